This is an optimization exercise on Yosys and OpenROAD, whose aim is small area, not a production implementation.
The RTL was checked by simulation tests, not by an equivalence proof against the original design.
Order is by start time. A run may have started before the one above it ended, and the first run may already hold edits.
Some runs may be left out. An edit can pass the tests and still lose a function that they never use.
The clock cells of runs 8 to 13 come from the design's own scripts or RTL, not from TritonCTS.
No driver is modelled on the clock port, so clock power and skew are understated where the tree is cut down; a real chip needs a root buffer or a tree.

[config.mk]
export PLATFORM = sky130hd
export DESIGN_NAME = top_nec_uart
export DESIGN_NICKNAME = top_nec_uart
export VERILOG_FILES = /design/flow/design.v
export SDC_FILE = /design/flow/constraint.sdc
export NUM_CORES = 4
export LEC_CHECK = 0
export CAP_MARGIN = 20
export CORE_MARGIN = 2
export CORE_UTILIZATION = 40
export SLEW_MARGIN = 20
[constraint.sdc]
create_clock -name core_clock -period 20.0 [get_ports {sys_clk}]
set_input_delay 4.0000 -clock core_clock [delete_from_list [all_inputs] [get_ports {sys_clk}]]
set_output_delay 4.0000 -clock core_clock [all_outputs]
set_load 0.01 [all_outputs]
[design.v]
package g;
    localparam int CLK_FREQ = 50_000_000;
    localparam int BAUD_RATE = 115200;
    localparam int NEC_SAMPLING_RATE = 80000;
    typedef logic [11:0] bcd_t;
endpackage
module syncer #(
    parameter int WIDTH     = 1,
    parameter bit RESET_VAL = 1'b0
) (
    input  logic             sys_clk,
    input  logic             sys_rst_n,
    input  logic [WIDTH-1:0] in,
    output logic [WIDTH-1:0] out,
    output logic             posedge_out,
    output logic             negedge_out
);
    (* syn_keep = 1 *)logic [WIDTH-1:0] sync_r0;
    (* syn_keep = 1 *)logic [WIDTH-1:0] sync_r1;
    always_ff @(posedge sys_clk or negedge sys_rst_n) begin
        if (!sys_rst_n) begin
            sync_r0 <= {WIDTH{RESET_VAL}};
            sync_r1 <= {WIDTH{RESET_VAL}};
        end else begin
            sync_r0 <= in;
            sync_r1 <= sync_r0;
        end
    end
    assign out = sync_r1;
    assign posedge_out = !sync_r0 && sync_r1;
    assign negedge_out = sync_r0 && !sync_r1;
endmodule
module bin2bcd (
    input  logic [ 7:0] bin,
    output logic [11:0] bcd
);
    logic [19:0] tmp;
    always_comb begin
        tmp = {12'b0, bin};
        for (int i = 0; i < 8; i = i + 1) begin
            tmp[11:8] = (tmp[11:8] > 4'd4) ? tmp[11:8] + 4'd3 : tmp[11:8];
            tmp[15:12] = (tmp[15:12] > 4'd4) ? tmp[15:12] + 4'd3 : tmp[15:12];
            tmp[19:16] = (tmp[19:16] > 4'd4) ? tmp[19:16] + 4'd3 : tmp[19:16];
            tmp = tmp << 1;
        end
        bcd = tmp[19:8];
    end
endmodule
module nec (
    input logic sys_clk,
    input logic sys_rst_n,
    input logic remote_in,
    output logic [7:0] data_out,
    output logic data_out_en,
    output logic repeat_out_en
);
    localparam int MAX_SAMPLING_CNT = g::CLK_FREQ / g::NEC_SAMPLING_RATE / 2 - 1;
    localparam int SAMPLING_9MS_CNT = 9 * g::NEC_SAMPLING_RATE / 1_000;
    localparam int SAMPLING_4_5MS_CNT = 45 * g::NEC_SAMPLING_RATE / 10_000;
    localparam int SAMPLING_2_25MS_CNT = 225 * g::NEC_SAMPLING_RATE / 100_000;
    localparam int SAMPLING_562_5US_CNT = 5625 * g::NEC_SAMPLING_RATE / 10_000_000;
    localparam int SAMPLING_1_6875MS_CNT = 16875 * g::NEC_SAMPLING_RATE / 10_000_000;
    localparam int TIMING_TOLERANCE = 10;
    localparam logic [5:0] MAX_DATA_CNT = 32;
    typedef enum logic [3:0] {
        S_IDLE = 0,
        S_WAIT_BURST_9MS = 1,
        S_JUDGEING = 2,
        S_FIN_REPEAT = 3,
        S_WAIT_DATA_562_5US = 4,
        S_WAIT_DATA_JUDGE = 5,
        S_GET_DATA_0 = 6,
        S_GET_DATA_1 = 7,
        S_CHK_DATA = 8,
        S_FIN_DATA = 9,
        S_FIN = 10
    } state_t;
    state_t current_state;
    state_t next_state;
    int sampling_cnt;
    logic sampling_clk;
    logic remote_in0;
    logic remote_in1;
    int timer_cnt;
    logic [5:0] data_cnt;
    logic [31:0] data_buf;
    logic clr_timer;
    assign clr_timer = current_state != next_state;
    logic sampling_tick;
    assign sampling_tick = (sampling_cnt == MAX_SAMPLING_CNT) && !sampling_clk;
    always_ff @(posedge sys_clk or negedge sys_rst_n) begin
        if (!sys_rst_n) begin
            remote_in0 <= 1;
            remote_in1 <= 1;
        end else if (sampling_tick) begin
            remote_in0 <= remote_in;
            remote_in1 <= remote_in0;
        end
    end
    always_ff @(posedge sys_clk or negedge sys_rst_n) begin
        if (!sys_rst_n) begin
            sampling_cnt <= 0;
            sampling_clk <= 0;
        end else if (sampling_cnt == MAX_SAMPLING_CNT) begin
            sampling_cnt <= 0;
            sampling_clk <= !sampling_clk;
        end else begin
            sampling_cnt <= sampling_cnt + 1;
        end
    end
    always_ff @(posedge sys_clk or negedge sys_rst_n) begin
        if (!sys_rst_n) begin
            current_state <= S_IDLE;
        end else if (sampling_tick) begin
            current_state <= next_state;
        end
    end
    always_comb begin
        next_state = current_state;
        case (current_state)
            S_IDLE: begin
                if (!remote_in1) begin
                    next_state = S_WAIT_BURST_9MS;
                end
            end
            S_WAIT_BURST_9MS: begin
                if (timer_cnt >= SAMPLING_9MS_CNT - TIMING_TOLERANCE && timer_cnt <= SAMPLING_9MS_CNT + TIMING_TOLERANCE && remote_in1) begin
                    next_state = S_JUDGEING;
                end else if (timer_cnt > SAMPLING_9MS_CNT + TIMING_TOLERANCE) begin
                    next_state = S_IDLE;
                end else if (remote_in1) begin
                    next_state = S_IDLE;
                end
            end
            S_JUDGEING: begin
                if (timer_cnt >= SAMPLING_2_25MS_CNT - TIMING_TOLERANCE && timer_cnt <= SAMPLING_2_25MS_CNT + TIMING_TOLERANCE) begin
                    if (!remote_in1) begin
                        next_state = S_FIN_REPEAT;
                    end
                end else if (timer_cnt >= SAMPLING_4_5MS_CNT - TIMING_TOLERANCE && timer_cnt <= SAMPLING_4_5MS_CNT + TIMING_TOLERANCE) begin
                    if (!remote_in1) begin
                        next_state = S_WAIT_DATA_562_5US;
                    end
                end else if (timer_cnt > SAMPLING_4_5MS_CNT + TIMING_TOLERANCE) begin
                    next_state = S_IDLE;
                end
            end
            S_FIN_REPEAT: begin
                next_state = S_FIN;
            end
            S_WAIT_DATA_562_5US: begin
                if (timer_cnt >= SAMPLING_562_5US_CNT - TIMING_TOLERANCE && timer_cnt <= SAMPLING_562_5US_CNT + TIMING_TOLERANCE) begin
                    if (remote_in1) begin
                        next_state = S_WAIT_DATA_JUDGE;
                    end
                end else if (timer_cnt > SAMPLING_562_5US_CNT + TIMING_TOLERANCE) begin
                    next_state = S_IDLE;
                end
            end
            S_WAIT_DATA_JUDGE: begin
                if (timer_cnt >= SAMPLING_562_5US_CNT - TIMING_TOLERANCE && timer_cnt <= SAMPLING_562_5US_CNT + TIMING_TOLERANCE) begin
                    if (!remote_in1) begin
                        next_state = S_GET_DATA_0;
                    end
                end else if (timer_cnt >= SAMPLING_1_6875MS_CNT - TIMING_TOLERANCE && timer_cnt <= SAMPLING_1_6875MS_CNT + TIMING_TOLERANCE) begin
                    if (!remote_in1) begin
                        next_state = S_GET_DATA_1;
                    end
                end else if (timer_cnt > SAMPLING_1_6875MS_CNT + TIMING_TOLERANCE) begin
                    next_state = S_IDLE;
                end
            end
            S_GET_DATA_0, S_GET_DATA_1: begin
                if (data_cnt == MAX_DATA_CNT) begin
                    next_state = S_CHK_DATA;
                end else begin
                    next_state = S_WAIT_DATA_562_5US;
                end
            end
            S_CHK_DATA: begin
                if (data_buf[31:24] == ~data_buf[23:16]) begin
                    next_state = S_FIN_DATA;
                end else begin
                    next_state = S_IDLE;
                end
            end
            S_FIN_DATA: begin
                next_state = S_FIN;
            end
            S_FIN: begin
                if (remote_in1) begin
                    next_state = S_IDLE;
                end
            end
            default: begin
            end
        endcase
    end
    always_ff @(posedge sys_clk or negedge sys_rst_n) begin
        if (!sys_rst_n) begin
            timer_cnt <= 0;
            data_cnt <= 0;
            data_out <= 0;
            data_out_en <= 0;
            repeat_out_en <= 0;
            data_buf <= 0;
        end else if (sampling_tick) begin
            if (clr_timer) begin
                timer_cnt <= 0;
            end else begin
                timer_cnt <= timer_cnt + 1;
            end
            case (next_state)
                S_IDLE: begin
                    timer_cnt <= 0;
                    data_cnt <= 0;
                    data_out <= 0;
                    data_out_en <= 0;
                    repeat_out_en <= 0;
                    data_buf <= 0;
                end
                S_FIN_REPEAT: begin
                    repeat_out_en <= 1;
                end
                S_GET_DATA_0: begin
                    data_buf[data_cnt[4:0]] <= 1'b0;
                    data_cnt <= data_cnt + 1'b1;
                end
                S_GET_DATA_1: begin
                    data_buf[data_cnt[4:0]] <= 1'b1;
                    data_cnt <= data_cnt + 1'b1;
                end
                S_FIN_DATA: begin
                    data_out <= data_buf[23:16];
                    data_out_en <= 1;
                end
                S_FIN: begin
                    data_out <= 0;
                    data_out_en <= 0;
                    repeat_out_en <= 0;
                end
                default: begin
                end
            endcase
        end
    end
endmodule
module nec_bcd (
    input logic sys_clk,
    input logic sys_rst_n,
    input logic [7:0] data_in,
    input logic data_in_en,
    input logic repeat_in_en,
    output g::bcd_t bcd_out,
    output logic bcd_out_en
);
    typedef enum logic [2:0] {
        S_IDLE,
        S_SEND,
        S_REPEAT
    } state_t;
    state_t current_state;
    state_t next_state;
    g::bcd_t tmp_bcd;
    g::bcd_t last_bcd;
    logic [7:0] data_in0;
    logic posedge_data_in;
    logic posedge_repeat_in;
    syncer #(
        .WIDTH(8)
    ) u_syncer_data_in (
        .sys_clk(sys_clk),
        .sys_rst_n(sys_rst_n),
        .in(data_in),
        .out(data_in0),
        .posedge_out(),
        .negedge_out()
    );
    syncer #(
        .WIDTH(1)
    ) u_syncer_data_in_en (
        .sys_clk(sys_clk),
        .sys_rst_n(sys_rst_n),
        .in(data_in_en),
        .out(),
        .posedge_out(posedge_data_in),
        .negedge_out()
    );
    syncer #(
        .WIDTH(1)
    ) u_syncer_repeat_in_en (
        .sys_clk(sys_clk),
        .sys_rst_n(sys_rst_n),
        .in(repeat_in_en),
        .out(),
        .posedge_out(posedge_repeat_in),
        .negedge_out()
    );
    bin2bcd u_bin2bcd (
        .bin(data_in0),
        .bcd(tmp_bcd)
    );
    always_ff @(posedge sys_clk or negedge sys_rst_n) begin
        if (!sys_rst_n) begin
            current_state <= S_IDLE;
        end else begin
            current_state <= next_state;
        end
    end
    always_comb begin
        next_state = current_state;
        case (current_state)
            S_IDLE: begin
                if (posedge_data_in) begin
                    next_state = S_SEND;
                end else if (posedge_repeat_in) begin
                    next_state = S_REPEAT;
                end
            end
            S_SEND, S_REPEAT: begin
                next_state = S_IDLE;
            end
            default: begin
            end
        endcase
    end
    always_ff @(posedge sys_clk or negedge sys_rst_n) begin
        if (!sys_rst_n) begin
            bcd_out_en <= 0;
            last_bcd <= 0;
        end else begin
            case (next_state)
                S_IDLE: begin
                    bcd_out_en <= 0;
                end
                S_SEND: begin
                    last_bcd <= tmp_bcd;
                    bcd_out_en <= 1;
                end
                S_REPEAT: begin
                    bcd_out_en <= 1;
                end
                default: begin
                end
            endcase
        end
    end
    always_ff @(posedge sys_clk) begin
        case (next_state)
            S_SEND: bcd_out <= tmp_bcd;
            S_REPEAT: bcd_out <= last_bcd;
            default: begin
            end
        endcase
    end
endmodule
module bcd_display (
    input logic sys_clk,
    input logic sys_rst_n,
    input logic bcd_in_en,
    input g::bcd_t bcd_in,
    input logic busy_in,
    output logic [7:0] data_out,
    output logic data_out_en
);
    typedef enum logic [2:0] {
        S_IDLE,
        S_START_TX,
        S_WAIT_BUSY,
        S_TX
    } state_t;
    state_t current_state;
    state_t next_state;
    localparam [2:0] MAX_OUT_IDX = 5;
    g::bcd_t bcd_buf;
    logic [2:0] out_idx;
    always_ff @(posedge sys_clk or negedge sys_rst_n) begin
        if (!sys_rst_n) begin
            current_state <= S_IDLE;
        end else begin
            current_state <= next_state;
        end
    end
    always_comb begin
        next_state = current_state;
        case (current_state)
            S_IDLE: begin
                if (bcd_in_en) begin
                    next_state = S_START_TX;
                end
            end
            S_START_TX: begin
                next_state = S_WAIT_BUSY;
            end
            S_WAIT_BUSY: begin
                if (!busy_in) begin
                    if (out_idx == MAX_OUT_IDX) begin
                        next_state = S_IDLE;
                    end else begin
                        next_state = S_TX;
                    end
                end
            end
            S_TX: begin
                next_state = S_WAIT_BUSY;
            end
            default: begin
            end
        endcase
    end
    always_ff @(posedge sys_clk or negedge sys_rst_n) begin
        if (!sys_rst_n) begin
            bcd_buf <= 0;
            out_idx <= 0;
            data_out <= '0;
            data_out_en <= 0;
        end else begin
            case (next_state)
                S_IDLE: begin
                    data_out <= '0;
                    data_out_en <= 0;
                    out_idx <= 0;
                end
                S_START_TX: begin
                    bcd_buf <= bcd_in;
                    data_out_en <= 0;
                end
                S_WAIT_BUSY: begin
                    data_out_en <= 0;
                end
                S_TX: begin
                    data_out_en <= 1;
                    out_idx <= out_idx + 1'b1;
                    case (out_idx)
                        0: data_out <= 8'd48 + {4'b0, bcd_buf[11:8]};
                        1: data_out <= 8'd48 + {4'b0, bcd_buf[7:4]};
                        2: data_out <= 8'd48 + {4'b0, bcd_buf[3:0]};
                        3: data_out <= 8'd13;
                        4: data_out <= 8'd10;
                    endcase
                end
                default: begin
                end
            endcase
        end
    end
endmodule
module uart_tx #(
    parameter int CLK_FREQ  = g::CLK_FREQ,
    parameter int BAUD_RATE = g::BAUD_RATE
) (
    input logic sys_clk,
    input logic sys_rst_n,
    input logic [7:0] data,
    input logic data_en,
    output logic busy,
    output logic tx
);
    localparam int MAX_CLK_CNT = CLK_FREQ / BAUD_RATE - 1;
    localparam logic [3:0] MAX_SHIFT_CNT = 10;
    int clk_cnt;
    logic [9:0] tmp_data;
    logic [3:0] shift_cnt;
    assign tmp_data = {1'b1, data, 1'b0};
    always_ff @(posedge sys_clk or negedge sys_rst_n) begin
        if (!sys_rst_n) begin
            busy <= 0;
        end else if (!busy && data_en) begin
            busy <= 1;
        end else if (shift_cnt == MAX_SHIFT_CNT) begin
            busy <= 0;
        end
    end
    always_ff @(posedge sys_clk or negedge sys_rst_n) begin
        if (!sys_rst_n) begin
            clk_cnt <= 0;
        end else if (busy) begin
            if (clk_cnt == MAX_CLK_CNT) begin
                clk_cnt <= 0;
            end else begin
                clk_cnt <= clk_cnt + 1;
            end
        end else begin
            clk_cnt <= 0;
        end
    end
    always_ff @(posedge sys_clk or negedge sys_rst_n) begin
        if (!sys_rst_n) begin
            shift_cnt <= 0;
        end else if (busy) begin
            if (clk_cnt == MAX_CLK_CNT) begin
                shift_cnt <= shift_cnt + 1'b1;
            end
        end else begin
            shift_cnt <= 0;
        end
    end
    always_ff @(posedge sys_clk or negedge sys_rst_n) begin
        if (!sys_rst_n) begin
            tx <= 1;
        end else if (busy) begin
            if (shift_cnt == MAX_SHIFT_CNT) begin
                tx <= 1;
            end else if (clk_cnt == 0) begin
                tx <= tmp_data[shift_cnt];
            end
        end else begin
            tx <= 1;
        end
    end
endmodule
module top_nec_uart #(
    parameter logic [27:0] MAX_TIMER_CNT = 27'd25_000_000 - 27'b1
) (
    input logic sys_clk,
    input logic sys_rst_n,
    input  logic remote_in,
    output logic uart_out
);
    logic [7:0] nec_data;
    logic nec_data_en;
    logic nec_repeat_en;
    g::bcd_t bcd;
    logic bcd_en;
    logic uart_busy;
    logic [7:0] data;
    logic data_en;
    nec u_nec (
        .sys_clk(sys_clk),
        .sys_rst_n(sys_rst_n),
        .remote_in(remote_in),
        .data_out(nec_data),
        .data_out_en(nec_data_en),
        .repeat_out_en(nec_repeat_en)
    );
    nec_bcd u_nec_bcd (
        .sys_clk  (sys_clk),
        .sys_rst_n(sys_rst_n),
        .data_in(nec_data),
        .data_in_en(nec_data_en),
        .repeat_in_en(nec_repeat_en),
        .bcd_out(bcd),
        .bcd_out_en(bcd_en)
    );
    bcd_display u_bcd_display (
        .sys_clk(sys_clk),
        .sys_rst_n(sys_rst_n),
        .bcd_in_en(bcd_en),
        .bcd_in(bcd),
        .busy_in(uart_busy),
        .data_out(data),
        .data_out_en(data_en)
    );
    uart_tx u_uart_tx (
        .sys_clk(sys_clk),
        .sys_rst_n(sys_rst_n),
        .data(data),
        .data_en(data_en),
        .busy(uart_busy),
        .tx(uart_out)
    );
endmodule
[run.sh]
#!/bin/bash
# synth_recipe.tcl (not shown) runs the flow's synth.tcl, then flattens the netlist and writes it again
# the make line also repeats each setting of config.mk as NAME=value (left out here)
make -C /OpenROAD-flow-scripts/flow DESIGN_CONFIG=/design/flow/config.mk WORK_HOME=/design/flow/orfs CLKGATE_MAP_FILE= SYNTH_SCRIPT=/design/flow/synth_recipe.tcl finish
==> flow_summary.toml, run 1 <==
[synthesis]
post_synth_most_frequent_cells = "sky130_fd_sc_hd__dfrtp_1 (194), sky130_fd_sc_hd__nand2_1 (137), sky130_fd_sc_hd__nor2_1 (91), sky130_fd_sc_hd__o21ai_0 (61), sky130_fd_sc_hd__nand3_1 (52)"
post-synth-top-count-cell = "sky130_fd_sc_hd__dfrtp_1"
synth_flop_cell = "sky130_fd_sc_hd__dfrtp_1"
postSynthAreaPerCell_um2 = 9.646
asyncSetResetFlopFracSynth_pct = 95.17
syn-num-nets = 1191
netlist_instances = 1154
netlist-cell-type-count = 85
synth_largest_type_area_fraction_pct = 43.61
synth_edf_count = 10
netlist_top_cells_area = "sky130_fd_sc_hd__dfrtp_1 (44%), sky130_fd_sc_hd__nand2_1 (4.6%), sky130_fd_sc_hd__ha_1 (3.8%), sky130_fd_sc_hd__xnor2_1 (3.6%), sky130_fd_sc_hd__nor2_1 (3.1%)"
yosysTopAreaCell = "sky130_fd_sc_hd__dfrtp_1"
ys_ff_latch = 207
yosys_warnings = 7
syn-cell-area_um2 = 11130
synth-seq-area-share_pct = 47.02

[worst_setup_path]
cp_slowest_stage_delay_ns = 0.53
critPathSlowestCell = "sky130_fd_sc_hd__dfstp_2"
critical_path_required_ns = 16.00
worst_setup_path_end_kind = "output port"
critical_path.cell_chain = "clkdlybuf4s50_1"
cp_data_arrival_time_ns = 1.58
critical_path.max_fanout = 2
gate_family_responsible_for_the_most_delay_along_the_worst_path = "flip-flops"
timing.critical_path.from_type = "register"
criticalPathCategory = "register to output port"
critPathBufInv = 1

[cells_and_area]
post_route_cells_drive_above_1_share_pct = 9.200
syn_to_final_growth_pct = 10.63
final_design_area_no_fill_um2 = 12320
layout.filler_cells = 2650
antenna_cells = 0
num-nets-final = 1182

[route]
drt_drc_violations_left = 0
via_count = 8291
route.final.wire_length_um = 22650
first_iter_violations = 537
wl_per_cell_um = 14.70
routed_vias_inst = 5.380
postRouteAntennaNets = 0
detailedRoute.firstPassIterationCount = 4

[floorplanning]
io_pins = 4
die_width_um = 170.8
start_util_pct = 40.29
die_height_um = 170.8
fp.dieArea_um2 = 29180
core.rowCount = 61
fp.coreArea_um2 = 27630

[cts]
cts_tree = "built"
post_cts_resize_count = 0
cts_hold_buffers = 0
postCtsSetupRepairBufs = 0
clock_path_buffers = 3
cts.sinks = 207
clk_root_buffer_cell = "sky130_fd_sc_hd__clkbuf_16"
cts-htree-levels = 1
cts_buffers = 24
worst_skew_pair_later_pin_latency_ns = 0.52
worst_setup_hold_path_clk_slew_ns = 0.06

[min_path]
hold_crit_path_type = "register to register"

[sta]
clock_skew_ns = 0.01440
max_slew.worst_pin.slew_ns = 0.9955
max-slew-margin-rel_pct = 33.63
setup_viol = 0
timing.final.hold_violations = 0
fin_max_slew_vios = 0
unrepaired_setup_endpoints_after_global_routing = "no"
timing.setup.tns_ns = 0
min_cycle_time_layout_ns = 5.583
final.setup.worst_slack_ns = 14.42
clock.fmax_mhz = 179.1
timing.final.crit_share_pct = 27.92

[grt]
grt_pass1_vias = 8243
grt_antenna_before_repair = 0
grt-ovfl-total = 0
total_global_routing_track_utilization_pct = 16.27
grt_start_max_net_pins = 83
wire_length_of_the_first_global_routing_pass_um = 39920

[run_status]
result_of_the_run = "complete, no violations"

[placed_design]
dp_slack_ns = 13.70
gp_congestion = 0.8432
placed_cell_area_um2 = 11450
placement.io_buffers = 3
hpwlAfterDp_um = 15290

[run]
drv_cap = 0
==> area by class of cell <==
class / count / area (um^2) / area share (%)
sequential: 207 / 5234 / 42.50
multi-input combinational: 854 / 5492 / 44.59
clock buffer: 32 / 701.9 / 5.699
inverter: 49 / 183.9 / 1.493
timing repair buffer: 9 / 82.58 / 0.6705
tap: 378 / 473.0 / 3.840
clock inverter: 12 / 148.9 / 1.209
==> cell usage in the layout (no fill, tap or decap), drive strengths merged, types with 28 or more instances in the layout <==
cell / Yosys / layout
clkbuf: 21 / 33
xnor2: 46 / 46
ha: 34 / 34
nand3: 52 / 52
inv: 49 / 49
a21oi: 46 / 46
o21ai: 65 / 65
xor2: 37 / 37
nor2: 96 / 96
mux2: 28 / 28
a31oi: 33 / 33
nand2: 137 / 137
dfrtp: 194 / 194
==> registers in the layout, summed over array words and instances (netlist names), 3 cells and up <==
name,cells
u_nec.data_buf,16
u_bcd_display.bcd_buf,10
u_nec.timer_cnt,32
u_nec.data_out,8
u_bcd_display.data_out,5
u_bcd_display.current_state,3
u_uart_tx.clk_cnt,32
u_bcd_display.out_idx,3
u_nec_bcd.u_syncer_data_in.sync_r0,8
u_nec_bcd.last_bcd,10
u_nec_bcd.u_syncer_data_in.sync_r1,8
u_nec_bcd.bcd_out,10
u_nec.data_cnt,6
u_nec_bcd.current_state,3
u_nec.current_state,4
u_uart_tx.shift_cnt,4
u_nec.sampling_cnt,32
==> worst paths after layout <==
path,from,endpoint,slack [ns],cells after the start
min in group asynchronous,sys_rst_n,u_uart_tx.clk_cnt[7],3.41,1
worst min-delay path,u_nec_bcd.u_syncer_data_in.sync_r0[3],u_nec_bcd.u_syncer_data_in.sync_r1[3],0.34,0
worst max-delay path,u_uart_tx.tx,uart_out,14.42,1
worst max register to register,u_nec_bcd.u_syncer_data_in.sync_r1[5],u_nec_bcd.bcd_out[5],15.15,21
max in group asynchronous,sys_rst_n,u_nec.timer_cnt[7],14.65,3
worst min register to register,u_nec_bcd.u_syncer_data_in.sync_r0[3],u_nec_bcd.u_syncer_data_in.sync_r1[3],0.34,0
==> routing by layer <==
metal / track usage [%] / part of all wire [%] / vias up
li1: - / - / 4108
met2: 27.67 / 48 / 96
met4: 3.574 / 1.7 / 0
met3: 2.429 / 2.9 / 28
met1: 22.05 / 47 / 4059
met5: 0 / 0 / -
==> per-stage QoR <==
stage | hold WS, ns | utilization (%) | std cells
2_1_floorplan | 0.3312 | - | 1154
3_3_place_gp | 0.3317 | 41.45 | 1497
3_5_place_dp | 0.3347 | 41.45 | 1497
4_1_cts | 0.3437 | 44.53 | 1541
5_1_grt | 0.3555 | 44.57 | 1541
6_report | 0.3375 | 44.57 | 1541
==> cell families (layout without fill, tap and decap cells) <==
family	after synthesis	count (layout)	synth area share, %
AOI/OAI and AO/OA	234	234	13.76
muxes	39	39	4.001
and+or+nand+nor	464	464	21.04
xor gates and xnor gates	83	83	6.530
DFF	207	207	47.02
buffers and inverters	93	102	3.833
adders and majority gates	34	34	3.822
Power of run 1 is not shown: the default activity estimate is doubtful for this run.
==> run 2, diff against run 1 <==
==> design.v (replaced) <==
package g;
    localparam int CLK_FREQ = 50_000_000;
    localparam int BAUD_RATE = 115200;
    localparam int NEC_SAMPLING_RATE = 80000;
    typedef logic [11:0] bcd_t;
endpackage
module top_nec_uart #(
    parameter logic [27:0] MAX_TIMER_CNT = 27'd25_000_000 - 27'b1
) (
    input logic sys_clk,
    input logic sys_rst_n,
    input  logic remote_in,
    output logic uart_out
);
    typedef enum logic [3:0] {
        S_IDLE = 0,
        S_WAIT_BURST_9MS = 1,
        S_JUDGEING = 2,
        S_FIN_REPEAT = 3,
        S_WAIT_DATA_562_5US = 4,
        S_WAIT_DATA_JUDGE = 5,
        S_GET_DATA_0 = 6,
        S_GET_DATA_1 = 7,
        S_CHK_DATA = 8,
        S_FIN_DATA = 9,
        S_FIN = 10
    } state_t;
    logic [9:0] pc;
    logic tick;
    assign tick = pc[9] & pc[6] & pc[5] & pc[3] & pc[2] & pc[1] & pc[0];   
    always_ff @(posedge sys_clk or negedge sys_rst_n) begin
        if (!sys_rst_n) pc <= 10'd312;
        else if (tick) pc <= 10'd0;
        else pc <= pc + 10'd1;
    end
    logic rin0, rin1;
    always_ff @(posedge sys_clk or negedge sys_rst_n) begin
        if (!sys_rst_n) begin
            rin0 <= 1'b1;
            rin1 <= 1'b1;
        end else if (tick) begin
            rin0 <= remote_in;
            rin1 <= rin0;
        end
    end
    state_t cur, nxt;
    logic [9:0] timer;
    logic [4:0] bit_cnt;   
    logic [7:0] cmd;       
    logic       bad;       
    logic [7:0] last;      
    logic t_9ms, t_2_25ms, t_4_5ms, t_562us, t_1_6875ms;
    assign t_9ms      = timer >= 10'd710 && timer <= 10'd730;
    assign t_2_25ms   = timer >= 10'd170 && timer <= 10'd190;
    assign t_4_5ms    = timer >= 10'd350 && timer <= 10'd370;
    assign t_562us    = timer >= 10'd35 && timer <= 10'd55;
    assign t_1_6875ms = timer >= 10'd125 && timer <= 10'd145;
    always_comb begin
        nxt = cur;
        case (cur)
            S_IDLE: if (!rin1) nxt = S_WAIT_BURST_9MS;
            S_WAIT_BURST_9MS: begin
                if (t_9ms && rin1) nxt = S_JUDGEING;
                else if (timer > 10'd730) nxt = S_IDLE;
                else if (rin1) nxt = S_IDLE;
            end
            S_JUDGEING: begin
                if (t_2_25ms) begin
                    if (!rin1) nxt = S_FIN_REPEAT;
                end else if (t_4_5ms) begin
                    if (!rin1) nxt = S_WAIT_DATA_562_5US;
                end else if (timer > 10'd370) nxt = S_IDLE;
            end
            S_FIN_REPEAT: nxt = S_FIN;
            S_WAIT_DATA_562_5US: begin
                if (t_562us) begin
                    if (rin1) nxt = S_WAIT_DATA_JUDGE;
                end else if (timer > 10'd55) nxt = S_IDLE;
            end
            S_WAIT_DATA_JUDGE: begin
                if (t_562us) begin
                    if (!rin1) nxt = S_GET_DATA_0;
                end else if (t_1_6875ms) begin
                    if (!rin1) nxt = S_GET_DATA_1;
                end else if (timer > 10'd145) nxt = S_IDLE;
            end
            S_GET_DATA_0, S_GET_DATA_1: begin
                if (bit_cnt == 5'd0) nxt = S_CHK_DATA;
                else nxt = S_WAIT_DATA_562_5US;
            end
            S_CHK_DATA: begin
                if (!bad) nxt = S_FIN_DATA;
                else nxt = S_IDLE;
            end
            S_FIN_DATA: nxt = S_FIN;
            S_FIN: if (rin1) nxt = S_IDLE;
            default: ;
        endcase
    end
    always_ff @(posedge sys_clk or negedge sys_rst_n) begin
        if (!sys_rst_n) cur <= S_IDLE;
        else if (tick) cur <= nxt;
    end
    always_ff @(posedge sys_clk) begin
        if (tick) begin
            if (cur != nxt || nxt == S_IDLE) timer <= 10'd0;
            else timer <= timer + 10'd1;
        end
    end
    logic get_bit, bit_val;
    assign get_bit = nxt == S_GET_DATA_0 || nxt == S_GET_DATA_1;
    assign bit_val = nxt == S_GET_DATA_1;
    always_ff @(posedge sys_clk) begin
        if (tick) begin
            if (nxt == S_IDLE) bit_cnt <= 5'd0;
            else if (get_bit) bit_cnt <= bit_cnt + 5'd1;
        end
    end
    always_ff @(posedge sys_clk) begin
        if (tick && get_bit) begin
            if (bit_cnt[4:3] == 2'b11) begin
                cmd <= {cmd[0], cmd[7:1]};
                bad <= bad | (bit_val == cmd[0]);
            end else begin
                cmd <= {bit_val, cmd[7:1]};
                bad <= 1'b0;
            end
        end
    end
    always_ff @(posedge sys_clk or negedge sys_rst_n) begin
        if (!sys_rst_n) last <= 8'd0;
        else if (tick && cur == S_CHK_DATA && !bad) last <= cmd;
    end
    logic [8:0] cyc;
    logic [3:0] slot;
    logic [2:0] chr;    
    logic idle, go, cyc_end;
    assign idle = chr == 3'd5;
    assign go = (cur == S_FIN_DATA || cur == S_FIN_REPEAT) && pc == 10'd196;
    assign cyc_end = cyc[8] & cyc[7] & cyc[5] & cyc[4] & cyc[0];   
    always_ff @(posedge sys_clk) begin
        if (go) begin
            cyc <= 9'd0;
            slot <= 4'd15;
        end else if (cyc_end) begin
            if (slot == 4'd9) begin
                cyc <= 9'd431;
                slot <= 4'd15;
            end else begin
                cyc <= 9'd0;
                slot <= slot + 4'd1;
            end
        end else begin
            cyc <= cyc + 9'd1;
        end
    end
    always_ff @(posedge sys_clk or negedge sys_rst_n) begin
        if (!sys_rst_n) chr <= 3'd5;
        else if (go) chr <= 3'd7;
        else if (!idle && cyc_end && slot == 4'd15) chr <= chr + 3'd1;
    end
    logic [1:0] d2;
    logic [3:0] d1, d0;
    always_comb begin
        logic [19:0] t;
        t = {12'b0, last};
        for (int i = 0; i < 8; i = i + 1) begin
            t[11:8]  = (t[11:8] > 4'd4) ? t[11:8] + 4'd3 : t[11:8];
            t[15:12] = (t[15:12] > 4'd4) ? t[15:12] + 4'd3 : t[15:12];
            t = t << 1;
        end
        d2 = t[17:16];
        d1 = t[15:12];
        d0 = t[11:8];
    end
    logic [7:0] ch;
    always_comb begin
        case (chr)
            3'd0: ch = {6'b001100, d2};
            3'd1: ch = {4'b0011, d1};
            3'd2: ch = {4'b0011, d0};
            3'd3: ch = 8'd13;
            default: ch = 8'd10;
        endcase
    end
    always_comb begin
        if (idle || slot == 4'd15 || slot == 4'd9) uart_out = 1'b1;
        else if (slot == 4'd0) uart_out = 1'b0;
        else uart_out = ch[slot[2:0]-3'd1];
    end
endmodule
==> flow_summary.toml, run 2 <==
[run_status]
result_of_the_run = "complete, no violations"

[floorplanning]
die_height_um = 110.0
core.rowCount = 38
fp.dieArea_um2 = 12100
io_pins = 4
die_width_um = 110.0
fp.coreArea_um2 = 10890
start_util_pct = 41.29

[grt]
wire_length_of_the_first_global_routing_pass_um = 15660
total_global_routing_track_utilization_pct = 16.29
grt_start_max_net_pins = 28
use_met3_pct = 3.939
grt_most_used_layer = "met2"
grt_pass1_vias = 3398
grt-ovfl-total = 0
grt_antenna_before_repair = 0
grt_use_met2_pct = 25.42
globalRouteMet1Util_pct = 22.39

[worst_setup_path]
gate_family_responsible_for_the_most_delay_along_the_worst_path = "compound AO/OA/AOI/OAI gates"
critical_path.cell_chain = "inv_1, ha_1, inv_1, ha_1, and2b_4, nor2_1, o221ai_1, or2b_1, a21oi_1, a31oi_1, ha_1, o21ai_0, a22oi_1, nand2_1, xnor2_1, ha_1, o21ai_1, xnor2_1, a211oi_1, nor3b_1, o31ai_1, o211ai_1, clkdlybuf4s50_1"
critPathSlowestCell = "sky130_fd_sc_hd__o221ai_1"
worst_r2r_endpoint = "timer[6]"
critPathBufInv = 3
cp_slowest_stage_delay_ns = 0.73
cp_data_arrival_time_ns = 6.01
worst_setup_path_end_kind = "output port"
timing.critical_path.from_type = "register"
regToRegStartpoint = "timer[1]"
criticalPathCategory = "register to output port"
critical_path.most_common_cell = "sky130_fd_sc_hd__ha_1"
critical_path_required_ns = 16.00
reg2reg_slack_ns = 16.48
critical_path.max_fanout = 14
rr_worst_depth = 11

[sta]
clock.fmax_mhz = 99.87
max-slew-margin-rel_pct = 37.62
timing.final.hold_violations = 0
timing.setup.tns_ns = 0
max_slew.worst_pin.slew_ns = 0.9357
unrepaired_setup_endpoints_after_global_routing = "no"
timing.final.crit_share_pct = 50.06
fin_max_slew_vios = 0
clock_skew_ns = 0.01005
min_cycle_time_layout_ns = 10.01
setup_viol = 0

[route]
routed_vias_inst = 5.550
via_count = 3602
first_iter_violations = 336
wl_per_cell_um = 14.11
postRouteAntennaNets = 0
detailedRoute.firstPassIterationCount = 5
drt_drc_violations_left = 0
route.final.wire_length_um = 9157

[cts]
cts_hold_buffers = 0
cts.sinks = 64
worst_skew_pair_later_pin_latency_ns = 0.35
clk_root_buffer_cell = "sky130_fd_sc_hd__clkbuf_8"
cts-htree-levels = 3
worst_setup_hold_path_clk_slew_ns = 0.07
cts_buffers = 9
postCtsSetupRepairBufs = 0
post_cts_resize_count = 0
cts_tree = "built"
clock_path_buffers = 2

[cells_and_area]
layout_commonest_cell = "sky130_fd_sc_hd__nor2_1"
layout_common_cells = "sky130_fd_sc_hd__nor2_1 (57), sky130_fd_sc_hd__nand2_1 (52), sky130_fd_sc_hd__inv_1 (33)"
num-nets-final = 536
layout_top_registers = "pc x10, timer x10, cyc x9"
antenna_cells = 0
syn_to_final_growth_pct = 6.374
post_route_cells_drive_above_1_share_pct = 8.841

[synthesis]
ys_ff_latch = 64
yosysTopAreaCell = "sky130_fd_sc_hd__edfxtp_1"
synth_flop_cell = "sky130_fd_sc_hd__edfxtp_1"
syn-num-nets = 545
yosys_warnings = 1
postSynthAreaPerCell_um2 = 8.763
netlist_top_cells_area = "sky130_fd_sc_hd__edfxtp_1 (16%), sky130_fd_sc_hd__dfrtp_1 (11%), sky130_fd_sc_hd__ha_1 (8.1%), sky130_fd_sc_hd__dfxtp_1 (5.8%), sky130_fd_sc_hd__nor2_1 (4.8%)"
netlist_instances = 513
synth_largest_type_area_fraction_pct = 16.03
syn-cell-area_um2 = 4496
post-synth-top-count-cell = "sky130_fd_sc_hd__nor2_1"
netlist-cell-type-count = 73
synth-seq-area-share_pct = 37.07
post_synth_most_frequent_cells = "sky130_fd_sc_hd__nor2_1 (57), sky130_fd_sc_hd__nand2_1 (52), sky130_fd_sc_hd__inv_1 (33), sky130_fd_sc_hd__o21ai_0 (32), sky130_fd_sc_hd__ha_1 (29)"
asyncSetResetFlopFracSynth_pct = 42.19
synth_edf_count = 24

[min_path]
whs_endpoint = "rin1"
number_of_cells_traversed_by_the_worst_hold_path = 2
hold_crit_path_type = "register to register"
min_from = "rin0"

[placed_design]
placement.io_buffers = 3
hpwlAfterDp_um = 6551
gp_congestion = 0.8980

[run]
drv_cap = 0
-- run 2: changes by cell type after synthesis, sizes merged, moves of 26 or more --
cell,previous run,this run
xnor2,46,20
o21ai,65,38
nand3,52,24
nand2,137,52
dfrtp,194,19
a31oi,33,6
nor2,96,57
-- run 2: worst register-to-register path: cells and delay by family, from the launching register on --
kind                     cells  cell delay [ns]
AO/OA/AOI/OAI                7             1.85
AND/OR/NAND/NOR              2             0.70
flip-flops                   1             0.52
adder cells (fa/ha/maj)      1             0.17
buffers and inverters        1             0.14
-- run 2: how the worst max path moves through the flow --
stage / from / to / slack, ns / cells after the start
3_5_place_dp: last[5] / uart_out / 10.40 / 23
6_report: last[5] / uart_out / 9.99 / 23
2_1_floorplan: last[5] / uart_out / 11.57 / 25
4_1_cts: last[5] / uart_out / 9.98 / 23
3_3_place_gp: last[5] / uart_out / 10.63 / 23
5_1_grt: last[5] / uart_out / 9.33 / 23
-- run 2: layout make-up --
type	instances	area [um^2]
clock buffer	9	123.9
fill	1054	6106
inverter	33	123.9
sequential	64	1667
multi-input combinational	391	2599
timing repair buffer	5	45.04
tap	140	175.2
clock inverter	7	48.80
-- run 2: layer usage --
layer | routed length [um] | vias to the layer above
li1 | - | 1811
met1 | 4570 | 1736
met2 | 4187 | 44
met3 | 281 | 11
met4 | 118 | 0
met5 | 0 | -
-- run 2: cell families after synthesis --
group / after synthesis / share of synthesized area (%)
flops: 64 / 37.07
compound gates: 133 / 20.51
xor+xnor: 37 / 7.375
mux: 10 / 2.561
fa+ha+maj: 29 / 8.071
buf+inv: 58 / 5.260
simple gates: 182 / 19.15
-- run 2: per-stage QoR --
| step | utilization, % | cells | cell area, um^2 | worst slack, ns | hold WS, ns |
|---|---|---|---|---|---|
| 6_report | 43.92 | 649 | 4782 | 9.987 | 0.4585 |
| 3_5_place_dp | 42.28 | 633 | 4603 | 10.40 | 0.4326 |
| 2_1_floorplan | - | 513 | 4496 | 11.57 | 0.4204 |
| 3_3_place_gp | 42.28 | 633 | 4603 | 10.63 | 0.4278 |
| 5_1_grt | 43.92 | 649 | 4782 | 9.328 | 0.4795 |
| 4_1_cts | 43.86 | 649 | 4776 | 9.983 | 0.4606 |
Power of run 2 is not shown: the default activity estimate is doubtful for this run.
==> run 3, diff against run 2 <==
--- a/config.mk
+++ b/config.mk
@@ -10,2 +10,5 @@
 export CORE_UTILIZATION = 40
+export CTS_BUF_LIST = sky130_fd_sc_hd__clkbuf_4
+export CTS_CLUSTER_DIAMETER = 100
+export CTS_CLUSTER_SIZE = 30
 export SLEW_MARGIN = 20
==> flow_summary.toml, run 3 <==
[route]
wl_per_cell_um = 13.96
routed_vias_inst = 5.565
detailedRoute.firstPassIterationCount = 4
postRouteAntennaNets = 0
route.final.wire_length_um = 9059
drt_drc_violations_left = 0
via_count = 3612
first_iter_violations = 308

[placed_design]
placement.io_buffers = 3
gp_congestion = 0.8980
hpwlAfterDp_um = 6551
dp_slack_ns = 10.40

[synthesis]
post_synth_most_frequent_cells = "sky130_fd_sc_hd__nor2_1 (57), sky130_fd_sc_hd__nand2_1 (52), sky130_fd_sc_hd__inv_1 (33), sky130_fd_sc_hd__o21ai_0 (32), sky130_fd_sc_hd__ha_1 (29)"
yosys_warnings = 1
syn-cell-area_um2 = 4496
post-synth-top-count-cell = "sky130_fd_sc_hd__nor2_1"
yosysTopAreaCell = "sky130_fd_sc_hd__edfxtp_1"
netlist_top_cells_area = "sky130_fd_sc_hd__edfxtp_1 (16%), sky130_fd_sc_hd__dfrtp_1 (11%), sky130_fd_sc_hd__ha_1 (8.1%), sky130_fd_sc_hd__dfxtp_1 (5.8%), sky130_fd_sc_hd__nor2_1 (4.8%)"
synth.mux.area_fraction_pct = 2.561
post_synth_fa_ha_maj_area_fraction_pct = 8.071
synth_simple_gate_area_share_pct = 19.15
synth_edf_count = 24
postSynthAreaPerCell_um2 = 8.763
asyncSetResetFlopFracSynth_pct = 42.19
ys_ff_latch = 64
synth-seq-area-share_pct = 37.07
netlist-cell-type-count = 73
synth-compound-area-share_pct = 20.51
syn-num-nets = 545
synth_xor_xnor_area_share_pct = 7.375
synth_flop_cell = "sky130_fd_sc_hd__edfxtp_1"
main_combinational_cell_family_by_area_after_synthesis = "compound AO/OA/AOI/OAI gates"
netlist_instances = 513
synth_largest_type_area_fraction_pct = 16.03

[cells_and_area]
layout_commonest_cell = "sky130_fd_sc_hd__nor2_1"
antenna_cells = 0
num-nets-final = 536
layout_top_registers = "pc x10, timer x10, cyc x9"
layout_common_cells = "sky130_fd_sc_hd__nor2_1 (57), sky130_fd_sc_hd__nand2_1 (52), sky130_fd_sc_hd__inv_1 (33)"
syn_to_final_growth_pct = 5.121
post_route_cells_drive_above_1_share_pct = 8.841

[worst_setup_path]
cp_slowest_stage_delay_ns = 0.73
critPathSlowestCell = "sky130_fd_sc_hd__o221ai_1"
critical_path.cell_chain = "inv_1, ha_1, inv_1, ha_1, and2b_4, nor2_1, o221ai_1, or2b_1, a21oi_1, a31oi_1, ha_1, o21ai_0, a22oi_1, nand2_1, xnor2_1, ha_1, o21ai_1, xnor2_1, a211oi_1, nor3b_1, o31ai_1, o211ai_1, clkdlybuf4s50_1"
critPathBufInv = 3
timing.critical_path.from_type = "register"
critical_path.max_fanout = 14
worst_setup_path_end_kind = "output port"
criticalPathCategory = "register to output port"
cp_data_arrival_time_ns = 6.10
critical_path_required_ns = 16.00
gate_family_responsible_for_the_most_delay_along_the_worst_path = "compound AO/OA/AOI/OAI gates"
critical_path.most_common_cell = "sky130_fd_sc_hd__ha_1"

[floorplanning]
start_util_pct = 41.29
die_height_um = 110.0
fp.coreArea_um2 = 10890
core.rowCount = 38
io_pins = 4
fp.dieArea_um2 = 12100
die_width_um = 110.0

[run]
drv_cap = 0

[sta]
final.setup.worst_slack_ns = 9.901
max_slew.worst_pin.slew_ns = 0.9266
unrepaired_setup_endpoints_after_global_routing = "no"
timing.final.crit_share_pct = 50.49
min_cycle_time_layout_ns = 10.10
timing.final.hold_violations = 0
timing.setup.tns_ns = 0
max-slew-margin-rel_pct = 38.23
fin_max_slew_vios = 0
setup_viol = 0
clock_skew_ns = 0.02085
hold_ws_ns = 0.4666
clock.fmax_mhz = 99.02

[cts]
clk_root_buffer_cell = "sky130_fd_sc_hd__clkbuf_4"
postCtsSetupRepairBufs = 0
cts.sinks = 64
cts_tree = "built"
worst_setup_hold_path_clk_slew_ns = 0.11
cts_hold_buffers = 0
cts_buffers = 9
post_cts_resize_count = 0
cts-htree-levels = 3
clock_path_buffers = 2
worst_skew_pair_later_pin_latency_ns = 0.42

[grt]
wire_length_of_the_first_global_routing_pass_um = 15660
grt_antenna_before_repair = 0
grt_start_max_net_pins = 28
grt_pass1_vias = 3410
total_global_routing_track_utilization_pct = 16.31
grt-ovfl-total = 0

[min_path]
hold_crit_path_type = "register to register"

[run_status]
result_of_the_run = "complete, no violations"
==> run 3: changes by cell type in the layout (fill, tap and decap cells not counted) <==
cell and delta:
sky130_fd_sc_hd__clkbuf_4 +9, sky130_fd_sc_hd__clkbuf_8 -9
==> run 3: layer usage <==
layer  track usage [%]  vias up  share of wire [%]
met1             22.28     1741                 50
li1                  -     1812                  -
met5                 0        -                  0
met4             5.063        0                1.2
met3             3.939       11                3.0
met2             25.50       48                 46
==> run 3: final timing paths <==
check                      cells after the start  slack (ns)  endpoint      start
max                                           23        9.90  uart_out    last[5]
max in group asynchronous                      2       15.73    chr[2]  sys_rst_n
min in group asynchronous                      2        3.94   last[7]  sys_rst_n
min reg2reg                                    2        0.47      rin1       rin0
max reg2reg                                   11       16.44  timer[6]   timer[1]
min                                            2        0.47      rin1       rin0
==> run 3: kinds of logic after synthesis <==
| group | count (synthesis) |
|---|---|
| compound gates | 133 |
| buf+inv | 58 |
| fa+ha+maj | 29 |
| mux | 10 |
| simple gates | 182 |
| flops | 64 |
| xor+xnor | 37 |
==> run 3: area by class of cell <==
cell class | count | area [um^2]
Tap cell | 140 | 175.2
Inverter | 33 | 123.9
Sequential cell | 64 | 1667
Clock buffer | 9 | 67.56
Fill cell | 1059 | 6162
Multi-Input combinational cell | 391 | 2599
Timing Repair Buffer | 5 | 45.04
Clock inverter | 7 | 48.80
==> run 3: per-stage QoR <==
step           std cells  utilization [%]  area, um^2
2_1_floorplan        513                -        4496
3_3_place_gp         633            42.28        4603
3_5_place_dp         633            42.28        4603
4_1_cts              649            43.35        4720
5_1_grt              649            43.40        4726
6_report             649            43.40        4726
==> run 3: worst min-delay path: stages, from the launching register on <==
cell,delay [ns]
sky130_fd_sc_hd__dfstp_2,0.39
sky130_fd_sc_hd__nand2_1,0.05
sky130_fd_sc_hd__nand2_1,0.04
Power of run 3 is not shown: the default activity estimate is doubtful for this run.
==> run 4, diff against run 3 <==
--- a/config.mk
+++ b/config.mk
@@ -10,5 +10,5 @@
 export CORE_UTILIZATION = 40
-export CTS_BUF_LIST = sky130_fd_sc_hd__clkbuf_4
-export CTS_CLUSTER_DIAMETER = 100
-export CTS_CLUSTER_SIZE = 30
+export CTS_BUF_LIST = sky130_fd_sc_hd__clkbuf_8
+export CTS_CLUSTER_DIAMETER = 500
+export CTS_CLUSTER_SIZE = 100
 export SLEW_MARGIN = 20
==> flow_summary.toml, run 4 <==
[run_status]
result_of_the_run = "complete, no violations"

[cells_and_area]
post_route_cells_drive_above_1_share_pct = 8.841
layout_common_cells = "sky130_fd_sc_hd__nor2_1 (57), sky130_fd_sc_hd__nand2_1 (52), sky130_fd_sc_hd__inv_1 (33)"
layout.filler_cells = 1054
layout_commonest_cell = "sky130_fd_sc_hd__nor2_1"
antenna_cells = 0
syn_to_final_growth_pct = 6.374
num-nets-final = 536
number_of_non_filler_instances_in_the_completed_layout = 649
layout_top_registers = "pc x10, timer x10, cyc x9"

[floorplanning]
die_height_um = 110.0
fp.dieArea_um2 = 12100
start_util_pct = 41.29
fp.coreArea_um2 = 10890
io_pins = 4
core.rowCount = 38
die_width_um = 110.0

[worst_setup_path]
worst_r2r_endpoint = "timer[6]"
criticalPathCategory = "register to output port"
critical_path.max_fanout = 14
cp_data_arrival_time_ns = 6.01
regToRegStartpoint = "timer[1]"
reg2reg_slack_ns = 16.48
rr_worst_depth = 11
critical_path_required_ns = 16.00
worst_setup_path_end_kind = "output port"
cp-startpoint = "last[5]"
timing.critical_path.from_type = "register"
critical_path.endpoint = "uart_out"

[synthesis]
netlist-cell-type-count = 73
netlist_top_cells_area = "sky130_fd_sc_hd__edfxtp_1 (16%), sky130_fd_sc_hd__dfrtp_1 (11%), sky130_fd_sc_hd__ha_1 (8.1%), sky130_fd_sc_hd__dfxtp_1 (5.8%), sky130_fd_sc_hd__nor2_1 (4.8%)"
asyncSetResetFlopFracSynth_pct = 42.19
yosys_warnings = 1
synth_flop_cell = "sky130_fd_sc_hd__edfxtp_1"
synth_edf_count = 24
yosysTopAreaCell = "sky130_fd_sc_hd__edfxtp_1"
synth_largest_type_area_fraction_pct = 16.03
netlist_instances = 513
syn-cell-area_um2 = 4496
syn-num-nets = 545
post-synth-top-count-cell = "sky130_fd_sc_hd__nor2_1"
postSynthAreaPerCell_um2 = 8.763
ys_ff_latch = 64
post_synth_most_frequent_cells = "sky130_fd_sc_hd__nor2_1 (57), sky130_fd_sc_hd__nand2_1 (52), sky130_fd_sc_hd__inv_1 (33), sky130_fd_sc_hd__o21ai_0 (32), sky130_fd_sc_hd__ha_1 (29)"
synth-seq-area-share_pct = 37.07

[sta]
hold_ws_ns = 0.4585
timing.setup.tns_ns = 0
clock_skew_ns = 0.01005
timing.final.crit_share_pct = 50.06
timing.final.hold_violations = 0
max-slew-margin-rel_pct = 37.62
clock.fmax_mhz = 99.87
unrepaired_setup_endpoints_after_global_routing = "no"
setup_viol = 0
fin_max_slew_vios = 0
min_cycle_time_layout_ns = 10.01
max_slew.worst_pin.slew_ns = 0.9357
final.setup.worst_slack_ns = 9.987

[cts]
clk_root_buffer_cell = "sky130_fd_sc_hd__clkbuf_8"
cts_hold_buffers = 0
worst_setup_hold_path_clk_slew_ns = 0.07
post_cts_resize_count = 0
clock_path_buffers = 2
worst_skew_pair_later_pin_latency_ns = 0.35
cts_tree = "built"
cts.sinks = 64
postCtsSetupRepairBufs = 0
cts_buffers = 9
cts-htree-levels = 3

[placed_design]
gp_congestion = 0.8980
hpwlAfterDp_um = 6551
placement.io_buffers = 3
dp_slack_ns = 10.40
placed_cells_incl_taps = 633

[min_path]
hold_crit_path_type = "register to register"

[grt]
grt-ovfl-total = 0
grt_start_max_net_pins = 28
wire_length_of_the_first_global_routing_pass_um = 15660
grt_pass1_vias = 3398
total_global_routing_track_utilization_pct = 16.29
grt_antenna_before_repair = 0

[route]
first_iter_violations = 336
route.final.wire_length_um = 9157
drt_drc_violations_left = 0
wl_per_cell_um = 14.11
postRouteAntennaNets = 0
via_count = 3602
detailedRoute.firstPassIterationCount = 5
routed_vias_inst = 5.550

[run]
drv_cap = 0
run 4: cell counts after synthesis:
No cell type changed its count.
run 4: worst min-delay path by stage:
stage | endpoint | cells past startpoint | startpoint | slack [ns]
CTS | cmd[6] | 0 | cmd[7] | 0.46
global placement | cmd[6] | 0 | cmd[7] | 0.43
detailed placement | cmd[3] | 0 | cmd[4] | 0.43
floorplan | cmd[3] | 0 | cmd[4] | 0.42
global route | cmd[6] | 0 | cmd[7] | 0.48
finish | rin1 | 2 | rin0 | 0.46
run 4: logic make-up after synthesis:
family	count (synthesis)	share of synthesized area [%]
compound gates	133	20.51
buf+inv	58	5.260
simple gates	182	19.15
mux	10	2.561
flops	64	37.07
xor+xnor	37	7.375
fa+ha+maj	29	8.071
run 4: through the flow:
step           util, %  instance area, um^2
5_1_grt          43.92                 4782
4_1_cts          43.86                 4776
3_5_place_dp     42.28                 4603
2_1_floorplan        -                 4496
6_report         43.92                 4782
3_3_place_gp     42.28                 4603
run 4: worst max-delay path: stages, from the launching register on:
cell and delay [ns]:
sky130_fd_sc_hd__dfrtp_1 0.44, sky130_fd_sc_hd__inv_1 0.12, sky130_fd_sc_hd__ha_1 0.25, sky130_fd_sc_hd__inv_1 0.06, sky130_fd_sc_hd__ha_1 0.32, sky130_fd_sc_hd__and2b_4 0.23
sky130_fd_sc_hd__nor2_1 0.07, sky130_fd_sc_hd__o221ai_1 0.73, sky130_fd_sc_hd__or2b_1 0.21, sky130_fd_sc_hd__a21oi_1 0.07, sky130_fd_sc_hd__a31oi_1 0.17, sky130_fd_sc_hd__ha_1 0.41
sky130_fd_sc_hd__o21ai_0 0.15, sky130_fd_sc_hd__a22oi_1 0.18, sky130_fd_sc_hd__nand2_1 0.09, sky130_fd_sc_hd__xnor2_1 0.31, sky130_fd_sc_hd__ha_1 0.26, sky130_fd_sc_hd__o21ai_1 0.13
sky130_fd_sc_hd__xnor2_1 0.18, sky130_fd_sc_hd__a211oi_1 0.38, sky130_fd_sc_hd__nor3b_1 0.10, sky130_fd_sc_hd__o31ai_1 0.21, sky130_fd_sc_hd__o211ai_1 0.11, sky130_fd_sc_hd__clkdlybuf4s50_1 0.49
run 4: metal layers:
metal	track usage (%)	routed length, um	up-vias
met1	22.39	4570	1736
li1	-	-	1811
met3	3.939	281	11
met4	4.792	118	0
met5	0	0	-
met2	25.42	4187	44
run 4: cell type report:
type                       count  area, um^2  share of cell area, %
sequential                    64        1667                  34.85
clock buffer                   9       123.9                  2.590
multi-input combinational    391        2599                  54.34
inverter                      33       123.9                  2.590
clock inverter                 7       48.80                  1.020
timing repair buffer           5       45.04                 0.9419
tap                          140       175.2                  3.663
Power of run 4 is not shown: the default activity estimate is doubtful for this run.
==> run 5, diff against run 4 <==
==> design.v (replaced) <==
package g;
    localparam int CLK_FREQ = 50_000_000;
    localparam int BAUD_RATE = 115200;
    localparam int NEC_SAMPLING_RATE = 80000;
    typedef logic [11:0] bcd_t;
endpackage
module top_nec_uart #(
    parameter logic [27:0] MAX_TIMER_CNT = 27'd25_000_000 - 27'b1
) (
    input logic sys_clk,
    input logic sys_rst_n,
    input  logic remote_in,
    output logic uart_out
);
    logic [9:0] pc;
    logic tick;
    assign tick = pc[9] & pc[6] & pc[5] & pc[3] & pc[2] & pc[1] & pc[0];   
    always_ff @(posedge sys_clk or negedge sys_rst_n) begin
        if (!sys_rst_n) pc <= 10'd312;
        else if (tick) pc <= 10'd0;
        else pc <= pc + 10'd1;
    end
    logic pre_event;
    logic [7:0] last;
    nec_rx u_rx (
        .sys_clk(sys_clk),
        .sys_rst_n(sys_rst_n),
        .tick(tick),
        .remote_in(remote_in),
        .pre_event(pre_event),
        .last(last)
    );
    logic [8:0] cyc;
    logic [3:0] slot;
    logic [2:0] chr;    
    logic idle, go, cyc_end;
    assign idle = chr == 3'd5;
    assign go = pre_event && pc == 10'd196;
    assign cyc_end = cyc[8] & cyc[7] & cyc[5] & cyc[4] & cyc[0];   
    always_ff @(posedge sys_clk) begin
        if (go) begin
            cyc <= 9'd0;
            slot <= 4'd15;
        end else if (cyc_end) begin
            if (slot == 4'd9) begin
                cyc <= 9'd431;
                slot <= 4'd15;
            end else begin
                cyc <= 9'd0;
                slot <= slot + 4'd1;
            end
        end else begin
            cyc <= cyc + 9'd1;
        end
    end
    always_ff @(posedge sys_clk or negedge sys_rst_n) begin
        if (!sys_rst_n) chr <= 3'd5;
        else if (go) chr <= 3'd7;
        else if (!idle && cyc_end && slot == 4'd15) chr <= chr + 3'd1;
    end
    logic [1:0] d2;
    logic [3:0] d1, d0;
    always_comb begin
        logic [19:0] t;
        t = {12'b0, last};
        for (int i = 0; i < 8; i = i + 1) begin
            t[11:8]  = (t[11:8] > 4'd4) ? t[11:8] + 4'd3 : t[11:8];
            t[15:12] = (t[15:12] > 4'd4) ? t[15:12] + 4'd3 : t[15:12];
            t = t << 1;
        end
        d2 = t[17:16];
        d1 = t[15:12];
        d0 = t[11:8];
    end
    logic [7:0] ch;
    always_comb begin
        case (chr)
            3'd0: ch = {6'b001100, d2};
            3'd1: ch = {4'b0011, d1};
            3'd2: ch = {4'b0011, d0};
            3'd3: ch = 8'd13;
            default: ch = 8'd10;
        endcase
    end
    always_comb begin
        if (idle || slot == 4'd15 || slot == 4'd9) uart_out = 1'b1;
        else if (slot == 4'd0) uart_out = 1'b0;
        else uart_out = ch[slot[2:0]-3'd1];
    end
endmodule
module nec_rx (
    input logic sys_clk,
    input logic sys_rst_n,
    input logic tick,
    input logic remote_in,
    output logic pre_event,
    output logic [7:0] last
);
    typedef enum logic [2:0] {
        S_IDLE,
        S_BURST,    
        S_JUDGE,    
        S_MARK,     
        S_SPACE,    
        S_GOT,      
        S_POST,     
        S_FIN       
    } state_t;
    logic rin0, rin1;
    always_ff @(posedge sys_clk or negedge sys_rst_n) begin
        if (!sys_rst_n) begin
            rin0 <= 1'b1;
            rin1 <= 1'b1;
        end else if (tick) begin
            rin0 <= remote_in;
            rin1 <= rin0;
        end
    end
    state_t cur, nxt;
    logic [9:0] timer;
    logic [4:0] bit_cnt;   
    logic [7:0] cmd;       
    logic       bad;       
    logic       one;       
    logic       tload;     
    always_comb begin
        nxt = cur;
        one = 1'b0;
        tload = 1'b0;
        case (cur)
            S_IDLE: if (!rin1) nxt = S_BURST;
            S_BURST: begin
                if (timer >= 10'd710 && timer <= 10'd730 && rin1) nxt = S_JUDGE;
                else if (timer > 10'd730 || rin1) nxt = S_IDLE;
            end
            S_JUDGE: begin
                if (timer >= 10'd170 && timer <= 10'd190) begin
                    if (!rin1) begin
                        nxt = S_POST;
                        tload = 1'b1;
                    end
                end else if (timer >= 10'd350 && timer <= 10'd370) begin
                    if (!rin1) nxt = S_MARK;
                end else if (timer > 10'd370) nxt = S_IDLE;
            end
            S_MARK: begin
                if (timer >= 10'd35 && timer <= 10'd55) begin
                    if (rin1) nxt = S_SPACE;
                end else if (timer > 10'd55) nxt = S_IDLE;
            end
            S_SPACE: begin
                if (timer >= 10'd35 && timer <= 10'd55) begin
                    if (!rin1) nxt = S_GOT;
                end else if (timer >= 10'd125 && timer <= 10'd145) begin
                    if (!rin1) begin
                        nxt = S_GOT;
                        one = 1'b1;
                    end
                end else if (timer > 10'd145) nxt = S_IDLE;
            end
            S_GOT: begin
                if (bit_cnt == 5'd0) nxt = S_POST;
                else nxt = S_MARK;
            end
            S_POST: begin
                if (timer[0]) nxt = S_FIN;
                else if (bad) nxt = S_IDLE;
            end
            S_FIN: if (rin1) nxt = S_IDLE;
            default: ;
        endcase
    end
    always_ff @(posedge sys_clk or negedge sys_rst_n) begin
        if (!sys_rst_n) cur <= S_IDLE;
        else if (tick) cur <= nxt;
    end
    always_ff @(posedge sys_clk) begin
        if (tick) begin
            if (cur != nxt) timer <= {9'd0, tload};
            else timer <= timer + 10'd1;
        end
    end
    logic get_bit;
    assign get_bit = cur == S_SPACE && nxt == S_GOT;
    always_ff @(posedge sys_clk) begin
        if (tick) begin
            if (cur == S_JUDGE) bit_cnt <= 5'd0;
            else if (get_bit) bit_cnt <= bit_cnt + 5'd1;
        end
    end
    always_ff @(posedge sys_clk) begin
        if (tick && get_bit) begin
            if (bit_cnt[4:3] == 2'b11) begin
                cmd <= {cmd[0], cmd[7:1]};
                bad <= bad | (one == cmd[0]);
            end else begin
                cmd <= {one, cmd[7:1]};
                bad <= 1'b0;
            end
        end
    end
    always_ff @(posedge sys_clk or negedge sys_rst_n) begin
        if (!sys_rst_n) last <= 8'd0;
        else if (tick && cur == S_POST && !timer[0] && !bad) last <= cmd;
    end
    assign pre_event = cur == S_POST && timer[0];
endmodule
==> flow/run.sh (new file) <==
#!/bin/bash
# Layout flow: the standard flow, with area-oriented ABC mapping and no
# adder extraction in synthesis.
set -euo pipefail
W=$(pwd)
sed "s|@FLOW_SYNTH@|$W/synth_recipe.tcl|" flow/my_synth.tcl.in > my_synth.tcl
bash standard.sh SYNTH_SCRIPT=$W/my_synth.tcl ADDER_MAP_FILE= finish > flow_make.log 2>&1
==> flow/my_synth.tcl.in (new file) <==
# Standard synthesis (synth_recipe.tcl) with ABC run for area: ABC's default
# liberty-mapping script with no delay target, in place of ORFS's speed script.
proc abc {args} {
  set out {}
  set skip 0
  foreach a $args {
    if {$skip} { set skip 0; continue }
    if {$a eq "-script" || $a eq "-D" || $a eq "-constr"} { set skip 1; continue }
    lappend out $a
  }
  yosys abc {*}$out
}
source @FLOW_SYNTH@
==> standard.sh (new file) <==
#!/bin/bash
# synth_recipe.tcl (not shown) runs the flow's synth.tcl, then flattens the netlist and writes it again
# the make line also repeats each setting of config.mk as NAME=value (left out here)
make -C /OpenROAD-flow-scripts/flow DESIGN_CONFIG=/design/flow/config.mk WORK_HOME=/design/flow/orfs CLKGATE_MAP_FILE= SYNTH_SCRIPT=/design/flow/synth_recipe.tcl "${@:-finish}"
--- a/config.mk
+++ b/config.mk
@@ -10,5 +10,2 @@
 export CORE_UTILIZATION = 40
-export CTS_BUF_LIST = sky130_fd_sc_hd__clkbuf_8
-export CTS_CLUSTER_DIAMETER = 500
-export CTS_CLUSTER_SIZE = 100
 export SLEW_MARGIN = 20
removed: run.sh
==> flow_summary.toml, run 5 <==
[run_status]
result_of_the_run = "complete, no violations"

[min_path]
hold_crit_path_type = "register to register"
number_of_cells_traversed_by_the_worst_hold_path = 0

[grt]
use_met3_pct = 3.724
total_global_routing_track_utilization_pct = 16.55
grt_most_used_layer = "met2"
grt_antenna_before_repair = 0
grt_start_max_net_pins = 27
grt-ovfl-total = 0
wire_length_of_the_first_global_routing_pass_um = 12050
globalRouteMet1Util_pct = 22.06
grt_pass1_vias = 2631
grt_use_met2_pct = 26.10

[synthesis]
post_synth_fa_ha_maj_area_fraction_pct = 0
post-synth-top-count-cell = "sky130_fd_sc_hd__nor2_1"
netlist-cell-type-count = 51
synth.mux.area_fraction_pct = 1.971
synth-compound-area-share_pct = 18.43
syn-cell-area_um2 = 3428
syn-num-nets = 382
synth_simple_gate_area_share_pct = 26.35
synth_largest_type_area_fraction_pct = 21.02
postSynthAreaPerCell_um2 = 9.046
netlist_instances = 379
post_synth_most_frequent_cells = "sky130_fd_sc_hd__nor2_1 (41), sky130_fd_sc_hd__nand2_1 (36), sky130_fd_sc_hd__o21ai_0 (34), sky130_fd_sc_hd__nor3_1 (27), sky130_fd_sc_hd__a21oi_1 (25)"
synth_edf_count = 24
yosysTopAreaCell = "sky130_fd_sc_hd__edfxtp_1"
main_combinational_cell_family_by_area_after_synthesis = "simple AND/OR/NAND/NOR gates"
netlist_top_cells_area = "sky130_fd_sc_hd__edfxtp_1 (21%), sky130_fd_sc_hd__dfrtp_1 (13%), sky130_fd_sc_hd__dfxtp_1 (7.6%), sky130_fd_sc_hd__dfstp_2 (6.1%), sky130_fd_sc_hd__o21ai_0 (5.0%)"
synth-seq-area-share_pct = 47.88
asyncSetResetFlopFracSynth_pct = 41.27
synth_flop_cell = "sky130_fd_sc_hd__edfxtp_1"
synth_xor_xnor_area_share_pct = 3.832
ys_ff_latch = 63
yosys_warnings = 2

[sta]
setup_viol = 0
max-slew-margin-rel_pct = 37.21
fin_max_slew_vios = 0
clock.fmax_mhz = 114.5
timing.setup.tns_ns = 0
min_cycle_time_layout_ns = 8.731
timing.final.crit_share_pct = 43.65
max_slew.worst_pin.slew_ns = 0.9340
final.setup.worst_slack_ns = 11.27
unrepaired_setup_endpoints_after_global_routing = "no"
timing.final.hold_violations = 0
clock_skew_ns = 0.01591

[worst_setup_path]
worst_r2r_endpoint = "u_rx.timer[3]"
cp-startpoint = "u_rx.last[5]"
critical_path.max_fanout = 6
worst_setup_path_end_kind = "output port"
critical_path_required_ns = 16.00
regToRegStartpoint = "u_rx.timer[9]"
timing.critical_path.from_type = "register"
cp_data_arrival_time_ns = 4.73
critical_path.endpoint = "uart_out"
reg2reg_slack_ns = 16.83
rr_worst_depth = 8
criticalPathCategory = "register to output port"

[cts]
worst_setup_hold_path_clk_slew_ns = 0.07
cts_buffers = 9
cts_tree = "built"
worst_skew_pair_later_pin_latency_ns = 0.35
cts-htree-levels = 3
post_cts_resize_count = 0
cts_hold_buffers = 0
postCtsSetupRepairBufs = 0
cts.sinks = 63
clk_root_buffer_cell = "sky130_fd_sc_hd__clkbuf_8"
clock_path_buffers = 2

[route]
detailedRoute.firstPassIterationCount = 4
via_count = 2875
postRouteAntennaNets = 0
first_iter_violations = 125
wl_per_cell_um = 13.88
drt_drc_violations_left = 0
routed_vias_inst = 5.704
route.final.wire_length_um = 6998

[cells_and_area]
layout_top_registers = "pc x10, u_rx.timer x10, cyc x9"
layout_common_cells = "sky130_fd_sc_hd__nor2_1 (41), sky130_fd_sc_hd__nand2_1 (36), sky130_fd_sc_hd__o21ai_0 (34)"
syn_to_final_growth_pct = 10.55
layout_commonest_cell = "sky130_fd_sc_hd__nor2_1"
number_of_non_filler_instances_in_the_completed_layout = 504
num-nets-final = 397
post_route_cells_drive_above_1_share_pct = 6.516
antenna_cells = 0

[floorplanning]
die_height_um = 96.58
die_width_um = 96.58
fp.dieArea_um2 = 9328
start_util_pct = 41.52
fp.coreArea_um2 = 8258
io_pins = 4
core.rowCount = 33

[placed_design]
placed_cells_incl_taps = 488
gp_congestion = 0.7530
dp_slack_ns = 11.66
hpwlAfterDp_um = 4939
placement.io_buffers = 3

[run]
drv_cap = 0
## run 5: changes by cell type after synthesis, sizes merged, moves of 16 or more
cell and delta:
clkbuf -19, ha -29, inv -33, nand2 -16
nor2 -16, nor3 +21
## run 5: final cells by class
class / count / area [um^2]
clock buffer: 10 / 148.9
clock inverter: 6 / 37.54
sequential: 63 / 1642
timing repair buffer: 4 / 37.54
fill: 816 / 4468
inverter: 14 / 52.55
multi-input combinational: 302 / 1740
tap: 105 / 131.4
## run 5: worst min path at each step
stage / from / end / slack [ns]
global route: u_rx.cmd[3] / u_rx.cmd[2] / 0.46
finish: u_rx.cmd[3] / u_rx.cmd[2] / 0.45
floorplan: u_rx.cmd[3] / u_rx.cmd[2] / 0.42
CTS: u_rx.cmd[3] / u_rx.cmd[2] / 0.45
global placement: u_rx.cmd[3] / u_rx.cmd[2] / 0.43
detailed placement: u_rx.cmd[3] / u_rx.cmd[2] / 0.43
## run 5: routing by layer
metal / routed length [um] / vias to the layer above
met1: 3394 / 1378
met2: 3308 / 41
met3: 201 / 6
met4: 93 / 0
met5: 0 / -
li1: - / 1450
## run 5: worst max-delay path, cell delays in order (launching register included)
cell and delay (ns):
sky130_fd_sc_hd__dfrtp_1 0.40, sky130_fd_sc_hd__and3b_1 0.23, sky130_fd_sc_hd__nor4_1 0.42, sky130_fd_sc_hd__nor3_1 0.14
sky130_fd_sc_hd__o32ai_1 0.57, sky130_fd_sc_hd__a21oi_1 0.19, sky130_fd_sc_hd__a2bb2oi_1 0.19, sky130_fd_sc_hd__o21bai_1 0.36
sky130_fd_sc_hd__xnor2_1 0.19, sky130_fd_sc_hd__and3_1 0.25, sky130_fd_sc_hd__nor3_1 0.24, sky130_fd_sc_hd__xor2_1 0.18
sky130_fd_sc_hd__o211ai_1 0.09, sky130_fd_sc_hd__a222oi_1 0.34, sky130_fd_sc_hd__o21ai_0 0.13, sky130_fd_sc_hd__clkdlybuf4s50_1 0.48
## run 5: cell families after synthesis
group | Yosys count
AOI/OAI and AO/OA | 101
muxes | 6
DFF | 63
xor gates and xnor gates | 15
and+or+nand+nor | 180
buffers and inverters | 14
## run 5: metrics by stage
step                      hold slack [ns]  utilization, %  cell area, um^2
after detailed placement           0.4315           43.64             3603
after floorplan                    0.4222               -             3428
after global placement             0.4336           43.64             3603
after global routing               0.4639           45.89             3790
final                              0.4464           45.89             3790
after CTS                          0.4470           45.89             3790
Power of run 5 is not shown: the default activity estimate is doubtful for this run.
==> run 6, diff against run 5 <==
==> flow/run.sh (replaced) <==
#!/bin/bash
# Layout flow: the standard flow, with area-oriented ABC mapping and no
# adder extraction in synthesis, and a clock tree without dummy loads.
set -euo pipefail
W=$(pwd)
sed "s|@FLOW_SYNTH@|$W/synth_recipe.tcl|" flow/my_synth.tcl.in > my_synth.tcl
bash standard.sh SYNTH_SCRIPT=$W/my_synth.tcl ADDER_MAP_FILE= \
  "CTS_ARGS=-sink_clustering_enable -repair_clock_nets -sink_clustering_size 100 -sink_clustering_max_diameter 500 -dont_use_dummy_load" \
  finish > flow_make.log 2>&1
==> flow_summary.toml, run 6 <==
[synthesis]
yosysTopAreaCell = "sky130_fd_sc_hd__edfxtp_1"
synth_edf_count = 24
syn-cell-area_um2 = 3428
asyncSetResetFlopFracSynth_pct = 41.27
netlist-cell-type-count = 51
netlist_instances = 379
postSynthAreaPerCell_um2 = 9.046
synth_largest_type_area_fraction_pct = 21.02
yosys_warnings = 2
post_synth_most_frequent_cells = "sky130_fd_sc_hd__nor2_1 (41), sky130_fd_sc_hd__nand2_1 (36), sky130_fd_sc_hd__o21ai_0 (34), sky130_fd_sc_hd__nor3_1 (27), sky130_fd_sc_hd__a21oi_1 (25)"
syn-num-nets = 382
netlist_top_cells_area = "sky130_fd_sc_hd__edfxtp_1 (21%), sky130_fd_sc_hd__dfrtp_1 (13%), sky130_fd_sc_hd__dfxtp_1 (7.6%), sky130_fd_sc_hd__dfstp_2 (6.1%), sky130_fd_sc_hd__o21ai_0 (5.0%)"
post-synth-top-count-cell = "sky130_fd_sc_hd__nor2_1"
synth_flop_cell = "sky130_fd_sc_hd__edfxtp_1"
ys_ff_latch = 63
synth-seq-area-share_pct = 47.88

[route]
first_iter_violations = 147
via_count = 2836
drt_drc_violations_left = 0
route.final.wire_length_um = 6899
routed_vias_inst = 5.706
detailedRoute.firstPassIterationCount = 4
postRouteAntennaNets = 0
wl_per_cell_um = 13.88

[cts]
cts_hold_buffers = 0
cts-htree-levels = 3
clk_root_buffer_cell = "sky130_fd_sc_hd__clkbuf_8"
cts.sinks = 63
cts_buffers = 9
postCtsSetupRepairBufs = 0
worst_setup_hold_path_clk_slew_ns = 0.06
worst_skew_pair_later_pin_latency_ns = 0.34
clock_path_buffers = 2
cts_tree = "built"
post_cts_resize_count = 0

[worst_setup_path]
cp_data_arrival_time_ns = 4.70
worst_r2r_endpoint = "u_rx.timer[3]"
critPathSlowestCell = "sky130_fd_sc_hd__o32ai_1"
reg2reg_slack_ns = 16.85
rr_worst_depth = 8
criticalPathCategory = "register to output port"
critical_path.cell_chain = "and3b_1, nor4_1, nor3_1, o32ai_1, a21oi_1, a2bb2oi_1, o21bai_1, xnor2_1, and3_1, nor3_1, xor2_1, o211ai_1, a222oi_1, o21ai_0, clkdlybuf4s50_1"
critical_path.max_fanout = 6
critical_path.most_common_cell = "sky130_fd_sc_hd__nor3_1"
timing.critical_path.from_type = "register"
critical_path_required_ns = 16.00
worst_setup_path_end_kind = "output port"
cp_slowest_stage_delay_ns = 0.57
regToRegStartpoint = "u_rx.timer[9]"

[floorplanning]
io_pins = 4
fp.dieArea_um2 = 9328
die_width_um = 96.58
die_height_um = 96.58
start_util_pct = 41.52
fp.coreArea_um2 = 8258
core.rowCount = 33

[cells_and_area]
num-nets-final = 397
layout_common_cells = "sky130_fd_sc_hd__nor2_1 (41), sky130_fd_sc_hd__nand2_1 (36), sky130_fd_sc_hd__o21ai_0 (34)"
antenna_cells = 0
syn_to_final_growth_pct = 8.722
layout.filler_cells = 815
post_route_cells_drive_above_1_share_pct = 4.847
layout_top_registers = "pc x10, u_rx.timer x10, cyc x9"
layout_commonest_cell = "sky130_fd_sc_hd__nor2_1"

[grt]
grt_pass1_vias = 2633
wire_length_of_the_first_global_routing_pass_um = 11990
grt_antenna_before_repair = 0
total_global_routing_track_utilization_pct = 16.52
grt-ovfl-total = 0
grt_start_max_net_pins = 27

[min_path]
hold_crit_path_type = "register to register"
number_of_cells_traversed_by_the_worst_hold_path = 0
whs_endpoint = "u_rx.cmd[2]"
min_from = "u_rx.cmd[3]"

[sta]
hold_ws_ns = 0.4411
clock.fmax_mhz = 114.9
setup_viol = 0
fin_max_slew_vios = 0
timing.final.crit_share_pct = 43.51
final.setup.worst_slack_ns = 11.30
min_cycle_time_layout_ns = 8.701
unrepaired_setup_endpoints_after_global_routing = "no"
clock_skew_ns = 0.03506
timing.setup.tns_ns = 0
max-slew-margin-rel_pct = 36.39
max_slew.worst_pin.slew_ns = 0.9462
timing.final.hold_violations = 0

[placed_design]
gp_congestion = 0.7530
dp_slack_ns = 11.66
hpwlAfterDp_um = 4939
placement.io_buffers = 3

[run]
drv_cap = 0

[run_status]
result_of_the_run = "complete, no violations"
## run 6: how the worst max path moves through the flow
stage,start,to,slack (ns),depth (start not counted)
after floorplan,u_rx.last[6],uart_out,12.53,14
after global placement,u_rx.last[6],uart_out,11.90,15
after detailed placement,u_rx.last[7],uart_out,11.66,15
after CTS,u_rx.last[7],uart_out,11.28,15
after global routing,u_rx.last[7],uart_out,10.86,15
final,u_rx.last[7],uart_out,11.30,15
## run 6: area by class of cell
class | count | area, um^2 | area share [%]
multi-input cells | 302 | 1740 | 46.69
flip-flops and latches | 63 | 1642 | 44.04
well taps | 105 | 131.4 | 3.525
clock buffers | 9 | 123.9 | 3.323
inverters | 14 | 52.55 | 1.410
repair buffers | 4 | 37.54 | 1.007
## run 6: per-stage QoR
stage / instance area (um^2) / util, % / std cells
2_1_floorplan: 3428 / - / 379
3_3_place_gp: 3603 / 43.64 / 488
3_5_place_dp: 3603 / 43.64 / 488
4_1_cts: 3727 / 45.14 / 497
5_1_grt: 3727 / 45.14 / 497
6_report: 3727 / 45.14 / 497
## run 6: critical path, delay by kind of cell, from the launching register on
kind / cells / cell delay [ns]
xor gates and xnor gates: 2 / 0.37
AOI/OAI and AO/OA: 7 / 1.87
DFF: 1 / 0.40
and+or+nand+nor: 5 / 1.26
buffers and inverters: 1 / 0.48
## run 6: layer usage
| layer | share of wire (%) | global-route usage (%) | vias up |
|---|---|---|---|
| met5 | 0 | 0 | - |
| met4 | 0.96 | 5.751 | 0 |
| met3 | 3.3 | 4.422 | 6 |
| met2 | 47 | 26.04 | 41 |
| met1 | 48 | 22.01 | 1348 |
| li1 | - | - | 1441 |
## run 6: kinds of logic after synthesis
logic type	Yosys count	share of synthesized area, %
XOR/XNOR	15	3.832
AND/OR/NAND/NOR	180	26.35
flip-flops	63	47.88
AO/OA/AOI/OAI	101	18.43
buffers and inverters	14	1.533
multiplexers	6	1.971
Power of run 6 is not shown: the default activity estimate is doubtful for this run.
==> run 7, diff against run 6 <==
==> design.v (replaced) <==
package g;
    localparam int CLK_FREQ = 50_000_000;
    localparam int BAUD_RATE = 115200;
    localparam int NEC_SAMPLING_RATE = 80000;
    typedef logic [11:0] bcd_t;
endpackage
module top_nec_uart #(
    parameter logic [27:0] MAX_TIMER_CNT = 27'd25_000_000 - 27'b1
) (
    input logic sys_clk,
    input logic sys_rst_n,
    input  logic remote_in,
    output logic uart_out
);
    logic [9:0] pc;
    logic tick, go_ph;
    assign tick  = pc == 10'b1000011011;   
    assign go_ph = pc == 10'b1110110001;   
    always_ff @(posedge sys_clk or negedge sys_rst_n) begin
        if (!sys_rst_n) pc <= 10'b1000111100;   
        else if (tick) pc <= 10'b1111111111;
        else pc <= {pc[0] ^ pc[3], pc[9:1]};
    end
    logic       pre_event;
    logic [7:0] last;
    nec_core u_core (
        .sys_clk(sys_clk),
        .sys_rst_n(sys_rst_n),
        .tick(tick),
        .go_ph(go_ph),
        .remote_in(remote_in),
        .pre_event(pre_event),
        .last(last),
        .uart_out(uart_out)
    );
endmodule
module nec_core (
    input logic sys_clk,
    input logic sys_rst_n,
    input logic tick,
    input logic go_ph,
    input logic remote_in,
    output logic pre_event,
    output logic [7:0] last,
    output logic uart_out
);
    typedef enum logic [2:0] {
        S_IDLE,
        S_BURST,    
        S_JUDGE,    
        S_MARK,     
        S_SPACE,    
        S_GOT,      
        S_POST,     
        S_FIN       
    } state_t;
    logic rin0, rin1;
    always_ff @(posedge sys_clk or negedge sys_rst_n) begin
        if (!sys_rst_n) begin
            rin0 <= 1'b1;
            rin1 <= 1'b1;
        end else if (tick) begin
            rin0 <= remote_in;
            rin1 <= rin0;
        end
    end
    state_t cur, nxt;
    logic [9:0] timer;
    logic one;     
    logic tload;   
    logic [8:0] sh;
    logic [4:0] cnt;
    logic [2:0] chr;   
    always_comb begin
        nxt = cur;
        one = 1'b0;
        tload = 1'b0;
        case (cur)
            S_IDLE: if (!rin1) nxt = S_BURST;
            S_BURST: begin
                if (timer >= 10'd710 && timer <= 10'd730 && rin1) nxt = S_JUDGE;
                else if (timer > 10'd730 || rin1) nxt = S_IDLE;
            end
            S_JUDGE: begin
                if (timer >= 10'd170 && timer <= 10'd190) begin
                    if (!rin1) begin
                        nxt = S_POST;
                        tload = 1'b1;
                    end
                end else if (timer >= 10'd350 && timer <= 10'd370) begin
                    if (!rin1) nxt = S_MARK;
                end else if (timer > 10'd370) nxt = S_IDLE;
            end
            S_MARK: begin
                if (timer >= 10'd35 && timer <= 10'd55) begin
                    if (rin1) nxt = S_SPACE;
                end else if (timer > 10'd55) nxt = S_IDLE;
            end
            S_SPACE: begin
                if (timer >= 10'd35 && timer <= 10'd55) begin
                    if (!rin1) nxt = S_GOT;
                end else if (timer >= 10'd125 && timer <= 10'd145) begin
                    if (!rin1) begin
                        nxt = S_GOT;
                        one = 1'b1;
                    end
                end else if (timer > 10'd145) nxt = S_IDLE;
            end
            S_GOT: begin
                if (cnt == 5'd0) nxt = S_POST;
                else nxt = S_MARK;
            end
            S_POST: begin
                if (timer[0]) nxt = S_FIN;
                else if (sh[8]) nxt = S_IDLE;
            end
            S_FIN: if (rin1) nxt = S_IDLE;
            default: ;
        endcase
    end
    always_ff @(posedge sys_clk or negedge sys_rst_n) begin
        if (!sys_rst_n) cur <= S_IDLE;
        else if (tick) cur <= nxt;
    end
    always_ff @(posedge sys_clk) begin
        if (tick) begin
            if (cur != nxt) timer <= {9'd0, tload};
            else timer <= timer + 10'd1;
        end
    end
    always_ff @(posedge sys_clk or negedge sys_rst_n) begin
        if (!sys_rst_n) last <= 8'd0;
        else if (tick && cur == S_POST && !timer[0] && !sh[8]) last <= sh[7:0];
    end
    assign pre_event = cur == S_POST && timer[0];
    logic busy, go, slot_end, load, rx_bit, chk;
    assign busy = chr != 3'd5;
    assign go = pre_event && go_ph;
    assign slot_end = busy && sh == 9'b111100100;
    assign load = go || slot_end;
    assign rx_bit = tick && cur == S_SPACE && nxt == S_GOT;
    assign chk = cnt[4:3] == 2'b11;   
    always_ff @(posedge sys_clk) begin
        if (load) begin
            sh <= (go || cnt[3:0] == 4'd8) ? 9'b111111111 : 9'b000111111;
        end else if (busy) begin
            sh <= {sh[0] ^ sh[4], sh[8:1]};
        end else if (rx_bit) begin
            sh[7:0] <= {chk ? sh[0] : one, sh[7:1]};
            sh[8] <= chk && (sh[8] || one == sh[0]);
        end
    end
    always_ff @(posedge sys_clk) begin
        if (go) cnt <= 5'd9;
        else if ((busy && slot_end && cnt[3] && cnt[0]) || (tick && cur == S_JUDGE)) cnt <= 5'd0;
        else if (slot_end || rx_bit) cnt <= cnt + 5'd1;
    end
    always_ff @(posedge sys_clk or negedge sys_rst_n) begin
        if (!sys_rst_n) chr <= 3'd5;
        else if (go) chr <= 3'd7;
        else if (slot_end && cnt[3] && cnt[0]) chr <= chr + 3'd1;
    end
    logic [1:0] d2;
    logic [3:0] d1, d0;
    always_comb begin
        logic [19:0] t;
        t = {12'b0, last};
        for (int i = 0; i < 8; i = i + 1) begin
            t[11:8]  = (t[11:8] > 4'd4) ? t[11:8] + 4'd3 : t[11:8];
            t[15:12] = (t[15:12] > 4'd4) ? t[15:12] + 4'd3 : t[15:12];
            t = t << 1;
        end
        d2 = t[17:16];
        d1 = t[15:12];
        d0 = t[11:8];
    end
    logic [7:0] ch;
    always_comb begin
        case (chr)
            3'd0: ch = {6'b001100, d2};
            3'd1: ch = {4'b0011, d1};
            3'd2: ch = {4'b0011, d0};
            3'd3: ch = 8'd13;
            default: ch = 8'd10;
        endcase
    end
    logic [3:0] slot;
    assign slot = cnt[3:0];
    always_comb begin
        if (!busy || slot == 4'd9) uart_out = 1'b1;
        else if (slot == 4'd0) uart_out = 1'b0;
        else uart_out = ch[slot[2:0]-3'd1];
    end
endmodule
==> flow_summary.toml, run 7 <==
[worst_setup_path]
cp_slowest_stage_delay_ns = 0.55
worst_setup_path_end_kind = "output port"
cp-startpoint = "u_core.last[5]"
criticalPathCategory = "register to output port"
reg2reg_slack_ns = 16.52
critical_path_required_ns = 16.00
critical_path.cell_chain = "and3b_1, nor4_1, nor3_1, o32ai_1, a21oi_1, o32a_1, o21ai_0, xnor2_1, or3_1, o31a_1, or3_1, nand4_1, nand4_1, o21ai_0, clkdlybuf4s50_1"
timing.critical_path.from_type = "register"
regToRegStartpoint = "u_core.timer[6]"
cp_data_arrival_time_ns = 4.74
critical_path.max_fanout = 7
critPathSlowestCell = "sky130_fd_sc_hd__clkdlybuf4s50_1"

[cts]
postCtsSetupRepairBufs = 0
cts.sinks = 50
cts_buffers = 5
clk_root_buffer_cell = "sky130_fd_sc_hd__clkbuf_8"
worst_skew_pair_later_pin_latency_ns = 0.30
clock_path_buffers = 2
worst_setup_hold_path_clk_slew_ns = 0.10
post_cts_resize_count = 0
cts_tree = "built"
cts-htree-levels = 2
cts_hold_buffers = 0

[route]
first_iter_violations = 144
via_count = 2553
route.final.wire_length_um = 6380
drt_drc_violations_left = 0
detailedRoute.firstPassIterationCount = 4
wl_per_cell_um = 14.30
routed_vias_inst = 5.724
postRouteAntennaNets = 0

[sta]
min_cycle_time_layout_ns = 8.736
timing.setup.tns_ns = 0
hold_ws_ns = 0.3803
timing.final.crit_share_pct = 43.68
max_slew.worst_pin.slew_ns = 0.6300
clock.fmax_mhz = 114.5
clock_skew_ns = 0.02390
fin_max_slew_vios = 0
setup_viol = 0
timing.final.hold_violations = 0
unrepaired_setup_endpoints_after_global_routing = "no"
max-slew-margin-rel_pct = 57.56

[placed_design]
hpwlAfterDp_um = 4609
placement.io_buffers = 3
gp_congestion = 0.8114

[cells_and_area]
antenna_cells = 0
layout_top_registers = "pc x10, u_core.timer x10, u_core.sh x9"
layout_common_cells = "sky130_fd_sc_hd__nor2_1 (41), sky130_fd_sc_hd__nand2_1 (31), sky130_fd_sc_hd__a21oi_1 (26)"
num-nets-final = 352
layout.filler_cells = 739
layout_commonest_cell = "sky130_fd_sc_hd__nor2_1"
post_route_cells_drive_above_1_share_pct = 4.323
syn_to_final_growth_pct = 7.093

[synthesis]
post_synth_most_frequent_cells = "sky130_fd_sc_hd__nor2_1 (41), sky130_fd_sc_hd__nand2_1 (31), sky130_fd_sc_hd__a21oi_1 (26), sky130_fd_sc_hd__nor3_1 (22), sky130_fd_sc_hd__o21ai_0 (22)"
synth-seq-area-share_pct = 43.92
post-synth-top-count-cell = "sky130_fd_sc_hd__nor2_1"
syn-num-nets = 345
ys_ff_latch = 50
postSynthAreaPerCell_um2 = 8.872
yosysTopAreaCell = "sky130_fd_sc_hd__edfxtp_1"
netlist-cell-type-count = 51
synth_edf_count = 19
synth_largest_type_area_fraction_pct = 18.80
asyncSetResetFlopFracSynth_pct = 52.00
netlist_top_cells_area = "sky130_fd_sc_hd__edfxtp_1 (19%), sky130_fd_sc_hd__dfrtp_1 (14%), sky130_fd_sc_hd__dfstp_2 (7.8%), sky130_fd_sc_hd__nor2_1 (5.1%), sky130_fd_sc_hd__a21oi_1 (4.3%)"
yosys_warnings = 2
synth_flop_cell = "sky130_fd_sc_hd__edfxtp_1"
syn-cell-area_um2 = 3034
netlist_instances = 342

[grt]
grt_start_max_net_pins = 27
grt_use_met2_pct = 27.22
grt_antenna_before_repair = 0
grt_most_used_layer = "met2"
grt_pass1_vias = 2481
globalRouteMet1Util_pct = 21.64
wire_length_of_the_first_global_routing_pass_um = 11230
grt-ovfl-total = 0
use_met3_pct = 2.490
total_global_routing_track_utilization_pct = 16.14

[min_path]
hold_crit_path_type = "register to register"
min_from = "pc[4]"

[run_status]
result_of_the_run = "complete, no violations"

[floorplanning]
start_util_pct = 41.61
fp.coreArea_um2 = 7292
die_height_um = 91.10
fp.dieArea_um2 = 8298
io_pins = 4
die_width_um = 91.10
core.rowCount = 31

[run]
drv_cap = 0
## run 7: through the flow
step / std cells / cell area, um^2 / util [%] / worst slack [ns]
after CTS: 446 / 3249 / 44.56 / 11.29
final: 446 / 3249 / 44.56 / 11.26
after global placement: 441 / 3181 / 43.62 / 11.78
after global routing: 446 / 3249 / 44.56 / 10.83
after floorplan: 342 / 3034 / - / 12.37
after detailed placement: 441 / 3181 / 43.62 / 11.63
## run 7: logic make-up after synthesis
logic type | synth area share, %
AND/OR/NAND/NOR | 30.80
AO/OA/AOI/OAI | 16.95
flip-flops | 43.92
XOR/XNOR | 3.753
buffers and inverters | 1.608
multiplexers | 2.969
## run 7: worst max-delay path: cells and delay by family, from the launching register on
kind	cells	cell delay (ns)
simple gates	7	1.62
compound gates	6	1.59
buf+inv	1	0.55
flops	1	0.42
xor+xnor	1	0.25
## run 7: routing by layer
layer	routed length [um]	share of wire, %
met1	3173	50
met2	3050	48
met3	125	2.0
met4	30	0.47
met5	0	0
## run 7: cell type report
type	count	area, um^2	area share (%)
inverters	9	33.78	1.040
multi-input cells	279	1653	50.87
repair buffers	4	37.54	1.155
flip-flops and latches	50	1333	41.01
well taps	99	123.9	3.812
clock buffers	5	68.82	2.118
## run 7: path summary, 6_finish.rpt
kind	end	cells after the start
worst min-delay path	pc[3]	0
worst max register to register	u_core.timer[5]	10
max in group asynchronous	u_core.chr[2]	2
min in group asynchronous	pc[1]	2
worst min register to register	pc[3]	0
worst max-delay path	uart_out	15
Power of run 7 is not shown: the default activity estimate is doubtful for this run.
==> run 8, diff against run 7 <==
==> flow/run.sh (replaced) <==
#!/bin/bash
# Layout flow: the standard flow (standard.sh) with
#  * synthesis: ABC maps for area (its default liberty script, no delay
#    target) and adders are not extracted (flow/my_synth.tcl.in);
#  * clock tree: flow/clock_tree.tcl replaces TritonCTS's H-tree (9 buffers)
#    with 3 clkbuf_16, each driving the registers near it.
# All tool output goes to the ORFS logs under orfs/logs and to flow_make.log.
set -euo pipefail
W=$(pwd)
sed "s|@FLOW_SYNTH@|$W/synth_recipe.tcl|" flow/my_synth.tcl.in > my_synth.tcl
bash standard.sh SYNTH_SCRIPT=$W/my_synth.tcl ADDER_MAP_FILE= \
  PRE_CTS_TCL=$W/flow/clock_tree.tcl \
  finish > flow_make.log 2>&1
==> flow/clock_tree.tcl (new file) <==
# PRE_CTS_TCL hook: replaces TritonCTS with a one-level clock tree. The
# registers are split into 3 groups by position (k-means); each
# group gets one buffer, placed at its centre and driven by the clock port.
proc clock_tree_synthesis {args} {
  set nbuf 3
  set cell sky130_fd_sc_hd__clkbuf_16
  set block [ord::get_db_block]
  set clk_port_net [$block findNet sys_clk]
  set master [[ord::get_db] findMaster $cell]
  set sinks {}
  foreach it [$clk_port_net getITerms] {
    set bb [[$it getInst] getBBox]
    lappend sinks [list $it [expr {([$bb xMin] + [$bb xMax]) / 2.0}] [expr {([$bb yMin] + [$bb yMax]) / 2.0}]]
  }
  set n [llength $sinks]
  # k-means, seeded with sinks spread along the list sorted by x+y
  set sorted [lsort -real -index 1 $sinks]
  set cent {}
  for {set k 0} {$k < $nbuf} {incr k} {
    set s [lindex $sorted [expr {int(($k + 0.5) * $n / $nbuf)}]]
    lappend cent [list [lindex $s 1] [lindex $s 2]]
  }
  for {set iter 0} {$iter < 50} {incr iter} {
    set assign {}
    foreach s $sinks {
      set best 0; set bd 1e30
      for {set k 0} {$k < $nbuf} {incr k} {
        set c [lindex $cent $k]
        set d [expr {abs([lindex $s 1] - [lindex $c 0]) + abs([lindex $s 2] - [lindex $c 1])}]
        if {$d < $bd} { set bd $d; set best $k }
      }
      lappend assign $best
    }
    set newc {}
    for {set k 0} {$k < $nbuf} {incr k} {
      set sx 0.0; set sy 0.0; set m 0
      foreach s $sinks a $assign {
        if {$a == $k} { set sx [expr {$sx + [lindex $s 1]}]; set sy [expr {$sy + [lindex $s 2]}]; incr m }
      }
      if {$m > 0} { lappend newc [list [expr {$sx / $m}] [expr {$sy / $m}]] } else { lappend newc [lindex $cent $k] }
    }
    set cent $newc
  }
  for {set k 0} {$k < $nbuf} {incr k} {
    set buf [odb::dbInst_create $block $master clkbuf_$k\_sys_clk]
    set net [odb::dbNet_create $block clknet_$k\_sys_clk]
    $net setSigType CLOCK
    set m 0
    foreach s $sinks a $assign {
      if {$a == $k} { set it [lindex $s 0]; $it disconnect; $it connect $net; incr m }
    }
    [$buf findITerm A] connect $clk_port_net
    [$buf findITerm X] connect $net
    set c [lindex $cent $k]
    $buf setLocation [expr {int([lindex $c 0])}] [expr {int([lindex $c 1])}]
    $buf setPlacementStatus PLACED
    puts "clock buffer $k ($cell): $m sinks"
  }
  set_propagated_clock [all_clocks]
}
==> flow_summary.toml, run 8 <==
[worst_setup_path]
criticalPathCategory = "register to output port"
critical_path_required_ns = 16.00
reg2reg_slack_ns = 16.49
critical_path.endpoint = "uart_out"
regToRegStartpoint = "u_core.timer[6]"
cp_data_arrival_time_ns = 4.58
cp-startpoint = "u_core.last[7]"
critical_path.max_fanout = 6
worst_r2r_endpoint = "u_core.timer[5]"
rr_worst_depth = 10
worst_setup_path_end_kind = "output port"
timing.critical_path.from_type = "register"

[route]
postRouteAntennaNets = 0
first_iter_violations = 114
drt_drc_violations_left = 0
routed_vias_inst = 5.750
wl_per_cell_um = 14.44
detailedRoute.firstPassIterationCount = 5
via_count = 2553
route.final.wire_length_um = 6410

[sta]
unrepaired_setup_endpoints_after_global_routing = "no"
setup_viol = 0
max-slew-margin-rel_pct = 57.70
timing.final.hold_violations = 0
clock_skew_ns = 0.02096
timing.setup.tns_ns = 0
clock.fmax_mhz = 116.5
max_slew.worst_pin.slew_ns = 0.6278
min_cycle_time_layout_ns = 8.585
fin_max_slew_vios = 0
timing.final.crit_share_pct = 42.92

[synthesis]
yosys_warnings = 2
netlist_instances = 342
syn-num-nets = 345
postSynthAreaPerCell_um2 = 8.872
ys_ff_latch = 50
synth_edf_count = 19
syn-cell-area_um2 = 3034
synth_largest_type_area_fraction_pct = 18.80
netlist-cell-type-count = 51
synth-seq-area-share_pct = 43.92
netlist_top_cells_area = "sky130_fd_sc_hd__edfxtp_1 (19%), sky130_fd_sc_hd__dfrtp_1 (14%), sky130_fd_sc_hd__dfstp_2 (7.8%), sky130_fd_sc_hd__nor2_1 (5.1%), sky130_fd_sc_hd__a21oi_1 (4.3%)"
post_synth_most_frequent_cells = "sky130_fd_sc_hd__nor2_1 (41), sky130_fd_sc_hd__nand2_1 (31), sky130_fd_sc_hd__a21oi_1 (26), sky130_fd_sc_hd__nor3_1 (22), sky130_fd_sc_hd__o21ai_0 (22)"
synth_flop_cell = "sky130_fd_sc_hd__edfxtp_1"
post-synth-top-count-cell = "sky130_fd_sc_hd__nor2_1"
asyncSetResetFlopFracSynth_pct = 52.00
yosysTopAreaCell = "sky130_fd_sc_hd__edfxtp_1"

[placed_design]
gp_congestion = 0.8114
placed_cells_incl_taps = 441
placement.io_buffers = 3
hpwlAfterDp_um = 4609

[cells_and_area]
final_util_pct = 44.65
antenna_cells = 0
layout_top_registers = "pc x10, u_core.timer x10, u_core.sh x9"
post_route_cells_drive_above_1_share_pct = 3.768
layout_common_cells = "sky130_fd_sc_hd__nor2_1 (41), sky130_fd_sc_hd__nand2_1 (31), sky130_fd_sc_hd__a21oi_1 (26)"
layout_commonest_cell = "sky130_fd_sc_hd__nor2_1"
num-nets-final = 350
syn_to_final_growth_pct = 7.299
number_of_non_filler_instances_in_the_completed_layout = 444

[grt]
total_global_routing_track_utilization_pct = 15.43
grt_pass1_vias = 2448
wire_length_of_the_first_global_routing_pass_um = 11190
grt_start_max_net_pins = 27
grt-ovfl-total = 0
grt_antenna_before_repair = 0

[cts]
worst_skew_pair_later_pin_latency_ns = 0.15
post_cts_resize_count = 0
worst_setup_hold_path_clk_slew_ns = 0.08
postCtsSetupRepairBufs = 0
cts_hold_buffers = 0

[floorplanning]
die_height_um = 91.10
io_pins = 4
fp.coreArea_um2 = 7292
start_util_pct = 41.61
die_width_um = 91.10
core.rowCount = 31
fp.dieArea_um2 = 8298

[run_status]
result_of_the_run = "complete, no violations"

[min_path]
hold_crit_path_type = "register to register"

[run]
drv_cap = 0
[run 8: layer usage]
layer	part of all wire (%)	wire length, um	vias to the layer above	GRT usage (%)
met5	0	0	-	0
met4	0.98	63	0	2.146
met3	2.3	145	4	0.7469
met2	48	3064	36	27.35
met1	49	3137	1222	21.44
li1	-	-	1291	-
[run 8: worst min-delay path by stage]
| stage | startpoint | endpoint | slack [ns] | cells past startpoint |
|---|---|---|---|---|
| 6_report | pc[4] | pc[3] | 0.38 | 0 |
| 5_1_grt | pc[4] | pc[3] | 0.39 | 0 |
| 4_1_cts | pc[4] | pc[3] | 0.38 | 0 |
| 3_5_place_dp | pc[4] | pc[3] | 0.37 | 0 |
| 3_3_place_gp | pc[4] | pc[3] | 0.37 | 0 |
| 2_1_floorplan | pc[6] | pc[5] | 0.43 | 1 |
[run 8: cell type report]
| type | instances | area (um^2) |
|---|---|---|
| Tap cell | 99 | 123.9 |
| Fill cell | 738 | 4036 |
| Multi-Input combinational cell | 279 | 1653 |
| Timing Repair Buffer | 4 | 37.54 |
| Inverter | 9 | 33.78 |
| Buffer | 3 | 75.07 |
| Sequential cell | 50 | 1333 |
[run 8: kinds of logic after synthesis]
logic type,share of synthesized area [%]
mux,2.969
compound gates,16.95
simple gates,30.80
flops,43.92
buf+inv,1.608
xor+xnor,3.753
[run 8: worst max-delay path: stages (launching register included)]
cell,delay (ns)
sky130_fd_sc_hd__dfrtp_1,0.42
sky130_fd_sc_hd__and3b_1,0.23
sky130_fd_sc_hd__nor4_1,0.42
sky130_fd_sc_hd__nor3_1,0.14
sky130_fd_sc_hd__o32ai_1,0.41
sky130_fd_sc_hd__a21oi_1,0.20
sky130_fd_sc_hd__o32a_1,0.22
sky130_fd_sc_hd__o21ai_0,0.52
sky130_fd_sc_hd__xnor2_1,0.24
sky130_fd_sc_hd__or3_1,0.35
sky130_fd_sc_hd__o31a_1,0.11
sky130_fd_sc_hd__or3_1,0.32
sky130_fd_sc_hd__nand4_1,0.09
sky130_fd_sc_hd__nand4_1,0.08
sky130_fd_sc_hd__o21ai_0,0.15
sky130_fd_sc_hd__clkdlybuf4s50_1,0.55
[run 8: per-stage QoR]
step / worst slack (ns) / instance area, um^2 / hold WS [ns]
finish: 11.42 / 3256 / 0.3796
floorplan: 12.37 / 3034 / 0.4263
global route: 11.02 / 3256 / 0.3884
CTS: 11.46 / 3256 / 0.3793
detailed placement: 11.63 / 3181 / 0.3668
global placement: 11.78 / 3181 / 0.3652
Power of run 8 is not shown: the default activity estimate is doubtful for this run.
==> run 9, diff against run 8 <==
==> flow/run.sh (replaced) <==
#!/bin/bash
# Layout flow: the standard flow (standard.sh) with
#  * synthesis: ABC maps for area with no delay target and adders are not
#    extracted (flow/my_synth.tcl.in);
#  * clock tree: flow/clock_tree.tcl replaces TritonCTS's H-tree with 2
#    clkbuf_16, each driving the registers near it;
#  * port buffers: buf_1.
# All tool output goes to the ORFS logs under orfs/logs and to flow_make.log.
set -euo pipefail
W=$(pwd)
sed -e "s|@FLOW_SYNTH@|$W/synth_recipe.tcl|" -e "s|@FLOW@|$W/flow|" flow/my_synth.tcl.in > my_synth.tcl
bash standard.sh SYNTH_SCRIPT=$W/my_synth.tcl ADDER_MAP_FILE= \
  PRE_CTS_TCL=$W/flow/clock_tree.tcl \
  "BUFFER_PORTS_ARGS=-buffer_cell sky130_fd_sc_hd__buf_1" \
  finish > flow_make.log 2>&1
--- a/flow/clock_tree.tcl
+++ b/flow/clock_tree.tcl
@@ -1,6 +1,6 @@
 # PRE_CTS_TCL hook: replaces TritonCTS with a one-level clock tree. The
-# registers are split into 3 groups by position (k-means); each
+# registers are split into 2 groups by position (k-means); each
 # group gets one buffer, placed at its centre and driven by the clock port.
 proc clock_tree_synthesis {args} {
-  set nbuf 3
+  set nbuf 2
   set cell sky130_fd_sc_hd__clkbuf_16
==> flow_summary.toml, run 9 <==
[run_status]
result_of_the_run = "complete, no violations"

[sta]
timing.final.crit_share_pct = 41.21
timing.final.hold_violations = 0
unrepaired_setup_endpoints_after_global_routing = "no"
clock_skew_ns = 0.02499
timing.setup.tns_ns = 0
max_slew.worst_pin.slew_ns = 0.6621
setup_viol = 0
clock.fmax_mhz = 121.3
fin_max_slew_vios = 0
final.setup.worst_slack_ns = 11.76
min_cycle_time_layout_ns = 8.243
max-slew-margin-rel_pct = 55.40
hold_ws_ns = 0.3804

[worst_setup_path]
regToRegStartpoint = "u_core.timer[6]"
worst_setup_path_end_kind = "output port"
gate_family_responsible_for_the_most_delay_along_the_worst_path = "compound AO/OA/AOI/OAI gates"
critical_path.cell_chain = "and3b_1, nor4_1, nor3_1, o32ai_1, a21oi_1, o32a_1, o21ai_0, xnor2_1, or3_1, o31a_1, or3_1, nand4_1, nand4_1, o21ai_0, buf_1"
critPathSlowestCell = "sky130_fd_sc_hd__o21ai_0"
cp_slowest_stage_delay_ns = 0.54
critPathBufInv = 1
reg2reg_slack_ns = 16.53
criticalPathCategory = "register to output port"
critical_path_required_ns = 16.00
crit_path_cell_count = 15
critical_path.max_fanout = 6
cp-startpoint = "u_core.last[7]"
worst_r2r_endpoint = "u_core.timer[8]"
rr_worst_depth = 10
timing.critical_path.from_type = "register"
cp_data_arrival_time_ns = 4.24
critical_path.endpoint = "uart_out"

[route]
via_count = 2501
wl_met2_um = 2854
detailedRoute.firstPassIterationCount = 4
first_iter_violations = 217
route.final.wire_length_um = 6137
drt_drc_violations_left = 0
wl_per_cell_um = 13.85
routed_vias_inst = 5.646
dr.max_layer_used = "met4"
met3RoutedLength_um = 175
postRouteAntennaNets = 0
drt-met1-wl_um = 3022

[floorplanning]
core.rowCount = 31
fp.coreArea_um2 = 7292
die_height_um = 91.10
fp.dieArea_um2 = 8298
die_width_um = 91.10
io_pins = 4
start_util_pct = 41.61

[synthesis]
syn-cell-area_um2 = 3034
synth-seq-area-share_pct = 43.92
asyncSetResetFlopFracSynth_pct = 52.00
netlist_top_cells_area = "sky130_fd_sc_hd__edfxtp_1 (19%), sky130_fd_sc_hd__dfrtp_1 (14%), sky130_fd_sc_hd__dfstp_2 (7.8%), sky130_fd_sc_hd__nor2_1 (5.1%), sky130_fd_sc_hd__a21oi_1 (4.3%)"
ys_ff_latch = 50
synth_flop_cell = "sky130_fd_sc_hd__edfxtp_1"
synth_largest_type_area_fraction_pct = 18.80
netlist-cell-type-count = 51
post-synth-top-count-cell = "sky130_fd_sc_hd__nor2_1"
yosys_warnings = 2
synth_edf_count = 19
yosysTopAreaCell = "sky130_fd_sc_hd__edfxtp_1"
postSynthAreaPerCell_um2 = 8.872
netlist_instances = 342
syn-num-nets = 345
post_synth_most_frequent_cells = "sky130_fd_sc_hd__nor2_1 (41), sky130_fd_sc_hd__nand2_1 (31), sky130_fd_sc_hd__a21oi_1 (26), sky130_fd_sc_hd__nor3_1 (22), sky130_fd_sc_hd__o21ai_0 (22)"

[placed_design]
hpwlAfterDp_um = 4538
dp_slack_ns = 12.02
gp_congestion = 0.7943
placement.io_buffers = 3

[cts]
worst_setup_hold_path_clk_slew_ns = 0.11
postCtsSetupRepairBufs = 0
cts_hold_buffers = 0
post_cts_resize_count = 0
worst_skew_pair_later_pin_latency_ns = 0.17

[cells_and_area]
num-nets-final = 349
antenna_cells = 0
layout.filler_cells = 748
post_route_cells_drive_above_1_share_pct = 3.488
syn_to_final_growth_pct = 5.856
layout_top_registers = "pc x10, u_core.timer x10, u_core.sh x9"
layout_common_cells = "sky130_fd_sc_hd__nor2_1 (41), sky130_fd_sc_hd__nand2_1 (31), sky130_fd_sc_hd__a21oi_1 (26)"
layout_commonest_cell = "sky130_fd_sc_hd__nor2_1"

[grt]
grt_antenna_before_repair = 0
wire_length_of_the_first_global_routing_pass_um = 11130
grt-ovfl-total = 0
grt_start_max_net_pins = 28
grt_pass1_vias = 2351
total_global_routing_track_utilization_pct = 15.34

[min_path]
hold_crit_path_type = "register to register"

[run]
drv_cap = 0
==> run 9: cell counts after synthesis <==
Identical to the previous run, type by type.
==> run 9: worst min-delay path by stage <==
stage / from / endpoint / slack [ns] / cells past startpoint
global route: pc[3] / pc[2] / 0.40 / 0
floorplan: pc[6] / pc[5] / 0.43 / 1
global placement: pc[4] / pc[3] / 0.37 / 0
detailed placement: pc[4] / pc[3] / 0.37 / 0
finish: pc[4] / pc[3] / 0.38 / 0
CTS: pc[4] / pc[3] / 0.38 / 0
==> run 9: stage by stage <==
step,cell area (um^2),utilization [%],cells
6_report,3212,44.05,443
5_1_grt,3212,44.05,443
4_1_cts,3212,44.05,443
3_5_place_dp,3162,43.36,441
3_3_place_gp,3162,43.36,441
2_1_floorplan,3034,-,342
==> run 9: worst register-to-register path: cells and delay by family (launching register included) <==
| kind | cells | cell delay, ns |
|---|---|---|
| flip-flops | 1 | 0.53 |
| AO/OA/AOI/OAI | 4 | 0.85 |
| AND/OR/NAND/NOR | 5 | 1.78 |
| XOR/XNOR | 1 | 0.15 |
==> run 9: metal layers <==
metal | vias to the layer above | GRT usage, %
met4 | 0 | 2.020
li1 | 1282 | -
met5 | - | 0
met2 | 42 | 25.68
met3 | 12 | 0.8299
met1 | 1165 | 22.54
==> run 9: kinds of logic (layout without fill, tap and decap cells) <==
family | Yosys count | in the layout | share of synthesized area, %
AO/OA/AOI/OAI | 81 | 81 | 16.95
buffers and inverters | 13 | 15 | 1.608
flip-flops | 50 | 50 | 43.92
multiplexers | 8 | 8 | 2.969
XOR/XNOR | 13 | 13 | 3.753
AND/OR/NAND/NOR | 177 | 177 | 30.80
==> run 9: cell type report <==
| type | instances | area [um^2] | area share (%) |
|---|---|---|---|
| buffer | 2 | 50.05 | 1.558 |
| inverter | 9 | 33.78 | 1.052 |
| multi-input combinational | 279 | 1653 | 51.46 |
| sequential | 50 | 1333 | 41.49 |
| tap | 99 | 123.9 | 3.857 |
| timing repair buffer | 4 | 18.77 | 0.5843 |
Power of run 9 is not shown: the default activity estimate is doubtful for this run.
==> run 10, diff against run 9 <==
==> flow/area.abc (new file) <==
strash
&get -n
&fraig -x
&put
scorr
dc2
dretime
strash
&get -n
&deepsyn -T 60
&put
dch -f
map -a
==> flow/my_synth.tcl.in (replaced) <==
proc abc {args} {
  set out {}
  set skip 0
  foreach a $args {
    if {$skip} { set skip 0; continue }
    if {$a eq "-script" || $a eq "-D" || $a eq "-constr"} { set skip 1; continue }
    lappend out $a
  }
  yosys abc -script @FLOW@/area.abc {*}$out
}
source @FLOW_SYNTH@
==> flow_summary.toml, run 10 <==
[grt]
grt-ovfl-total = 0
grt_start_max_net_pins = 30
grt_pass1_vias = 2297
grt_antenna_before_repair = 0
total_global_routing_track_utilization_pct = 15.50
wire_length_of_the_first_global_routing_pass_um = 10230

[synthesis]
netlist-cell-type-count = 32
postSynthAreaPerCell_um2 = 7.303
netlist_instances = 399
ys_ff_latch = 50
netlist_top_cells_area = "sky130_fd_sc_hd__edfxtp_1 (20%), sky130_fd_sc_hd__dfrtp_1 (15%), sky130_fd_sc_hd__nor2_1 (10%), sky130_fd_sc_hd__clkinv_1 (9.8%), sky130_fd_sc_hd__dfstp_2 (8.1%)"
syn-cell-area_um2 = 2914
syn-num-nets = 402
synth_flop_cell = "sky130_fd_sc_hd__edfxtp_1"
synth_largest_type_area_fraction_pct = 19.58
asyncSetResetFlopFracSynth_pct = 52.00
synth-seq-area-share_pct = 45.73
yosysTopAreaCell = "sky130_fd_sc_hd__edfxtp_1"
post-synth-top-count-cell = "sky130_fd_sc_hd__nor2_1"
synth_edf_count = 19
post_synth_most_frequent_cells = "sky130_fd_sc_hd__nor2_1 (80), sky130_fd_sc_hd__clkinv_1 (76), sky130_fd_sc_hd__nand2_1 (55), sky130_fd_sc_hd__o21ai_0 (33), sky130_fd_sc_hd__nor3_1 (28)"
yosys_warnings = 2

[min_path]
whs_endpoint = "pc[3]"
number_of_cells_traversed_by_the_worst_hold_path = 0
min_from = "pc[4]"
hold_crit_path_type = "register to register"

[floorplanning]
start_util_pct = 40.83
fp.coreArea_um2 = 7137
die_height_um = 89.35
io_pins = 4
die_width_um = 89.35
fp.dieArea_um2 = 7983
core.rowCount = 31

[cells_and_area]
final_util_pct = 43.43
layout_top_registers = "pc x10, u_core.timer x10, u_core.sh x9"
num-nets-final = 407
layout_commonest_cell = "sky130_fd_sc_hd__nor2_1"
post_route_cells_drive_above_1_share_pct = 3.980
seqCellArea_um2 = 1333
layout.filler_cells = 764
antenna_cells = 0
layout_common_cells = "sky130_fd_sc_hd__nor2_1 (80), sky130_fd_sc_hd__clkinv_1 (76), sky130_fd_sc_hd__nand2_1 (55)"
syn_to_final_growth_pct = 6.355
multiInputGateArea_um2 = 1281

[worst_setup_path]
worst_setup_path_end_kind = "output port"
worst_r2r_endpoint = "u_core.sh[1]"
critPathSlowestCell = "sky130_fd_sc_hd__dfrtp_1"
regToRegStartpoint = "u_core.timer[3]"
cp_data_arrival_time_ns = 3.95
rr_worst_depth = 12
reg2reg_slack_ns = 16.97
cp_slowest_stage_delay_ns = 0.34
criticalPathCategory = "register to output port"
critical_path.most_common_cell = "sky130_fd_sc_hd__nand2_1"
critical_path.max_fanout = 7
critical_path_required_ns = 16.00
timing.critical_path.from_type = "register"

[cts]
worst_skew_pair_later_pin_latency_ns = 0.16
cts_hold_buffers = 0
worst_setup_hold_path_clk_slew_ns = 0.10
postCtsSetupRepairBufs = 0
post_cts_resize_count = 0

[sta]
fin_max_slew_vios = 0
clock_skew_ns = 0.01842
max-slew-margin-rel_pct = 42.42
setup_viol = 0
timing.setup.tns_ns = 0
min_cycle_time_layout_ns = 7.951
timing.final.crit_share_pct = 39.75
max_slew.worst_pin.slew_ns = 0.8605
unrepaired_setup_endpoints_after_global_routing = "no"
timing.final.hold_violations = 0
clock.fmax_mhz = 125.8

[route]
detailedRoute.firstPassIterationCount = 4
routed_vias_inst = 5.040
wl_per_cell_um = 11.72
postRouteAntennaNets = 0
route.final.wire_length_um = 5872
first_iter_violations = 105
via_count = 2525
drt_drc_violations_left = 0

[placed_design]
placement.io_buffers = 3
gp_congestion = 0.8964
hpwlAfterDp_um = 4615

[run]
drv_cap = 0

[run_status]
result_of_the_run = "complete, no violations"
==> run 10: through the flow <==
step / hold slack (ns) / cell area (um^2) / worst slack, ns / cells
after detailed placement: 0.3641 / 3049 / 12.31 / 499
after global routing: 0.3813 / 3099 / 11.37 / 501
final: 0.3734 / 3099 / 12.05 / 501
after CTS: 0.3768 / 3099 / 12.08 / 501
after global placement: 0.3596 / 3049 / 12.45 / 499
after floorplan: 0.4309 / 2914 / 12.78 / 399
==> run 10: worst max path at each step <==
| stage | to | depth (start not counted) | slack, ns | start |
|---|---|---|---|---|
| final | uart_out | 30 | 12.05 | u_core.last[7] |
| after global routing | uart_out | 31 | 11.37 | u_core.last[7] |
| after CTS | uart_out | 33 | 12.08 | u_core.last[7] |
| after detailed placement | uart_out | 33 | 12.31 | u_core.last[7] |
| after global placement | uart_out | 33 | 12.45 | u_core.last[7] |
| after floorplan | uart_out | 32 | 12.78 | u_core.last[7] |
==> run 10: per-layer routing <==
layer  routed length, um  track usage, %  vias up
li1                    -               -     1341
met1                3003           23.27     1150
met2                2671           25.99       30
met3                 133          0.6464        4
met4                  63           1.221        0
met5                   0               0        -
==> run 10: cells by family after synthesis <==
kind of cell | Yosys count | synth area share (%)
XOR/XNOR | 3 | 0.9018
AND/OR/NAND/NOR | 190 | 27.52
AO/OA/AOI/OAI | 76 | 15.54
buffers and inverters | 80 | 10.30
flip-flops | 50 | 45.73
==> run 10: layout make-up <==
cell class	instances	area share (%)
Buffer	2	1.615
Inverter	76	9.205
Multi-Input combinational cell	269	41.34
Sequential cell	50	43.00
Tap cell	99	3.997
Timing Repair Buffer	5	0.8478
==> run 10: worst max-delay path: cells and delay by family, from the launching register on <==
family	cells	cell delay (ns)
AND/OR/NAND/NOR	16	1.58
AO/OA/AOI/OAI	7	1.20
buffers and inverters	7	0.70
flip-flops	1	0.34
Power of run 10 is not shown: the default activity estimate is doubtful for this run.
==> run 11, diff against run 10 <==
--- a/design.v
+++ b/design.v
@@ -125,6 +125,4 @@
     always_ff @(posedge sys_clk) begin
-        if (tick) begin
-            if (cur != nxt) timer <= {9'd0, tload};
-            else timer <= timer + 10'd1;
-        end
+        if (tick && cur != nxt) timer <= {9'd0, tload};
+        else timer <= timer + {9'd0, tick};
     end
@@ -155,3 +153,3 @@
         else if ((busy && slot_end && cnt[3] && cnt[0]) || (tick && cur == S_JUDGE)) cnt <= 5'd0;
-        else if (slot_end || rx_bit) cnt <= cnt + 5'd1;
+        else cnt <= cnt + {4'd0, slot_end || rx_bit};
     end
@@ -176,18 +174,30 @@
     end
-    logic [7:0] ch;
-    always_comb begin
-        case (chr)
-            3'd0: ch = {6'b001100, d2};
-            3'd1: ch = {4'b0011, d1};
-            3'd2: ch = {4'b0011, d0};
-            3'd3: ch = 8'd13;
-            default: ch = 8'd10;
-        endcase
-    end
     logic [3:0] slot;
+    logic [3:0] dg;
+    logic db, cb;
     assign slot = cnt[3:0];
     always_comb begin
+        case (chr[1:0])
+            2'd0: dg = {2'b00, d2};
+            2'd1: dg = d1;
+            default: dg = d0;
+        endcase
+        case (slot[1:0])
+            2'd1: db = dg[0];
+            2'd2: db = dg[1];
+            2'd3: db = dg[2];
+            default: db = dg[3];
+        endcase
+        case (slot)
+            4'd1: cb = chr[0];
+            4'd2: cb = !chr[0];
+            4'd3: cb = chr[0];
+            4'd4: cb = 1'b1;
+            default: cb = 1'b0;
+        endcase
         if (!busy || slot == 4'd9) uart_out = 1'b1;
         else if (slot == 4'd0) uart_out = 1'b0;
-        else uart_out = ch[slot[2:0]-3'd1];
+        else if (chr[2] || chr == 3'd3) uart_out = cb;
+        else if (slot >= 4'd5) uart_out = slot <= 4'd6;   
+        else uart_out = db;
     end
--- a/flow/area.abc
+++ b/flow/area.abc
@@ -12,2 +12,2 @@
 dch -f
-map -a
+amap
==> flow_summary.toml, run 11 <==
[route]
routed_vias_inst = 5.719
drt_drc_violations_left = 0
route.final.wire_length_um = 5989
wl_per_cell_um = 14.03
postRouteAntennaNets = 0
first_iter_violations = 112
via_count = 2442
detailedRoute.firstPassIterationCount = 4

[worst_setup_path]
cp_slowest_stage_delay_ns = 0.38
critical_path.max_fanout = 4
rr_worst_depth = 14
criticalPathCategory = "register to output port"
critical_path.most_common_cell = "sky130_fd_sc_hd__clkinv_1"
worst_r2r_endpoint = "u_core.timer[0]"
cp_data_arrival_time_ns = 4.63
critPathSlowestCell = "sky130_fd_sc_hd__dfrtp_1"
timing.critical_path.from_type = "register"
critical_path_required_ns = 16.00
worst_setup_path_end_kind = "output port"
regToRegStartpoint = "u_core.timer[0]"
reg2reg_slack_ns = 16.74
critPathBufInv = 6
gate_family_responsible_for_the_most_delay_along_the_worst_path = "compound AO/OA/AOI/OAI gates"
crit_path_cell_count = 25

[synthesis]
synth_largest_type_area_fraction_pct = 15.71
syn-cell-area_um2 = 2708
post-synth-top-count-cell = "sky130_fd_sc_hd__nor2_1"
syn-num-nets = 350
yosys_warnings = 2
synth_flop_cell = "sky130_fd_sc_hd__dfrtp_1"
ys_ff_latch = 50
post_synth_most_frequent_cells = "sky130_fd_sc_hd__nor2_1 (73), sky130_fd_sc_hd__clkinv_1 (52), sky130_fd_sc_hd__nand2_1 (33), sky130_fd_sc_hd__a21oi_1 (24)"
netlist_instances = 347
yosysTopAreaCell = "sky130_fd_sc_hd__dfrtp_1"
netlist-cell-type-count = 40
postSynthAreaPerCell_um2 = 7.803
netlist_top_cells_area = "sky130_fd_sc_hd__dfrtp_1 (16%), sky130_fd_sc_hd__dfxtp_1 (11%), sky130_fd_sc_hd__nor2_1 (10%), sky130_fd_sc_hd__edfxtp_1 (10%), sky130_fd_sc_hd__dfstp_2 (8.7%)"
asyncSetResetFlopFracSynth_pct = 52.00
synth-seq-area-share_pct = 45.52
synth_edf_count = 9

[cells_and_area]
layout_commonest_cell = "sky130_fd_sc_hd__nor2_1"
syn_to_final_growth_pct = 5.823
layout_common_cells = "sky130_fd_sc_hd__nor2_1 (73), sky130_fd_sc_hd__clkinv_1 (52), sky130_fd_sc_hd__nand2_1 (33)"
layout.filler_cells = 661
post_route_cells_drive_above_1_share_pct = 3.714
num-nets-final = 355
antenna_cells = 0
final_design_area_no_fill_um2 = 2865
layout_top_registers = "pc x10, u_core.timer x10, u_core.sh x9"
multiInputGateArea_um2 = 1265
seqCellArea_um2 = 1232

[grt]
grt_most_used_layer = "met2"
use_met3_pct = 1.048
grt_start_max_net_pins = 27
grt_antenna_before_repair = 0
grt_use_met2_pct = 27.84
grt_pass1_vias = 2289
grt-ovfl-total = 0
total_global_routing_track_utilization_pct = 16.55
wire_length_of_the_first_global_routing_pass_um = 10450
globalRouteMet1Util_pct = 24.46

[floorplanning]
fp.dieArea_um2 = 7443
die_height_um = 86.28
core.rowCount = 29
start_util_pct = 41.92
die_width_um = 86.28
io_pins = 4
fp.coreArea_um2 = 6459

[min_path]
hold_crit_path_type = "register to register"
whs_endpoint = "pc[3]"
min_from = "pc[4]"
number_of_cells_traversed_by_the_worst_hold_path = 0

[sta]
clock_skew_ns = 0.004698
timing.setup.tns_ns = 0
max-slew-margin-rel_pct = 45.58
final.setup.worst_slack_ns = 11.37
hold_ws_ns = 0.3704
timing.final.hold_violations = 0
timing.final.crit_share_pct = 43.17
unrepaired_setup_endpoints_after_global_routing = "no"
setup_viol = 0
clock.fmax_mhz = 115.8
fin_max_slew_vios = 0
min_cycle_time_layout_ns = 8.635
max_slew.worst_pin.slew_ns = 0.8163

[placed_design]
placed_cell_area_um2 = 2815
placement.io_buffers = 3
dp_slack_ns = 11.62
gp_congestion = 0.8982
hpwlAfterDp_um = 4610

[cts]
worst_skew_pair_later_pin_latency_ns = 0.16
worst_setup_hold_path_clk_slew_ns = 0.10
postCtsSetupRepairBufs = 0
post_cts_resize_count = 0
cts_hold_buffers = 0

[run_status]
result_of_the_run = "complete, no violations"

[run]
drv_cap = 0
## run 11: logic make-up (layout without fill, tap and decap cells)
logic type	Yosys count	count (layout)	share of synthesized area, %
AOI/OAI and AO/OA	88	88	22.09
DFF	50	50	45.52
buffers and inverters	56	59	7.763
and+or+nand+nor	153	153	24.63
## run 11: per-layer routing
layer  part of all wire (%)  vias up
met5                      0        -
met4                   0.62        0
met3                    4.7        3
met2                     45       51
met1                     50     1144
li1                       -     1244
## run 11: how the worst max path moves through the flow
stage / start / slack, ns / endpoint
after floorplan: u_core.last[7] / 12.27 / uart_out
after global placement: u_core.last[7] / 11.86 / uart_out
after detailed placement: u_core.last[7] / 11.62 / uart_out
after CTS: u_core.last[7] / 11.39 / uart_out
after global routing: u_core.last[7] / 10.78 / uart_out
final: u_core.last[7] / 11.37 / uart_out
## run 11: per-stage QoR
step / utilization [%] / std cells
4_1_cts: 44.36 / 427
3_3_place_gp: 43.59 / 425
5_1_grt: 44.36 / 427
2_1_floorplan: - / 347
3_5_place_dp: 43.59 / 425
6_report: 44.36 / 427
## run 11: cell type report
type | count | area share [%]
buffer | 2 | 1.747
inverter | 52 | 6.812
multi-input combinational | 241 | 44.15
sequential | 50 | 43.01
tap | 77 | 3.362
timing repair buffer | 5 | 0.9170
## run 11: worst register-to-register path, cell delays in order (launching register included)
cell	delay, ns
sky130_fd_sc_hd__dfxtp_1	0.40
sky130_fd_sc_hd__clkinv_1	0.22
sky130_fd_sc_hd__o21ai_0	0.39
sky130_fd_sc_hd__o21a_1	0.16
sky130_fd_sc_hd__nor2_1	0.03
sky130_fd_sc_hd__o21ai_0	0.36
sky130_fd_sc_hd__nor3_1	0.09
sky130_fd_sc_hd__a21oi_1	0.21
sky130_fd_sc_hd__o2111ai_1	0.18
sky130_fd_sc_hd__nor2_1	0.13
sky130_fd_sc_hd__a21oi_1	0.05
sky130_fd_sc_hd__o221ai_1	0.64
sky130_fd_sc_hd__nor2_1	0.08
sky130_fd_sc_hd__nor2_1	0.15
sky130_fd_sc_hd__a21oi_1	0.05
Power of run 11 is not shown: the default activity estimate is doubtful for this run.
==> run 12, diff against run 11 <==
--- a/config.mk
+++ b/config.mk
@@ -9,3 +9,4 @@
 export CORE_MARGIN = 2
-export CORE_UTILIZATION = 40
+export CORE_UTILIZATION = 70
+export PLACE_DENSITY = 0.85
 export SLEW_MARGIN = 20
==> flow_summary.toml, run 12 <==
[run_status]
result_of_the_run = "complete, no violations"

[synthesis]
synth-seq-area-share_pct = 45.52
netlist_top_cells_area = "sky130_fd_sc_hd__dfrtp_1 (16%), sky130_fd_sc_hd__dfxtp_1 (11%), sky130_fd_sc_hd__nor2_1 (10%), sky130_fd_sc_hd__edfxtp_1 (10%), sky130_fd_sc_hd__dfstp_2 (8.7%)"
postSynthAreaPerCell_um2 = 7.803
synth_largest_type_area_fraction_pct = 15.71
post_synth_most_frequent_cells = "sky130_fd_sc_hd__nor2_1 (73), sky130_fd_sc_hd__clkinv_1 (52), sky130_fd_sc_hd__nand2_1 (33), sky130_fd_sc_hd__a21oi_1 (24)"
asyncSetResetFlopFracSynth_pct = 52.00
yosys_warnings = 2
netlist-cell-type-count = 40
ys_ff_latch = 50
synth_flop_cell = "sky130_fd_sc_hd__dfrtp_1"
post-synth-top-count-cell = "sky130_fd_sc_hd__nor2_1"
syn-cell-area_um2 = 2708
synth_edf_count = 9
netlist_instances = 347
syn-num-nets = 350
yosysTopAreaCell = "sky130_fd_sc_hd__dfrtp_1"

[route]
postRouteAntennaNets = 0
via_count = 2593
detailedRoute.firstPassIterationCount = 5
wl_per_cell_um = 16.34
routed_vias_inst = 6.515
first_iter_violations = 280
drt_drc_violations_left = 0
route.final.wire_length_um = 6502

[worst_setup_path]
timing.critical_path.from_type = "register"
cp_data_arrival_time_ns = 4.98
worst_setup_path_end_kind = "output port"
criticalPathCategory = "register to output port"
worst_r2r_endpoint = "u_core.last[6]"
critical_path_required_ns = 16.00
rr_worst_depth = 9
reg2reg_slack_ns = 16.56
regToRegStartpoint = "pc[0]"
critical_path.max_fanout = 4
critical_path.most_common_cell = "sky130_fd_sc_hd__clkinv_1"
critPathSlowestCell = "sky130_fd_sc_hd__a311oi_1"
cp_slowest_stage_delay_ns = 0.48

[sta]
timing.final.crit_share_pct = 44.91
max_slew.worst_pin.slew_ns = 0.8956
timing.setup.tns_ns = 0
timing.final.hold_violations = 0
min_cycle_time_layout_ns = 8.982
clock.fmax_mhz = 111.3
fin_max_slew_vios = 0
setup_viol = 0
clock_skew_ns = 0.02861
unrepaired_setup_endpoints_after_global_routing = "no"
max-slew-margin-rel_pct = 39.74

[cells_and_area]
final_util_pct = 76.70
num-nets-final = 355
number_of_non_filler_instances_in_the_completed_layout = 398
post_route_cells_drive_above_1_share_pct = 3.714
layout_commonest_cell = "sky130_fd_sc_hd__nor2_1"
layout_common_cells = "sky130_fd_sc_hd__nor2_1 (73), sky130_fd_sc_hd__clkinv_1 (52), sky130_fd_sc_hd__nand2_1 (33)"
syn_to_final_growth_pct = 4.482
seqCellArea_um2 = 1232
antenna_cells = 0
final_design_area_no_fill_um2 = 2829
multiInputGateArea_um2 = 1265
layout.filler_cells = 283
layout_top_registers = "pc x10, u_core.timer x10, u_core.sh x9"

[min_path]
number_of_cells_traversed_by_the_worst_hold_path = 0
whs_endpoint = "pc[3]"
min_from = "pc[4]"
hold_crit_path_type = "register to register"

[run]
drv_cap = 0

[cts]
worst_skew_pair_later_pin_latency_ns = 0.17
postCtsSetupRepairBufs = 0
post_cts_resize_count = 0
worst_setup_hold_path_clk_slew_ns = 0.11
cts_hold_buffers = 0

[floorplanning]
core.rowCount = 22
start_util_pct = 73.41
fp.coreArea_um2 = 3689
fp.dieArea_um2 = 4382
die_height_um = 66.20
die_width_um = 66.20
io_pins = 4

[grt]
total_global_routing_track_utilization_pct = 31.43
grt-ovfl-total = 0
grt_start_max_net_pins = 31
grt_antenna_before_repair = 0
wire_length_of_the_first_global_routing_pass_um = 10870
grt_pass1_vias = 2377

[placed_design]
placement.io_buffers = 3
gp_congestion = 0.9378
placed_cells_incl_taps = 396
hpwlAfterDp_um = 4997
placed_cell_area_um2 = 2779
-- run 12: critical path: cells and delay by family, from the launching register on --
| kind | cells | cell delay, ns |
|---|---|---|
| AND/OR/NAND/NOR | 10 | 1.56 |
| buffers and inverters | 6 | 0.95 |
| flip-flops | 1 | 0.41 |
| AO/OA/AOI/OAI | 9 | 1.91 |
-- run 12: kinds of logic (layout without fill, tap and decap cells) --
family	after synthesis	in the layout	synth area share, %
simple gates	153	153	24.63
compound gates	88	88	22.09
buf+inv	56	59	7.763
flops	50	50	45.52
-- run 12: worst max path at each step --
stage | cells after the start | end | slack [ns] | start
after floorplan | 24 | uart_out | 12.27 | u_core.last[7]
after global routing | 25 | uart_out | 10.61 | u_core.last[7]
after CTS | 25 | uart_out | 11.14 | u_core.last[7]
after global placement | 26 | uart_out | 11.85 | u_core.last[7]
after detailed placement | 25 | uart_out | 11.34 | u_core.last[7]
final | 25 | uart_out | 11.02 | u_core.last[7]
-- run 12: stage by stage --
| step | setup slack, ns | hold slack [ns] |
|---|---|---|
| after floorplan | 12.27 | 0.4288 |
| after global placement | 11.85 | 0.3558 |
| after detailed placement | 11.34 | 0.3615 |
| after CTS | 11.14 | 0.3774 |
| after global routing | 10.61 | 0.3835 |
| final | 11.02 | 0.3804 |
-- run 12: area by class of cell --
cell class | instances | share of cell area [%]
Inverter | 52 | 6.900
Buffer | 2 | 1.769
Sequential cell | 50 | 43.56
Multi-Input combinational cell | 241 | 44.71
Timing Repair Buffer | 5 | 0.9288
Tap cell | 48 | 2.123
-- run 12: per-layer routing --
metal / part of all wire [%] / track usage (%)
met3: 6.1 / 3.237
met4: 2.6 / 8.418
met2: 48 / 51.88
met5: 0 / 0
met1: 43 / 44.28
Power of run 12 is not shown: the default activity estimate is doubtful for this run.
==> run 13, diff against run 12 <==
--- a/flow/run.sh
+++ b/flow/run.sh
@@ -5,3 +5,4 @@
 #  * clock tree: flow/clock_tree.tcl replaces TritonCTS's H-tree with 2
-#    clkbuf_16, each driving the registers near it;
+#    buf_12 (smaller than clkbuf_16 and within the clock-pin slew limit),
+#    each driving the registers near it;
 #  * port buffers: buf_1.
--- a/flow/clock_tree.tcl
+++ b/flow/clock_tree.tcl
@@ -5,3 +5,3 @@
   set nbuf 2
-  set cell sky130_fd_sc_hd__clkbuf_16
+  set cell sky130_fd_sc_hd__buf_12
   set block [ord::get_db_block]
--- a/config.mk
+++ b/config.mk
@@ -9,4 +9,3 @@
 export CORE_MARGIN = 2
-export CORE_UTILIZATION = 70
-export PLACE_DENSITY = 0.85
+export CORE_UTILIZATION = 40
 export SLEW_MARGIN = 20
==> flow_summary.toml, run 13 <==
[run_status]
result_of_the_run = "complete, no violations"

[synthesis]
main_combinational_cell_family_by_area_after_synthesis = "simple AND/OR/NAND/NOR gates"
netlist_top_cells_area = "sky130_fd_sc_hd__dfrtp_1 (16%), sky130_fd_sc_hd__dfxtp_1 (11%), sky130_fd_sc_hd__nor2_1 (10%), sky130_fd_sc_hd__edfxtp_1 (10%), sky130_fd_sc_hd__dfstp_2 (8.7%)"
synth-compound-area-share_pct = 22.09
synth_simple_gate_area_share_pct = 24.63
synth_largest_type_area_fraction_pct = 15.71
yosys_warnings = 2
syn-cell-area_um2 = 2708
synth_flop_cell = "sky130_fd_sc_hd__dfrtp_1"
asyncSetResetFlopFracSynth_pct = 52.00
syn-num-nets = 350
synth_edf_count = 9
synth-seq-area-share_pct = 45.52
netlist-cell-type-count = 40
synth.mux.area_fraction_pct = 0
yosysTopAreaCell = "sky130_fd_sc_hd__dfrtp_1"
synth_xor_xnor_area_share_pct = 0
postSynthAreaPerCell_um2 = 7.803
post_synth_most_frequent_cells = "sky130_fd_sc_hd__nor2_1 (73), sky130_fd_sc_hd__clkinv_1 (52), sky130_fd_sc_hd__nand2_1 (33), sky130_fd_sc_hd__a21oi_1 (24)"
ys_ff_latch = 50
post_synth_fa_ha_maj_area_fraction_pct = 0
post-synth-top-count-cell = "sky130_fd_sc_hd__nor2_1"
netlist_instances = 347

[cts]
postCtsSetupRepairBufs = 0
post_cts_resize_count = 0
cts_hold_buffers = 0
worst_setup_hold_path_clk_slew_ns = 0.10
worst_skew_pair_later_pin_latency_ns = 0.13

[worst_setup_path]
worst_r2r_endpoint = "u_core.timer[0]"
reg2reg_slack_ns = 16.70
rr_worst_depth = 14
critical_path.max_fanout = 4
cp_data_arrival_time_ns = 4.61
critical_path_required_ns = 16.00
criticalPathCategory = "register to output port"
timing.critical_path.from_type = "register"
regToRegStartpoint = "u_core.timer[0]"
worst_setup_path_end_kind = "output port"

[run]
drv_cap = 0

[cells_and_area]
layout_commonest_cell = "sky130_fd_sc_hd__nor2_1"
layout.filler_cells = 663
syn_to_final_growth_pct = 5.453
layout_top_registers = "pc x10, u_core.timer x10, u_core.sh x9"
num-nets-final = 355
layout_common_cells = "sky130_fd_sc_hd__nor2_1 (73), sky130_fd_sc_hd__clkinv_1 (52), sky130_fd_sc_hd__nand2_1 (33)"
seqCellArea_um2 = 1232
multiInputGateArea_um2 = 1265
post_route_cells_drive_above_1_share_pct = 3.714
antenna_cells = 0

[grt]
grt_start_max_net_pins = 27
grt_pass1_vias = 2289
total_global_routing_track_utilization_pct = 16.57
wire_length_of_the_first_global_routing_pass_um = 10460
grt_antenna_before_repair = 0
grt-ovfl-total = 0

[route]
detailedRoute.firstPassIterationCount = 4
routed_vias_inst = 5.731
route.final.wire_length_um = 5990
via_count = 2447
drt_drc_violations_left = 0
first_iter_violations = 117
wl_per_cell_um = 14.03
postRouteAntennaNets = 0

[floorplanning]
die_width_um = 86.28
fp.dieArea_um2 = 7443
start_util_pct = 41.92
fp.coreArea_um2 = 6459
die_height_um = 86.28
core.rowCount = 29
io_pins = 4

[sta]
timing.setup.tns_ns = 0
hold_ws_ns = 0.3707
min_cycle_time_layout_ns = 8.614
fin_max_slew_vios = 0
unrepaired_setup_endpoints_after_global_routing = "no"
clock.fmax_mhz = 116.1
max-slew-margin-rel_pct = 44.10
clock_skew_ns = 0.003038
max_slew.worst_pin.slew_ns = 0.8385
timing.final.hold_violations = 0
timing.final.crit_share_pct = 43.07
setup_viol = 0

[placed_design]
hpwlAfterDp_um = 4610
placement.io_buffers = 3
gp_congestion = 0.8982

[min_path]
hold_crit_path_type = "register to register"
whs_endpoint = "pc[3]"
min_from = "pc[4]"
number_of_cells_traversed_by_the_worst_hold_path = 0
==> run 13: cell counts after synthesis <==
Identical to the previous run, type by type.
==> run 13: how the worst max path moves through the flow <==
stage                         startpoint       end  cells after the start
after floorplan           u_core.last[7]  uart_out                     24
after global placement    u_core.last[7]  uart_out                     25
after detailed placement  u_core.last[7]  uart_out                     25
after CTS                 u_core.last[7]  uart_out                     25
after global routing      u_core.last[7]  uart_out                     25
final                     u_core.last[7]  uart_out                     25
==> run 13: kinds of logic (layout without fill, tap and decap cells) <==
logic type / count (synthesis) / in the layout
simple gates: 153 / 153
compound gates: 88 / 88
buf+inv: 56 / 59
flops: 50 / 50
==> run 13: worst max-delay path: stages (launching register included) <==
cell and delay, ns:
sky130_fd_sc_hd__dfrtp_1 0.38, sky130_fd_sc_hd__clkinv_1 0.12, sky130_fd_sc_hd__nor2_1 0.21, sky130_fd_sc_hd__clkinv_1 0.12, sky130_fd_sc_hd__nand2_1 0.09, sky130_fd_sc_hd__nor2_1 0.05, sky130_fd_sc_hd__nor3_1 0.31, sky130_fd_sc_hd__nand2_1 0.09
sky130_fd_sc_hd__a311oi_1 0.36, sky130_fd_sc_hd__clkinv_1 0.19, sky130_fd_sc_hd__a31oi_1 0.30, sky130_fd_sc_hd__clkinv_1 0.20, sky130_fd_sc_hd__a22oi_1 0.20, sky130_fd_sc_hd__o221ai_1 0.14, sky130_fd_sc_hd__nor2_1 0.19, sky130_fd_sc_hd__clkinv_1 0.10
sky130_fd_sc_hd__a21oi_1 0.16, sky130_fd_sc_hd__nor2_1 0.05, sky130_fd_sc_hd__a221oi_1 0.24, sky130_fd_sc_hd__o221ai_1 0.16, sky130_fd_sc_hd__or3_1 0.32, sky130_fd_sc_hd__nand2_1 0.06, sky130_fd_sc_hd__nand2b_1 0.09, sky130_fd_sc_hd__o211ai_1 0.08
sky130_fd_sc_hd__o311ai_0 0.09, sky130_fd_sc_hd__buf_1 0.19
==> run 13: metrics by stage <==
stage	std cells	area (um^2)	utilization, %	setup WS (ns)
6_report	427	2855	44.21	11.39
5_1_grt	427	2855	44.21	10.80
3_5_place_dp	425	2815	43.59	11.62
3_3_place_gp	425	2815	43.59	11.86
4_1_cts	427	2855	44.21	11.41
2_1_floorplan	347	2708	-	12.27
==> run 13: cell type report <==
type,instances,share of cell area (%)
buffer,2,1.402
inverter,52,6.836
multi-input combinational,241,44.30
sequential,50,43.16
tap,77,3.374
timing repair buffer,5,0.9202
==> run 13: layer usage <==
metal	vias up	global-route usage [%]	part of all wire, %
li1	1239	-	-
met5	-	0	0
met2	63	27.84	44
met1	1138	24.46	49
met4	0	1.705	0.88
met3	7	1.143	5.5
Power of run 13 is not shown: the default activity estimate is doubtful for this run.

==> what the ideal ports hide <==
How much do the figures lean on ideal ports? The routed layouts below were timed once more, with nothing changed but the port constraints.
Step 1 sets driving cells, clkbuf_16 on the clock port and buf_2 on the other inputs (assumed; they add their load-dependent delay and slew).
Step 2 times the ports against the registers' clock, not the clock port: input delays grow and output delays shrink by t, the midpoint of the rising clock arrivals with the driver on.
Three values: ideal ports, drivers, drivers and shift; two values: the first two.
run | shift t [ns] | slack for setup (ns) | hold WS [ns] | worst setup path at the end
run 1 | 0.564 | 14.417 / 14.370 / 14.099 | 0.338 / 0.338 / 0.338 | input, reset recovery
run 2 | 0.378 | 9.987 / 9.953 / 10.331 | 0.459 / 0.459 / 0.459 | register to output
run 3 | 0.438 | 9.901 / 9.871 / 10.308 | 0.467 / 0.467 / 0.467 | register to output
run 4 | 0.378 | 9.987 / 9.953 / 10.331 | 0.459 / 0.459 / 0.459 | register to output
run 5 | 0.373 | 11.270 / 11.237 / 11.610 | 0.446 / 0.446 / 0.446 | register to output
run 6 | 0.357 | 11.299 / 11.267 / 11.623 | 0.441 / 0.441 / 0.441 | register to output
run 7 | 0.314 | 11.264 / 11.235 / 11.549 | 0.380 / 0.380 / 0.380 | register to output
run 8 | 0.202 | 11.415 / 11.353 / 11.555 | 0.380 / 0.380 / 0.380 | register to output
run 9 | 0.204 | 11.757 / 11.711 / 11.915 | 0.380 / 0.380 / 0.380 | register to output
run 10 | 0.203 | 12.049 / 12.001 / 12.203 | 0.373 / 0.373 / 0.373 | register to output
run 11 | 0.207 | 11.365 / 11.315 / 11.523 | 0.370 / 0.370 / 0.370 | register to output
run 12 | 0.206 | 11.018 / 10.969 / 11.174 | 0.380 / 0.380 / 0.380 | register to output
run 13 | 0.184 | 11.386 / 11.332 / 11.516 | 0.371 / 0.371 / 0.371 | register to output
After both steps every run listed still meets setup and hold. For run 1, which loses most, drivers alone change the setup slack by -0.047 ns; drivers and shift together by -0.318 ns. Setup slack includes reset recovery checks.
